This is an optimization exercise on Yosys and OpenROAD, whose aim is small area, not a production implementation.
Function was checked by simulation only, so behaviour that the tests miss may differ from the original.
Runs are listed by start time; runs that overlapped did not see each other's results, and the first one shown may already differ from the original design.
Not every run is shown, and edits may drop behaviour that the tests do not exercise.
Power and IR drop assume default switching activity.

<file path="run.sh">
#!/bin/bash
# synth_recipe.tcl (not shown) runs the flow's synth.tcl, then flattens the netlist and writes it again
# the make line also repeats each setting of config.mk as NAME=value (left out here)
make -C /OpenROAD-flow-scripts/flow DESIGN_CONFIG=/design/flow/config.mk WORK_HOME=/design/flow/orfs CLKGATE_MAP_FILE= SYNTH_SCRIPT=/design/flow/synth_recipe.tcl finish
</file>
<file path="config.mk">
export PLATFORM = sky130hd
export DESIGN_NAME = MIPS_core
export DESIGN_NICKNAME = MIPS_core
export VERILOG_FILES = /design/flow/design.v
export SDC_FILE = /design/flow/constraint.sdc
export NUM_CORES = 4
export LEC_CHECK = 0
export CAP_MARGIN = 20
export CORE_MARGIN = 2
export CORE_UTILIZATION = 40
export SLEW_MARGIN = 20
</file>
<file path="constraint.sdc">
create_clock -name core_clock -period 9.5 [get_ports {clk}]
set_input_delay 1.9000 -clock core_clock [delete_from_list [all_inputs] [get_ports {clk}]]
set_output_delay 1.9000 -clock core_clock [all_outputs]
set_load 0.01 [all_outputs]
</file>
<file path="design.v">
package mips_pkg;
parameter ADDRESS_32_W = 32;
parameter DATA_32_W = ADDRESS_32_W;
parameter INSTR_32_W  = 32;
parameter REG_ADDR_W = 5;
parameter INSTR_OPCODE_W = 6;
parameter FUNCT3_W = 3;
parameter FUNCT7_W = 7;
parameter U_IMM_W = 25;
parameter PC_CNT_ADDR_WIDTH = 1024 ;
parameter PC_CNT_ADDR_SIZE = $clog2(PC_CNT_ADDR_WIDTH);
parameter GPIO_BYTE = 8;
parameter CLK_DIV_NAT = 4; 
parameter CLK_DIV = $clog2(CLK_DIV_NAT) ;  
parameter STACK_UPPER   = 32'h7fffeffc;
parameter TEXT_LOWER    = 32'h00400000;
parameter DATA_LOWER    = 32'h10010000;
parameter MMIO_LOWER    = 32'hffff0000;
typedef logic [REG_ADDR_W - 1:0] t_register_addr; 
typedef logic [ADDRESS_32_W - 1:0] t_pc_addr;
typedef struct packed {
    logic [6:0] funct7;
    logic [2:0] funct3;
    logic [6:0] opcode;
} t_current_operation;
parameter INST_OPCODE_MSB       = 6;
parameter INST_RD_LSB           = INST_OPCODE_MSB + 1;                   
parameter INST_RD_MSB           = INST_RD_LSB + REG_ADDR_W - 1;          
parameter INST_FUNCT3_LSB       = INST_RD_MSB + 1;                       
parameter INST_FUNCT3_MSB       = INST_FUNCT3_LSB + FUNCT3_W - 1;        
parameter INST_RS1_LSB          = INST_FUNCT3_MSB + 1;                   
parameter INST_RS1_MSB          = INST_RS1_LSB + REG_ADDR_W - 1;         
parameter INST_RS2_LSB          = INST_RS1_MSB + 1;                      
parameter INST_RS2_MSB          = INST_RS2_LSB + REG_ADDR_W - 1;         
parameter INST_FUNCT7_LSB       = INST_RS2_MSB + 1;                      
parameter INST_FUNCT7_MSB       = INST_FUNCT7_LSB + FUNCT7_W - 1;             
typedef enum logic [3:0] {
    ALU_ADD,     
    ALU_SUB,     
    ALU_SLL,     
    ALU_SLT,     
    ALU_ABS,     
    ALU_XOR,     
    ALU_SRL,     
    ALU_SRA,     
    ALU_OR,      
    ALU_AND      
} t_alu_opcode;
	parameter ZERO        = 6'b0;
	parameter ADD 		= 6'b100000;
	parameter AND 		= 6'b100100;
	parameter MULT        = 6'b011000;
	parameter MULTU       = 6'b011001;
	parameter OR          = 6'b100101;
	parameter SLT	        = 6'b101010;
	parameter SUB	        = 6'b100010;
	parameter XOR         = 6'b100110;
	parameter ADDI		= 6'b001000;
	parameter ADDIU		= 6'b001001;
	parameter BEQ 		= 6'b000100;
	parameter LW          = 6'b100011;
	parameter SW          = 6'b101011;
	parameter JUMP		= 6'b000010;
	parameter ABS         = 6'b100001;
typedef enum logic [INSTR_OPCODE_W-1:0] {
    NEM_ZERO        = 6'b0,
    NEM_ADD 		= 6'b100000,
    NEM_AND 		= 6'b100100,
    NEM_MULT        = 6'b011000,
    NEM_MULTU       = 6'b011001,
    NEM_OR          = 6'b100101,
    NEM_SLT	        = 6'b101010,
    NEM_SUB	        = 6'b100010,
    NEM_XOR         = 6'b100110,
    NEM_ADDI		= 6'b001000,
    NEM_ADDIU		= 6'b001001,
    NEM_BEQ 		= 6'b000100,
    NEM_LW          = 6'b100011,
    NEM_SW          = 6'b101011,
    NEM_JUMP		= 6'b000010,
    NEM_ABS         = 6'b100001
} t_instr_pnmen;
typedef enum {
    OP_ADD, 
    OP_SUB, 
    OP_XOR, 
    OP_OR, 
    OP_AND, 
    OP_SLL, 
    OP_SRL, 
    OP_SRA, 
    OP_SLT, 
    OP_SLTU,
    OP_ADDI, 
    OP_XORI, 
    OP_ORI, 
    OP_ANDI, 
    OP_SLLI, 
    OP_SRLI, 
    OP_SRAI, 
    OP_SLTI,
    OP_SLTIU, 
    OP_LB, 
    OP_LH, 
    OP_LW, 
    OP_LBU, 
    OP_LHU, 
    OP_JALR, 
    OP_ECALL, 
    OP_EBREAK,
    OP_SB, 
    OP_SH, 
    OP_SW,
    OP_BEQ, 
    OP_BNE, 
    OP_BLT, 
    OP_BGE, 
    OP_BLTU, 
    OP_BGEU,
    OP_JAL,
    OP_LUI, 
    OP_AUIPC,
    OP_NA
} t_instr_nmemonic;
typedef enum logic[REG_ADDR_W-1:0] { 
    ZZERO    = 5'd0,
    RA      = 5'd1,
    SP      = 5'd2,
    GP      = 5'd3,
    TP      = 5'd4,
    T0      = 5'd5,
    T1      = 5'd6,
    T2      = 5'd7,
    S0      = 5'd8,
    S1      = 5'd9,
    A0      = 5'd10,
    A1      = 5'd11,
    A2      = 5'd12,
    A3      = 5'd13,
    A4      = 5'd14,
    A5      = 5'd15,
    A6      = 5'd16,
    A7      = 5'd17,
    S2      = 5'd18,
    S3      = 5'd19,
    S4      = 5'd20,
    S5      = 5'd21,
    S6      = 5'd22,
    S7      = 5'd23,
    S8      = 5'd24,
    S9      = 5'd25,
    S10     = 5'd26,
    S11     = 5'd27,
    T3      = 5'd28,
    T4      = 5'd29,
    T5      = 5'd30,
    T6      = 5'd31
} t_instr_register;
parameter DATA_MAPPING_STACK_DIV = 32 / 2;
parameter MEM_MAP_STACK_UPPER_LIMIT = STACK_UPPER;                                      
parameter MEM_MAP_STACK_LOWER_LIMIT = MEM_MAP_STACK_UPPER_LIMIT - DATA_MAPPING_STACK_DIV;        
parameter MEM_MAP_DATA_LOWER_LIMIT = DATA_LOWER;
parameter MEM_MAP_DATA_UPPER_LIMIT = MEM_MAP_DATA_LOWER_LIMIT + DATA_MAPPING_STACK_DIV - 1;     
parameter MEM_MAP_TEXT_LOWER_LIMIT = TEXT_LOWER;
parameter MEM_MAP_TEXT_UPPER_LIMIT = MEM_MAP_TEXT_LOWER_LIMIT + 1024;
parameter MEM_MAP_MMIO_UPPER_LIMIT = MMIO_LOWER + 64;
parameter MEM_MAP_MMIO_LOWER_LIMIT = MMIO_LOWER;
endpackage
import mips_pkg::*;
module ALU (
    input logic [DATA_32_W - 1:0] alu_src_a,
    input logic [DATA_32_W - 1:0] alu_src_b,
    input mips_pkg::t_alu_opcode alu_ctrl,
    input logic alu_signed,
    output logic [DATA_32_W - 1:0] alu_result,
    output logic alu_zero,
    output logic alu_slt
);
always_comb begin
    case (alu_ctrl)
        ALU_ADD                     : begin
            alu_result = alu_src_a + alu_src_b;
        end
        ALU_SUB                     : begin
            alu_result = alu_src_a - alu_src_b;
        end
        ALU_SLL              : begin
            alu_result = alu_src_a << alu_src_b;
        end
        ALU_SLT           : begin          
            if (alu_signed) begin
                if ($signed(alu_src_a) < $signed(alu_src_b)) begin
                    alu_result  = 'h1;
                end
                else begin
                    alu_result  = 'h0;
                end
            end
            else begin 
                if (alu_src_a < alu_src_b) begin
                    alu_result  = 'h1;
                end
                else begin
                    alu_result  = 'h0;
                end                
            end
        end
        ALU_XOR                     : begin
            alu_result = alu_src_a ^ alu_src_b;
        end
        ALU_SRL                     : begin
            alu_result = alu_src_a  >> alu_src_b;
        end
        ALU_SRA                     : begin
            alu_result = alu_src_a  >>> alu_src_b;
        end
        ALU_OR                      : begin
            alu_result = alu_src_a | alu_src_b;
        end
        ALU_AND                     : begin
            alu_result = alu_src_a & alu_src_b;
        end 
		ALU_ABS						: begin  
			alu_result = (alu_src_a[31] == 1'b1) ?
							~alu_src_a +1 :
							alu_src_a;
		end
        default                     : begin
            alu_result = 'hDEADBEEF;
        end
    endcase
end
always_comb begin
    if (alu_signed) alu_slt = ($signed(alu_src_a) < $signed(alu_src_b)) ? 1'b1 : 1'b0;
    else            alu_slt = (alu_src_a < alu_src_b)? 1'b1 : 1'b0;
end
assign alu_zero = ~(|alu_result);
endmodule
import mips_pkg::*;
module control (
	input logic [5:0] instruction31_26,
	input logic [5:0] instruction5_0,
	output mips_pkg::t_alu_opcode alu_control,
	output logic RegDst,
	output logic Branch,
	output logic MemRead,
	output logic MemToReg,
	output logic MemWrite,
	output logic ALUSrc,
	output logic RegWrite,
	output logic Jump);
mips_pkg::t_instr_pnmen instr_pnem;
	always_comb begin
	Jump		= 0;
	RegDst		= 0;
	RegWrite	= 0;
	ALUSrc		= 0;
	alu_control	= ALU_ADD;
	MemWrite	= 0;
	MemRead		= 0;
	MemToReg	= 0;
	Branch		= 0;
	instr_pnem = NEM_ZERO;
		case(instruction31_26)
			ZERO: begin
				case(instruction5_0)
					ADD: begin
						RegDst		= 1;
						RegWrite	= 1;
						ALUSrc		= 0;
						alu_control	= ALU_ADD;
						MemWrite	= 0;
						MemRead		= 0;
						MemToReg	= 0;
						Branch		= 0;
						instr_pnem = NEM_ADD;
					end
					AND: begin
						RegDst		= 1;
						RegWrite		= 1;
						ALUSrc		= 0;
						alu_control	= ALU_AND;
						MemWrite		= 0;
						MemRead		= 0;
						MemToReg		= 0;
						Branch		= 0;
						instr_pnem = NEM_AND;
					end
					OR: begin
						RegDst		= 1;
						RegWrite		= 1;
						ALUSrc		= 0;
						alu_control	= ALU_OR;
						MemWrite		= 0;
						MemRead		= 0;
						MemToReg		= 0;
						Branch		= 0;
						instr_pnem = NEM_OR;
					end
					SLT: begin
						RegDst		= 1;
						RegWrite		= 1;
						ALUSrc		= 0;
						alu_control	= ALU_SLT;
						MemWrite		= 0;
						MemRead		= 0;
						MemToReg		= 0;
						Branch		= 0;
						instr_pnem = NEM_SLT;
					end
					SUB: begin
						RegDst		= 1;
						RegWrite		= 1;
						ALUSrc		= 0;
						alu_control	= ALU_SUB;
						MemWrite		= 0;
						MemRead		= 0;
						MemToReg		= 0;
						Branch		= 0;
						instr_pnem = NEM_SUB;
					end
					XOR: begin
						RegDst		= 1;
						RegWrite		= 1;
						ALUSrc		= 0;
						alu_control	= ALU_XOR;
						MemWrite		= 0;
						MemRead		= 0;
						MemToReg		= 0;
						Branch		= 0;
						instr_pnem = NEM_XOR;
					end
					ZERO: begin
						RegDst		= 0;
						RegWrite		= 0;
						ALUSrc		= 0;
						alu_control	= ALU_ADD;
						MemWrite		= 0;
						MemRead		= 0;
						MemToReg		= 0;
						Branch		= 0;
						instr_pnem = NEM_ZERO;
					end
				endcase
			end
			ADDI: begin
				RegDst		= 0;
				RegWrite		= 1;
				ALUSrc		= 1;
				alu_control	= ALU_ADD;
				MemWrite		= 0;
				MemRead		= 0;
				MemToReg		= 0;
				Branch		= 0;
				instr_pnem = NEM_ADDI;
			end
			ADDIU: begin
				RegDst		= 0;
				RegWrite		= 1;
				ALUSrc		= 1;
				alu_control	= ALU_ADD;
				MemWrite		= 0;
				MemRead		= 0;
				MemToReg		= 0;
				Branch		= 0;
				instr_pnem = NEM_ADDIU;
			end
			BEQ: begin
				RegDst		= 1'b0;
				RegWrite		= 0;
				ALUSrc		= 0;
				alu_control	= ALU_SUB;
				MemWrite		= 0;
				MemRead		= 0;
				MemToReg		= 1'b0;
				Branch		= 1;
				instr_pnem = NEM_BEQ;
			end
			LW: begin
				RegDst		= 0;
				RegWrite		= 1;
				ALUSrc		= 1;
				alu_control	= ALU_ADD;
				MemWrite		= 0;
				MemRead		= 1;
				MemToReg		= 1;
				Branch		= 0;
				instr_pnem = NEM_LW;
			end
			SW: begin
				RegDst		= 1'b0;
				RegWrite		= 0;
				ALUSrc		= 1;
				alu_control	= ALU_ADD;
				MemWrite		= 1;
				MemRead		= 0;
				MemToReg		= 1'b0;
				Branch		= 0;
				instr_pnem = NEM_SW;
			end
			JUMP: begin
				RegDst		= 0;
				RegWrite		= 0;
				ALUSrc		= 0;
				alu_control	= ALU_ADD;
				MemWrite		= 0;
				MemRead		= 0;
				MemToReg		= 0;
				Branch		= 0;
				Jump			= 1;
				instr_pnem = NEM_JUMP;
			end
			ABS: begin
				RegDst		= 0;
				RegWrite		= 1;
				ALUSrc		= 0;
				alu_control	= ALU_ABS;
				MemWrite		= 0;
				MemRead		= 0;
				MemToReg		= 0;
				Branch		= 0;
				instr_pnem = NEM_ABS;
			end
		endcase
	end
endmodule
module RegBank(
	input clk,
	input rst,
	input [4:0] ReadReg1,
	input [4:0] ReadReg2,
	input [4:0] WriteReg,
	input RegWrite,
	input [31:0] WriteData,
	input done,
	output logic [31:0] ReadData1,
	output logic [31:0] ReadData2);
	logic [31:0] regs [31:0];
		assign ReadData1 = regs[ReadReg1];
		assign ReadData2 = regs[ReadReg2];
	always_ff @ (posedge clk ) begin
		if (rst) begin
		 	for(int j = 0; j<32; j= j +1) begin
				regs[j] <= 0;
			end	
		end
		else if(RegWrite) begin
			regs[WriteReg] <= WriteData;
		end
	end
endmodule
import mips_pkg::*;
module DataMemory #(
    parameter DATA_MEM_DEPTH = 16
)(
    input logic clk,
    input logic rst,
    input [$clog2(DATA_MEM_DEPTH) + 1:0] Address,      
    input logic MemWrite,               
    input logic [DATA_32_W - 1:0] WriteData,
    output logic [DATA_32_W - 1:0] ReadData
);
parameter DATA_BYTES = DATA_32_W/8;
logic [DATA_MEM_DEPTH - 1:0][DATA_32_W - 1:0] data_mem;
logic [DATA_MEM_DEPTH - 1:0][DATA_32_W - 1:0] data_mem_ff;
logic [$clog2(DATA_MEM_DEPTH) - 1:0] Address_allign;
logic error_addr;
assign Address_allign = Address >> 2;
assign error_addr = |(Address_allign % 4);
genvar depth;
generate
    for (depth = 0; depth < DATA_MEM_DEPTH; depth++) begin : g_data_mem 
        assign data_mem[depth] = (MemWrite & (depth == Address_allign))? WriteData : data_mem_ff[depth];
	always_ff @(posedge clk)					
		begin																
          if (rst) data_mem_ff[depth] <= '0 ;										
			else data_mem_ff[depth] <= data_mem[depth] ;												
		end  
    end
endgenerate
assign ReadData = (Address_allign < DATA_MEM_DEPTH) ? data_mem_ff[Address_allign] : 'b0;
endmodule
module pc (
	input [9:0] pcIn,
	input rst,
	input clk,
	output logic [9:0] pcOut);
	always_ff @(posedge clk) begin
		if (rst)
			pcOut <= 0;
		else
			pcOut <= pcIn;
	end
endmodule
module incrementer (
	input [9:0] instruction,
	output logic [9:0] instructionB);
	assign instructionB = instruction + 10'h4;
endmodule
module adderInstruction (
	input [9:0] instructionB,
	input [9:0] SignExtend,
	output logic [9:0] instructionC);
	assign instructionC = instructionB + SignExtend;
endmodule
module signExtend (
	input [15:0] in16,
	output logic [31:0] out32);
	logic [15:0] tmp16;
	assign tmp16 = (in16[15]==1)? 16'hffff : 16'h0000;
	assign out32 = {tmp16,in16};
endmodule
import mips_pkg::*;
module MIPS_core (
	input clk,
	input rst,
	output logic [9:0] imem_addr,		 
	input  logic [31:0] imem_data,		 
	output logic wb_valid,				 
	output logic [4:0] wb_reg,
	output logic [31:0] wb_data,
	output logic st_valid,				 
	output logic [4:0] st_addr,
	output logic [31:0] st_data);
	logic [9:0] MuxBranch;
	logic [9:0] pcOut;
	logic [9:0] instructionB;
	logic [9:0] instructionC;
	mips_pkg::t_alu_opcode alu_control;																	 
	logic RegDst;
	logic Branch;
	logic MemRead;
	logic MemToReg;
	logic MemWrite;
	logic ALUSrc;
	logic RegWrite;
	logic zero;																				 
	logic [31:0] muxALUSrc;																	 
	logic [31:0] signExt;																	 
	logic [4:0] muxWriteReg; 																 
	logic [31:0] muxMemToReg;																
	logic [31:0] AddressData;																 
	logic [31:0] ReadDataMem;																 
	logic [31:0] ReadData1;																	 
	logic [31:0] ReadData2;
	logic [31:0] Instruction;
	logic beq_valid;
	logic Jump;
	logic [9:0] muxJump;	
	logic [9:0] instructionJump;
	logic [31:0] signExt_shift;
	assign beq_valid = (Branch & zero)? 1 : 0;					 
	assign MuxBranch = (beq_valid)? instructionC :  instructionB;  
	assign muxJump = (Jump)? instructionJump : MuxBranch;	 
	pc programCounter(
		.clk(clk), 
		.rst(rst), 
		.pcIn(muxJump), 
		.pcOut(pcOut));
	incrementer incrementer(			
		.instruction(pcOut), 
		.instructionB(instructionB));
	adderInstruction adder(
		.instructionB(instructionB),	 
		.SignExtend(signExt_shift),			 
		.instructionC(instructionC));	 
	assign imem_addr = pcOut;
	assign Instruction = imem_data;
	control control(
		.instruction31_26(Instruction[31:26]), 
		.instruction5_0(Instruction[5:0]), 
		.alu_control(alu_control), 
		.RegDst(RegDst), 
		.Branch(Branch), 
		.MemRead(MemRead), 
		.MemToReg(MemToReg), 
		.MemWrite(MemWrite), 
		.ALUSrc(ALUSrc), 
		.RegWrite(RegWrite), 
		.Jump(Jump));
	assign muxWriteReg = (RegDst)? Instruction[15:11] : Instruction[20:16];
	RegBank RegBank(
		.clk(clk), 
		.rst(rst), 
		.ReadReg1(Instruction[25:21]), 
		.ReadReg2(Instruction[20:16]), 
		.WriteReg(muxWriteReg), 
		.RegWrite(RegWrite), 
		.WriteData(muxMemToReg), 
		.ReadData1(ReadData1), 
		.ReadData2(ReadData2)
	);
	signExtend signExtend(
		.in16(Instruction[15:0]), 
		.out32(signExt)
	);
	assign signExt_shift = {signExt[29:0], 2'h0};
	assign muxALUSrc = (ALUSrc)? signExt : ReadData2;
	ALU ALU(
		.alu_src_a(ReadData1), 
		.alu_src_b(muxALUSrc), 
		.alu_ctrl(alu_control), 
		.alu_signed(1'b1), 
		.alu_result(AddressData), 
		.alu_zero(zero)
	);
	assign instructionJump = {4'h0, Instruction[26:0],2'h0};
	assign muxMemToReg = (MemToReg)? ReadDataMem : AddressData;
	DataMemory #(
    .DATA_MEM_DEPTH(32)
	) DataMemory(
		.clk(clk), 
		.rst(rst), 
		.MemWrite(MemWrite), 
		.Address(AddressData[$clog2(32) + 1:0]), 
		.WriteData(ReadData2), 
		.ReadData(ReadDataMem)
	);
	always_ff @(posedge clk) begin
		if (rst) begin
			wb_valid <= 1'b0;
			wb_reg   <= '0;
			wb_data  <= '0;
			st_valid <= 1'b0;
			st_addr  <= '0;
			st_data  <= '0;
		end
		else begin
			wb_valid <= RegWrite;
			wb_reg   <= muxWriteReg;
			wb_data  <= muxMemToReg;
			st_valid <= MemWrite;
			st_addr  <= AddressData[$clog2(32) + 1:2];
			st_data  <= ReadData2;
		end
	end
endmodule
</file>
==> flow_metrics.env, run 1 <==
export IMPL_hold_end="DataMemory.data_mem_ff[960]"
export IMPL_grt_antenna_before_repair=26
export IMPL_pwr_share_clk_pct=35.2
export IMPL_worstRegToRegCells=27
export IMPL_swShare_pct=34.1
export IMPL_overflow=0
export IMPL_reg2reg_from="RegBank.regs[12][1]"
export IMPL_worst_slew_pin_slew_ns=1.23
export IMPL_seqCellArea_um2=52900
export IMPL_hold_start="DataMemory.data_mem_ff[960]"
export IMPL_synth_area_leaders="edfxtp_1 28%, dfxtp_1 20%, mux4_2 10%, a211oi_1 9.1%, nor2_1 4.5%"
export IMPL_period_needed_ns=8.56
export IMPL_vdd_drop_max_mv=0.185
export IMPL_cp_slowest_stage_delay_ns=0.70
export IMPL_final_cell_mix="1312 x a211oi_1, 1268 x nor2_1, 1108 x dfxtp_1"
export IMPL_grt_max_degree=200
export IMPL_p_int_w=0.0178
export IMPL_ant_nets=0
export IMPL_layout_nets=10277
export IMPL_avgSynthCellArea_um2=10.5
export IMPL_clockRootBuffer="clkbuf_16"
export IMPL_viasPerCell=6.35
export IMPL_final_setup_tns_ns=0
export IMPL_area_delta_synth_final_pct=14.3
export IMPL_criticalPathCategory="primary input to flip-flop"
export IMPL_drt_iter0_drc=11893
export IMPL_crit_arrival_ns=9.44
export IMPL_power_net_switching_w=0.00917
export IMPL_vias=88311
export IMPL_reg2reg_setup_slack_ns=2.59
export IMPL_crit_slowest_cell="buf_8"
export IMPL_grt_usage_pct=30.3
export IMPL_synth_edff_count=1024
export IMPL_routedWlPerCell_um=31.0
export IMPL_async_flop_share_pct=0
export IMPL_ys_types=112
export IMPL_reg_top3="DataMemory.data_mem_ff (1024), RegBank.regs (1024)"
export IMPL_final_common_cell="a211oi_1"
export IMPL_firstDrtPassIters=8
export IMPL_dieArea_um2=276000
export IMPL_syn_inst=10350
export IMPL_fillers=24611
export IMPL_combPwrFrac_pct=27.7
export IMPL_post_cts_buffers=0
export IMPL_endpoint_kind="flip-flop"
export IMPL_yosys_warnings=7
export IMPL_start_util_pct=40.2
export IMPL_place_congestion=0.991
export IMPL_hold_depth=2
export IMPL_io_pins=120
export IMPL_synth_top_area_share_pct=28.3
export IMPL_cp_top_family="compound AO/OA/AOI/OAI gates"
export IMPL_setup_viol=0
export IMPL_clk_latency_ns=0.96
export IMPL_fp_dieW_um=526
export IMPL_netlist_area_um2=109000
export IMPL_cp_required_ns=10.38
export IMPL_clk_path_buf_depth=4
export IMPL_status="complete, no violations"
export IMPL_skew_ns=0.135
export IMPL_synth_top_cell_by_area="edfxtp_1"
export IMPL_cts_sinks=2132
export IMPL_cts_tree="done"
export IMPL_synth_seq_cells=2132
export IMPL_h_tree_depth=4
export IMPL_r2r_end="wb_data[20]"
export IMPL_die_h_um=526
export IMPL_cts_resized_gates=0
export IMPL_rows=191
export IMPL_io_buffers=117
export IMPL_drv_cap=0
export IMPL_grt_setup_unrepaired="false"
export IMPL_cts_buffers=234
export IMPL_stdcell_area_um2=124000
export IMPL_cp_max_fo=117
export IMPL_report_power_total_w=0.0269
export IMPL_clk_pin_slew_ns=0.06
export IMPL_finalCritPeriodShare_pct=90.1
export IMPL_ys_flop_type="dfxtp_1"
export IMPL_cts_hold_fix_buffers=0
export IMPL_path_buf_inv=7
export IMPL_hpwl_um=268000
export IMPL_leakage_nw=41.3
export IMPL_final_hold_viol_count=0
export IMPL_drive_above_1_share_pct=16.3
export IMPL_placed_area_um2=116000
export IMPL_slew_limit_headroom_pct=17.7
export IMPL_core_um2=271000
export IMPL_drt_wl_total_um=431000
export IMPL_power_density_nw_per_um2=217
export IMPL_hold_class="flip-flop to flip-flop"
export IMPL_max_freq_ghz=0.117
export IMPL_grt_pass1_wl_um=614000
export IMPL_startpoint_type="primary input"
export IMPL_grt_pass1_vias=85422
export IMPL_drc=0
export IMPL_crit_start="imem_data[16]"
export IMPL_power_frac_seq_pct=37.1
export IMPL_maxSlewViolCount=0
export IMPL_ys_seq_area_share_pct=48.7
export IMPL_multi_input_area_um2=51800
==> worst max-delay path by stage <==
| stage | endpoint | cells after the start | slack, ns |
|---|---|---|---|
| 2_1_floorplan | programCounter.pcOut[5] | 25 | 1.08 |
| 3_3_place_gp | RegBank.regs[23][26] | 26 | 0.01 |
| 3_5_place_dp | RegBank.regs[26][26] | 26 | 0.15 |
| 4_1_cts | RegBank.regs[17][26] | 26 | 1.13 |
| 5_1_grt | programCounter.pcOut[4] | 26 | 0.60 |
| 6_report | wb_data[20] | 28 | 0.94 |
==> layout make-up <==
class,instances,area share (%)
flip-flops and latches,2132,42.6
multi-input cells,6974,41.7
repair buffers,665,5.44
clock buffers,305,5.16
well taps,3570,3.59
clock inverters,115,1.15
inverters,129,0.390
diodes,14,0.0282
==> through the flow <==
step                worst slack (ns)  utilization [%]  cells  hold slack, ns
finish                         0.941             45.9  13904           0.493
global route                   0.598             45.9  13894           0.509
CTS                             1.13             45.9  13889           0.495
detailed placement             0.146             43.0  13469           0.487
global placement              0.0111             43.0  13469           0.481
floorplan                       1.08                -  10351           0.474
==> routing by layer <==
metal | routed length, um | up-vias | track usage [%]
li1 | - | 38014 | -
met1 | 158000 | 43487 | 37.2
met2 | 197000 | 5366 | 48.1
met3 | 45600 | 1438 | 7.27
met4 | 30600 | 6 | 18.3
met5 | 45 | - | 0
==> logic make-up (layout without fill, tap and decap cells) <==
family	after synthesis	in the layout	synth area share, %
AND/OR/NAND/NOR	3608	3608	15.9
AO/OA/AOI/OAI	2463	2463	16.3
flip-flops	2132	2132	48.7
buffers and inverters	1245	1214	4.84
multiplexers	754	754	12.7
adder cells (fa/ha/maj)	107	107	1.25
XOR/XNOR	40	40	0.322
other	1	16	0.00345
==> cell usage after synthesis (all sizes together) (20+ instances only) <==
cell    number
nor2      1318
a211oi    1313
dfxtp     1108
edfxtp    1024
clkbuf     800
and2       710
nand2      665
mux4       495
nor3       351
a21oi      334
buf        316
nor2b      274
mux2i      248
a31oi      144
a22oi      134
a311oi     132
inv        125
o21ai      117
ha         104
nand3       75
a21o        44
nor4        39
or2         37
xnor2       35
nand4       33
a221oi      32
nand2b      29
a22o        22
o21bai      20
==> power groups by stage <==
stage	Sequential [W]	Combinational, W	Clock [W]
detailed placement	0.0102	0.00726	0
finish	0.00998	0.00746	0.00949
global route	0.00999	0.00777	0.00988
global placement	0.0102	0.00723	0
CTS	0.00998	0.00729	0.00954
floorplan	0.0101	0.00408	0
==> worst register-to-register path, delay by kind of cell (launching register included) <==
family | cells | cell delay, ns
buf+inv | 5 | 1.11
simple gates | 5 | 1.06
compound gates | 13 | 2.64
flops | 1 | 0.42
fa+ha+maj | 1 | 0.35
mux | 3 | 1.25
==> run 2, diff against run 1 <==
==> design.v (replaced) <==
package mips_pkg;
parameter ADDRESS_32_W = 32;
parameter DATA_32_W = ADDRESS_32_W;
parameter INSTR_32_W  = 32;
parameter REG_ADDR_W = 5;
parameter INSTR_OPCODE_W = 6;
parameter FUNCT3_W = 3;
parameter FUNCT7_W = 7;
parameter U_IMM_W = 25;
parameter PC_CNT_ADDR_WIDTH = 1024 ;
parameter PC_CNT_ADDR_SIZE = $clog2(PC_CNT_ADDR_WIDTH);
parameter GPIO_BYTE = 8;
parameter CLK_DIV_NAT = 4; 
parameter CLK_DIV = $clog2(CLK_DIV_NAT) ;  
parameter STACK_UPPER   = 32'h7fffeffc;
parameter TEXT_LOWER    = 32'h00400000;
parameter DATA_LOWER    = 32'h10010000;
parameter MMIO_LOWER    = 32'hffff0000;
typedef logic [REG_ADDR_W - 1:0] t_register_addr; 
typedef logic [ADDRESS_32_W - 1:0] t_pc_addr;
typedef struct packed {
    logic [6:0] funct7;
    logic [2:0] funct3;
    logic [6:0] opcode;
} t_current_operation;
parameter INST_OPCODE_MSB       = 6;
parameter INST_RD_LSB           = INST_OPCODE_MSB + 1;                   
parameter INST_RD_MSB           = INST_RD_LSB + REG_ADDR_W - 1;          
parameter INST_FUNCT3_LSB       = INST_RD_MSB + 1;                       
parameter INST_FUNCT3_MSB       = INST_FUNCT3_LSB + FUNCT3_W - 1;        
parameter INST_RS1_LSB          = INST_FUNCT3_MSB + 1;                   
parameter INST_RS1_MSB          = INST_RS1_LSB + REG_ADDR_W - 1;         
parameter INST_RS2_LSB          = INST_RS1_MSB + 1;                      
parameter INST_RS2_MSB          = INST_RS2_LSB + REG_ADDR_W - 1;         
parameter INST_FUNCT7_LSB       = INST_RS2_MSB + 1;                      
parameter INST_FUNCT7_MSB       = INST_FUNCT7_LSB + FUNCT7_W - 1;             
typedef enum logic [3:0] {
    ALU_ADD,     
    ALU_SUB,     
    ALU_SLL,     
    ALU_SLT,     
    ALU_ABS,     
    ALU_XOR,     
    ALU_SRL,     
    ALU_SRA,     
    ALU_OR,      
    ALU_AND      
} t_alu_opcode;
	parameter ZERO        = 6'b0;
	parameter ADD 		= 6'b100000;
	parameter AND 		= 6'b100100;
	parameter MULT        = 6'b011000;
	parameter MULTU       = 6'b011001;
	parameter OR          = 6'b100101;
	parameter SLT	        = 6'b101010;
	parameter SUB	        = 6'b100010;
	parameter XOR         = 6'b100110;
	parameter ADDI		= 6'b001000;
	parameter ADDIU		= 6'b001001;
	parameter BEQ 		= 6'b000100;
	parameter LW          = 6'b100011;
	parameter SW          = 6'b101011;
	parameter JUMP		= 6'b000010;
	parameter ABS         = 6'b100001;
typedef enum logic [INSTR_OPCODE_W-1:0] {
    NEM_ZERO        = 6'b0,
    NEM_ADD 		= 6'b100000,
    NEM_AND 		= 6'b100100,
    NEM_MULT        = 6'b011000,
    NEM_MULTU       = 6'b011001,
    NEM_OR          = 6'b100101,
    NEM_SLT	        = 6'b101010,
    NEM_SUB	        = 6'b100010,
    NEM_XOR         = 6'b100110,
    NEM_ADDI		= 6'b001000,
    NEM_ADDIU		= 6'b001001,
    NEM_BEQ 		= 6'b000100,
    NEM_LW          = 6'b100011,
    NEM_SW          = 6'b101011,
    NEM_JUMP		= 6'b000010,
    NEM_ABS         = 6'b100001
} t_instr_pnmen;
typedef enum {
    OP_ADD, 
    OP_SUB, 
    OP_XOR, 
    OP_OR, 
    OP_AND, 
    OP_SLL, 
    OP_SRL, 
    OP_SRA, 
    OP_SLT, 
    OP_SLTU,
    OP_ADDI, 
    OP_XORI, 
    OP_ORI, 
    OP_ANDI, 
    OP_SLLI, 
    OP_SRLI, 
    OP_SRAI, 
    OP_SLTI,
    OP_SLTIU, 
    OP_LB, 
    OP_LH, 
    OP_LW, 
    OP_LBU, 
    OP_LHU, 
    OP_JALR, 
    OP_ECALL, 
    OP_EBREAK,
    OP_SB, 
    OP_SH, 
    OP_SW,
    OP_BEQ, 
    OP_BNE, 
    OP_BLT, 
    OP_BGE, 
    OP_BLTU, 
    OP_BGEU,
    OP_JAL,
    OP_LUI, 
    OP_AUIPC,
    OP_NA
} t_instr_nmemonic;
typedef enum logic[REG_ADDR_W-1:0] { 
    ZZERO    = 5'd0,
    RA      = 5'd1,
    SP      = 5'd2,
    GP      = 5'd3,
    TP      = 5'd4,
    T0      = 5'd5,
    T1      = 5'd6,
    T2      = 5'd7,
    S0      = 5'd8,
    S1      = 5'd9,
    A0      = 5'd10,
    A1      = 5'd11,
    A2      = 5'd12,
    A3      = 5'd13,
    A4      = 5'd14,
    A5      = 5'd15,
    A6      = 5'd16,
    A7      = 5'd17,
    S2      = 5'd18,
    S3      = 5'd19,
    S4      = 5'd20,
    S5      = 5'd21,
    S6      = 5'd22,
    S7      = 5'd23,
    S8      = 5'd24,
    S9      = 5'd25,
    S10     = 5'd26,
    S11     = 5'd27,
    T3      = 5'd28,
    T4      = 5'd29,
    T5      = 5'd30,
    T6      = 5'd31
} t_instr_register;
parameter DATA_MAPPING_STACK_DIV = 32 / 2;
parameter MEM_MAP_STACK_UPPER_LIMIT = STACK_UPPER;                                      
parameter MEM_MAP_STACK_LOWER_LIMIT = MEM_MAP_STACK_UPPER_LIMIT - DATA_MAPPING_STACK_DIV;        
parameter MEM_MAP_DATA_LOWER_LIMIT = DATA_LOWER;
parameter MEM_MAP_DATA_UPPER_LIMIT = MEM_MAP_DATA_LOWER_LIMIT + DATA_MAPPING_STACK_DIV - 1;     
parameter MEM_MAP_TEXT_LOWER_LIMIT = TEXT_LOWER;
parameter MEM_MAP_TEXT_UPPER_LIMIT = MEM_MAP_TEXT_LOWER_LIMIT + 1024;
parameter MEM_MAP_MMIO_UPPER_LIMIT = MMIO_LOWER + 64;
parameter MEM_MAP_MMIO_LOWER_LIMIT = MMIO_LOWER;
endpackage
module MIPS_core (
	input clk,
	input rst,
	output logic [9:0] imem_addr,
	input  logic [31:0] imem_data,
	output logic wb_valid,
	output logic [4:0] wb_reg,
	output logic [31:0] wb_data,
	output logic st_valid,
	output logic [4:0] st_addr,
	output logic [31:0] st_data);
	logic [7:0] pc;
	logic [31:0][31:0] regs;
	logic [31:0][31:0] mem;
	logic [4:0] tr_idx;
	logic [31:0] tr_data;
	wire [31:0] ins = imem_data;
	wire [5:0] op = ins[31:26];
	wire [5:0] fn = ins[5:0];
	wire [4:0] rs = ins[25:21];
	wire [4:0] rt = ins[20:16];
	wire [4:0] rd = ins[15:11];
	wire rtype  = (op == 6'h00);
	wire f_add  = rtype & (fn == 6'h20);
	wire f_sub  = rtype & (fn == 6'h22);
	wire f_and  = rtype & (fn == 6'h24);
	wire f_or   = rtype & (fn == 6'h25);
	wire f_xor  = rtype & (fn == 6'h26);
	wire f_slt  = rtype & (fn == 6'h2a);
	wire o_addi = (op[5:1] == 5'b00100);
	wire o_abs  = (op == 6'h21);
	wire o_lw   = (op == 6'h23);
	wire o_sw   = (op == 6'h2b);
	wire o_beq  = (op == 6'h04);
	wire o_j    = (op == 6'h02);
	wire r_wr   = f_add | f_sub | f_and | f_or | f_xor | f_slt;
	wire we     = r_wr | o_addi | o_abs | o_lw;
	wire [4:0] widx = rtype ? rd : rt;
	wire [31:0] dec_rs = 32'b1 << rs;
	wire [31:0] dec_rt = 32'b1 << rt;
	logic [31:0] a, b;
	always_comb begin
		a = '0;
		b = '0;
		for (int k = 0; k < 32; k++) begin
			a = a | ({32{dec_rs[k]}} & regs[k]);
			b = b | ({32{dec_rt[k]}} & regs[k]);
		end
	end
	wire [6:0] maddr_full = a[6:0] + ins[6:0];
	wire [4:0] maddr = maddr_full[6:2];
	wire [31:0] dec_m = 32'b1 << maddr;
	logic [31:0] mrd;
	always_comb begin
		mrd = '0;
		for (int k = 0; k < 32; k++)
			mrd = mrd | ({32{dec_m[k]}} & mem[k]);
	end
	wire sub = f_sub | f_slt;
	wire [31:0] se = {{16{ins[15]}}, ins[15:0]};
	wire [31:0] bop = (o_addi | o_lw | o_sw) ? se : (o_abs ? {32{a[31]}} : b);
	wire [32:0] sum_c = {a, 1'b1} + {bop ^ {32{sub}}, sub};
	wire [31:0] sum = sum_c[32:1];
	wire lt = (a[31] ^ b[31]) ? a[31] : sum[31];
	wire eq = (a == b);
	wire nr = ~rst;
	wire s_sum  = nr & (f_add | f_sub | o_addi | (o_abs & ~a[31]));
	wire s_nsum = nr & o_abs & a[31];
	wire s_y    = nr & (f_and | f_or);
	wire s_x    = nr & (f_xor | f_or);
	wire s_slt  = nr & f_slt;
	wire s_lw   = nr & o_lw;
	wire s_sw   = nr & o_sw;
	wire [31:0] wbus = ({32{s_sum}} & sum) | ({32{s_nsum}} & ~sum)
	                 | ({32{s_y}} & (a & b)) | ({32{s_x}} & (a ^ b))
	                 | {31'b0, s_slt & lt}
	                 | ({32{s_lw}} & mrd) | ({32{s_sw}} & b);
	wire [31:0] dec_w = 32'b1 << widx;
	genvar k;
	generate
		for (k = 0; k < 32; k++) begin : g_words
			always_ff @(posedge clk)
				if (rst | (we & dec_w[k])) regs[k] <= wbus;
			always_ff @(posedge clk)
				if (rst | (o_sw & dec_m[k])) mem[k] <= wbus;
		end
	endgenerate
	wire [7:0] pc1 = pc + 8'd1;
	wire [7:0] pcb = pc1 + ins[7:0];
	always_ff @(posedge clk)
		if (rst) pc <= '0;
		else if (o_j) pc <= ins[7:0];
		else if (o_beq & eq) pc <= pcb;
		else pc <= pc1;
	assign imem_addr = {pc, 2'b00};
	always_ff @(posedge clk) begin
		wb_valid <= nr & we;
		st_valid <= nr & o_sw;
		tr_idx   <= rst ? 5'd0 : (o_sw ? maddr : widx);
		tr_data  <= wbus;
	end
	assign wb_reg  = tr_idx;
	assign st_addr = tr_idx;
	assign wb_data = tr_data;
	assign st_data = tr_data;
endmodule
==> flow_metrics.env, run 2 <==
export IMPL_status="complete, no violations"
export IMPL_yosys_warnings=1
export IMPL_cp_slowest_stage_delay_ns=0.97
export IMPL_synth_top_cell_by_area="edfxtp_1"
export IMPL_period_needed_ns=9.27
export IMPL_finalCritPeriodShare_pct=97.6
export IMPL_grt_pass1_wl_um=562000
export IMPL_slew_limit_headroom_pct=17.0
export IMPL_final_hold_viol_count=0
export IMPL_h_tree_depth=4
export IMPL_cts_hold_fix_buffers=0
export IMPL_netlist_area_um2=87500
export IMPL_skew_ns=0.137
export IMPL_ant_nets=0
export IMPL_hpwl_um=267000
export IMPL_io_pins=120
export IMPL_setup_viol=0
export IMPL_overflow=0
export IMPL_cts_resized_gates=0
export IMPL_synth_area_leaders="edfxtp_1 70%, a22oi_1 8.9%, nand2_1 2.4%, a222oi_1 1.6%, nand4_1 1.2%"
export IMPL_final_common_cell="edfxtp_1"
export IMPL_die_h_um=472
export IMPL_place_congestion=1.03
export IMPL_synth_top_area_share_pct=70.3
export IMPL_avgSynthCellArea_um2=14.6
export IMPL_cp_max_fo=32
export IMPL_cts_buffers=214
export IMPL_post_synth_top_count_cell="edfxtp_1"
export IMPL_worstPathCellList="clkdlybuf4s50_1 > buf_4 > or3b_2 > nor2_4 > a221oi_1 > nand4_1 > or4_1 > ha_1 > nand2_1 > nor2_1 > a21boi_2 > o21a_1 > nor2_4 > buf_4 > buf_4 > mux2_2 > a222oi_1 > o21ai_0 > nor4_1 > o211ai_1 > buf_4"
export IMPL_syn_inst=5977
export IMPL_ys_flop_type="edfxtp_1"
export IMPL_drt_iter0_drc=15456
export IMPL_crit_arrival_ns=9.86
export IMPL_clk_path_buf_depth=3
export IMPL_firstDrtPassIters=7
export IMPL_cts_sinks=2095
export IMPL_cp_required_ns=10.09
export IMPL_synth_commonest_cells="2048 x edfxtp_1, 1039 x a22oi_1, 552 x nand2_1"
export IMPL_crit_path_frequent_cell="buf_4"
export IMPL_io_buffers=117
export IMPL_async_flop_share_pct=0
export IMPL_dieArea_um2=223000
export IMPL_clk_latency_ns=0.95
export IMPL_cts_tree="done"
export IMPL_synth_edff_count=2048
export IMPL_post_cts_buffers=0
export IMPL_worst_slew_pin_slew_ns=1.24
export IMPL_vias=68832
export IMPL_vdd_drop_max_mv=0.202
export IMPL_leakage_nw=36.8
export IMPL_crit_slowest_cell="nor4_1"
export IMPL_power_density_nw_per_um2=253
export IMPL_grt_max_degree=66
export IMPL_maxSlewViolCount=0
export IMPL_rows=171
export IMPL_routedWlPerCell_um=44.5
export IMPL_path_buf_inv=5
export IMPL_area_delta_synth_final_pct=18.9
export IMPL_core_um2=217000
export IMPL_fin_util_pct=47.9
export IMPL_grt_antenna_before_repair=18
export IMPL_reg_top3="mem (1024), regs (1024), tr_data (32)"
export IMPL_post_place_cells=9100
export IMPL_drive_above_1_share_pct=17.3
export IMPL_hold_class="flip-flop to flip-flop"
export IMPL_drv_cap=0
export IMPL_ys_types=105
export IMPL_setup_ws_ns=0.226
export IMPL_endpoint_kind="flip-flop"
export IMPL_start_util_pct=40.3
export IMPL_synth_seq_cells=2095
export IMPL_stdcell_count=9507
export IMPL_drt_wl_total_um=423000
export IMPL_drc=0
export IMPL_clockRootBuffer="clkbuf_16"
export IMPL_fp_dieW_um=472
export IMPL_viasPerCell=7.24
export IMPL_startpoint_type="primary input"
export IMPL_stdcell_area_um2=104000
export IMPL_criticalPathCategory="primary input to flip-flop"
export IMPL_ys_seq_area_share_pct=71.3
export IMPL_final_cell_mix="2048 x edfxtp_1, 1037 x a22oi_1, 505 x buf_4"
export IMPL_report_power_total_w=0.0263
export IMPL_placed_area_um2=96900
export IMPL_grt_pass1_vias=63843
export IMPL_layout_nets=6573
export IMPL_cp_top_family="simple AND/OR/NAND/NOR gates"
export IMPL_grt_usage_pct=37.0
export IMPL_grt_setup_unrepaired="false"
export IMPL_preCtsSetupSlack_ns=-0.336
export IMPL_clk_pin_slew_ns=0.06
export IMPL_max_freq_ghz=0.108
[run 2: stage by stage]
stage | hold WS, ns | TNS, ns
4_1_cts | 0.744 | 0
6_report | 0.752 | 0
3_5_place_dp | 0.734 | -29.45
2_1_floorplan | 0.712 | 0
3_3_place_gp | 0.717 | -19.14
5_1_grt | 0.814 | 0
[run 2: area by class of cell]
type	instances	area [um2]
well taps	2854	3570
diodes	6	15.0
multi-input cells	3409	24100
repair buffers	709	6700
clock buffers	264	5600
fillers	18578	113000
flip-flops and latches	2095	62400
inverters	33	125
clock inverters	137	1510
[run 2: cell families (layout without fill, tap and decap cells)]
family	count (synthesis)	in the layout	synth area share [%]
xor+xnor	79	79	0.799
simple gates	1338	1338	7.44
buf+inv	474	1143	2.40
compound gates	1851	1851	16.2
mux	62	62	0.726
flops	2095	2095	71.3
fa+ha+maj	77	77	1.11
other cells	1	8	0.00428
[run 2: worst paths after layout]
| kind | cells past startpoint | endpoint | slack, ns | start |
|---|---|---|---|---|
| worst max-delay path | 21 | regs[504] | 0.23 | imem_data[21] |
| worst min-delay path | 3 | pc[0] | 0.75 | pc[0] |
| worst max register to register | 18 | regs[504] | 2.46 | regs[641] |
| worst min register to register | 3 | pc[0] | 0.75 | pc[0] |
[run 2: worst min-delay path: stages, from the launching register on]
cell,delay (ns)
dfxtp_1,0.43
nor2_1,0.07
a21oi_1,0.12
a211oi_1,0.08
[run 2: power by group]
part	internal, W	switching [W]
clock	0.00477	0.00379
combinational	0.00154	0.00374
sequential	0.0119	0.000592
[run 2: per-layer routing]
| layer | wire length (um) | track usage [%] | share of wire [%] |
|---|---|---|---|
| met1 | 155000 | 50.8 | 37 |
| met2 | 173000 | 51.4 | 41 |
| met4 | 30300 | 21.2 | 7.2 |
| met3 | 65300 | 11.6 | 15 |
| met5 | 132 | 0 | 0.031 |
==> run 3, diff against run 2 <==
--- a/design.v
+++ b/design.v
@@ -204,26 +204,22 @@
 	wire r_wr   = f_add | f_sub | f_and | f_or | f_xor | f_slt;
 	wire we     = r_wr | o_addi | o_abs | o_lw;
 	wire [4:0] widx = rtype ? rd : rt;
+	wire [31:0] dec_tr = 32'b1 << tr_idx;
+	wire [31:0] pend_r = {32{wb_valid}} & dec_tr;
+	wire [31:0] pend_m = {32{st_valid}} & dec_tr;
 	wire [31:0] dec_rs = 32'b1 << rs;
 	wire [31:0] dec_rt = 32'b1 << rt;
+	wire byp_a = wb_valid & (tr_idx == rs);
+	wire byp_b = wb_valid & (tr_idx == rt);
 	logic [31:0] a, b;
-	always_comb begin
-		a = '0;
-		b = '0;
-		for (int k = 0; k < 32; k++) begin
-			a = a | ({32{dec_rs[k]}} & regs[k]);
-			b = b | ({32{dec_rt[k]}} & regs[k]);
-		end
-	end
+	rd_port rd_a (.sel({byp_a, dec_rs & ~pend_r}), .words({tr_data, regs}), .y(a));
+	rd_port rd_b (.sel({byp_b, dec_rt & ~pend_r}), .words({tr_data, regs}), .y(b));
 	wire [6:0] maddr_full = a[6:0] + ins[6:0];
 	wire [4:0] maddr = maddr_full[6:2];
 	wire [31:0] dec_m = 32'b1 << maddr;
+	wire byp_m = st_valid & (tr_idx == maddr);
 	logic [31:0] mrd;
-	always_comb begin
-		mrd = '0;
-		for (int k = 0; k < 32; k++)
-			mrd = mrd | ({32{dec_m[k]}} & mem[k]);
-	end
+	rd_port rd_m (.sel({byp_m, dec_m & ~pend_m}), .words({tr_data, mem}), .y(mrd));
 	wire sub = f_sub | f_slt;
 	wire [31:0] se = {{16{ins[15]}}, ins[15:0]};
 	wire [31:0] bop = (o_addi | o_lw | o_sw) ? se : (o_abs ? {32{a[31]}} : b);
@@ -239,18 +235,18 @@
 	wire s_slt  = nr & f_slt;
 	wire s_lw   = nr & o_lw;
 	wire s_sw   = nr & o_sw;
-	wire [31:0] wbus = ({32{s_sum}} & sum) | ({32{s_nsum}} & ~sum)
-	                 | ({32{s_y}} & (a & b)) | ({32{s_x}} & (a ^ b))
-	                 | {31'b0, s_slt & lt}
-	                 | ({32{s_lw}} & mrd) | ({32{s_sw}} & b);
-	wire [31:0] dec_w = 32'b1 << widx;
+	wire [31:0] res = ({32{s_sum}} & sum) | ({32{s_nsum}} & ~sum)
+	                | ({32{s_y}} & (a & b)) | ({32{s_x}} & (a ^ b))
+	                | {31'b0, s_slt & lt}
+	                | ({32{s_lw}} & mrd) | ({32{s_sw}} & b);
+	wire [31:0] wd = {32{nr}} & tr_data;
 	genvar k;
 	generate
 		for (k = 0; k < 32; k++) begin : g_words
 			always_ff @(posedge clk)
-				if (rst | (we & dec_w[k])) regs[k] <= wbus;
+				if (rst | pend_r[k]) regs[k] <= wd;
 			always_ff @(posedge clk)
-				if (rst | (o_sw & dec_m[k])) mem[k] <= wbus;
+				if (rst | pend_m[k]) mem[k] <= wd;
 		end
 	endgenerate
 	wire [7:0] pc1 = pc + 8'd1;
@@ -265,10 +261,44 @@
 		wb_valid <= nr & we;
 		st_valid <= nr & o_sw;
 		tr_idx   <= rst ? 5'd0 : (o_sw ? maddr : widx);
-		tr_data  <= wbus;
+		tr_data  <= res;
 	end
 	assign wb_reg  = tr_idx;
 	assign st_addr = tr_idx;
 	assign wb_data = tr_data;
 	assign st_data = tr_data;
 endmodule
+module rd_port (
+	input  logic [32:0] sel,
+	input  logic [32:0][31:0] words,
+	output logic [31:0] y);
+	genvar i, j;
+	generate
+		for (i = 0; i < 32; i++) begin : g_bit
+			logic [32:0] d;
+			for (j = 0; j < 33; j++) begin : g_d
+				assign d[j] = words[j][i];
+			end
+			rd_bit u (.s(sel), .d(d), .y(y[i]));
+		end
+	endgenerate
+endmodule
+module rd_bit (
+	input  logic [32:0] s,
+	input  logic [32:0] d,
+	output logic y);
+	logic [10:0] n;
+	genvar i;
+	generate
+		for (i = 0; i < 11; i++) begin : g_aoi
+			aoi222 u (.a0(d[3*i]), .b0(s[3*i]), .a1(d[3*i+1]), .b1(s[3*i+1]),
+			          .a2(d[3*i+2]), .b2(s[3*i+2]), .y(n[i]));
+		end
+	endgenerate
+	assign y = ~(&n[3:0]) | ~(&n[7:4]) | ~(&n[10:8]);
+endmodule
+module aoi222 (
+	input  logic a0, b0, a1, b1, a2, b2,
+	output logic y);
+	assign y = ~((a0 & b0) | (a1 & b1) | (a2 & b2));
+endmodule
--- a/config.mk
+++ b/config.mk
@@ -8,4 +8,9 @@
 export CAP_MARGIN = 20
 export CORE_MARGIN = 2
 export CORE_UTILIZATION = 40
+export CTS_BUF_LIST = sky130_fd_sc_hd__clkbuf_16
+export CTS_CLUSTER_DIAMETER = 80
+export CTS_CLUSTER_SIZE = 30
 export SLEW_MARGIN = 20
+export SYNTH_HIERARCHICAL = 1
+export SYNTH_MINIMUM_KEEP_SIZE = 0
==> flow_metrics.env, run 3 <==
export IMPL_leakage_nw=31.4
export IMPL_synth_area_leaders="edfxtp_1 74%, a222oi_1 13%, nand4_1 1.6%, ha_1 1.2%, dfxtp_1 1.1%"
export IMPL_firstDrtPassIters=13
export IMPL_finalCritPeriodShare_pct=90.8
export IMPL_status="complete, no violations"
export IMPL_final_cell_mix="2048 x edfxtp_1, 1080 x a222oi_1, 229 x buf_4"
export IMPL_layout_nets=5235
export IMPL_combPwrFrac_pct=13.9
export IMPL_endpoint_kind="flip-flop"
export IMPL_cp_max_fo=12
export IMPL_startpoint_type="flip-flop"
export IMPL_start_util_pct=40.2
export IMPL_power_net_switching_w=0.00552
export IMPL_ys_flop_type="edfxtp_1"
export IMPL_cts_hold_fix_buffers=0
export IMPL_synth_commonest_cells="2048 x edfxtp_1, 1080 x a222oi_1, 207 x nand4_1"
export IMPL_fin_util_pct=45.3
export IMPL_synth_seq_cells=2095
export IMPL_ant_nets=0
export IMPL_cts_tree="done"
export IMPL_syn_inst=4779
export IMPL_die_h_um=460
export IMPL_hold_class="flip-flop to flip-flop"
export IMPL_path_buf_inv=1
export IMPL_grt_use_met1_pct=36.9
export IMPL_criticalPathCategory="flip-flop to flip-flop"
export IMPL_final_hold_viol_count=0
export IMPL_grt_setup_unrepaired="false"
export IMPL_power_frac_seq_pct=57.3
export IMPL_ys_types=75
export IMPL_period_needed_ns=8.62
export IMPL_clockRootBuffer="clkbuf_16"
export IMPL_drt_iter0_drc=13462
export IMPL_yosys_warnings=7
export IMPL_synth_top_cell_by_area="edfxtp_1"
export IMPL_pwr_share_clk_pct=28.8
export IMPL_area_delta_synth_final_pct=12.7
export IMPL_core_um2=207000
export IMPL_place_congestion=1.03
export IMPL_fillers=17569
export IMPL_cp_required_ns=10.18
export IMPL_swShare_pct=28.5
export IMPL_h_tree_depth=3
export IMPL_io_buffers=117
export IMPL_viasPerCell=7.14
export IMPL_drv_cap=0
export IMPL_fp_dieW_um=460
export IMPL_hpwl_um=194000
export IMPL_dieArea_um2=211000
export IMPL_max_freq_ghz=0.116
export IMPL_ys_seq_area_share_pct=75.2
export IMPL_netlist_area_um2=83000
export IMPL_crit_arrival_ns=9.31
export IMPL_skew_ns=0.0505
export IMPL_cp_slowest_stage_delay_ns=1.05
export IMPL_power_density_nw_per_um2=207
export IMPL_synth_edff_count=2048
export IMPL_crit_slowest_cell="dfxtp_1"
export IMPL_clk_pin_slew_ns=0.10
export IMPL_drc=0
export IMPL_avgSynthCellArea_um2=17.4
export IMPL_vias=56877
export IMPL_grt_usage_pct=27.8
export IMPL_grt_pass1_wl_um=418000
export IMPL_global_route_usage_met2_pct=43.0
export IMPL_p_int_w=0.0139
export IMPL_maxSlewViolCount=0
export IMPL_grt_antenna_before_repair=42
export IMPL_synth_top_area_share_pct=74.1
export IMPL_routedWlPerCell_um=38.2
export IMPL_overflow=0
export IMPL_cp_top_family="simple AND/OR/NAND/NOR gates"
export IMPL_clk_path_buf_depth=3
export IMPL_cts_sinks=2095
export IMPL_post_synth_top_count_cell="edfxtp_1"
export IMPL_cts_resized_gates=0
export IMPL_met3_usage_pct=5.53
export IMPL_async_flop_share_pct=0
export IMPL_drt_wl_total_um=304000
export IMPL_top_usage_layer="met2"
export IMPL_post_cts_buffers=0
export IMPL_io_pins=120
export IMPL_reg_top3="mem (1024), regs (1024), tr_data (32)"
export IMPL_grt_max_degree=93
export IMPL_clk_latency_ns=0.81
export IMPL_final_setup_tns_ns=0
export IMPL_setup_viol=0
export IMPL_worst_slew_pin_slew_ns=1.20
export IMPL_slew_limit_headroom_pct=19.7
export IMPL_drive_above_1_share_pct=12.2
export IMPL_cts_buffers=106
export IMPL_grt_pass1_vias=53064
export IMPL_rows=167
export IMPL_final_common_cell="edfxtp_1"
export IMPL_vdd_drop_max_mv=0.151
-- run 3: cell types whose count changed after synthesis, moves of 65 or more --
cell / change
a22oi_1: -1035
a222oi_1: +940
nand2_1: -412
clkbuf_1: -195
a221oi_1: -100
or3_1: +80
nor2_1: -76
or2_2: +65
-- run 3: kinds of logic after synthesis --
| kind of cell | share of synthesized area, % |
|---|---|
| xor gates and xnor gates | 0.897 |
| adders and majority gates | 1.20 |
| buffers and inverters | 0.821 |
| muxes | 0.196 |
| other | 0.00452 |
| and+or+nand+nor | 6.71 |
| AOI/OAI and AO/OA | 15.0 |
| DFF | 75.2 |
-- run 3: routing by layer --
layer / vias up / share of wire, %
met3: 528 / 12
met2: 4290 / 46
met1: 29236 / 36
li1: 22809 / -
met4: 14 / 6.3
met5: - / 0.028
-- run 3: through the flow --
stage	power, W	area (um2)	setup slack [ns]	hold WS (ns)	std cells
floorplan	0.0125	83000	0.000668	0.652	4780
global placement	0.0139	89600	0.478	0.740	7716
detailed placement	0.0139	89600	0.513	0.763	7717
CTS	0.0193	93400	1.33	0.780	7903
global route	0.0198	93500	0.717	0.840	7950
finish	0.0194	93600	0.875	0.778	7961
-- run 3: power by group through the flow --
stage / combinational (W) / clock (W) / sequential [W]
finish: 0.00270 / 0.00558 / 0.0111
CTS: 0.00263 / 0.00561 / 0.0111
floorplan: 0.00130 / 0 / 0.0112
global placement: 0.00260 / 0 / 0.0113
detailed placement: 0.00262 / 0 / 0.0113
global route: 0.00278 / 0.00591 / 0.0111
-- run 3: path summary, 6_finish.rpt --
check | slack [ns] | to | start | cells past startpoint
worst max-delay path | 0.88 | tr_data[30] | tr_idx[3] | 25
worst min-delay path | 0.78 | pc[6] | pc[6] | 3
worst max register to register | 0.88 | tr_data[30] | tr_idx[3] | 25
worst min register to register | 0.78 | pc[6] | pc[6] | 3
-- run 3: tightest hold or removal path, delay by kind of cell, from the launching register on --
kind	cells	cell delay (ns)
flops	1	0.35
compound gates	2	0.22
xor+xnor	1	0.16
-- run 3: per-module statistics from Yosys (local to each module, per instance), a selection --
module / area, um2 / flops+latches / cells inside / times used
aoi222: 10.0 / 0 / 1 / 1056
MIPS_core: 70200 / 2095 / 3339 / 1
rd_bit: 23.8 / 0 / 4 / 96
-- run 3: final cells by class --
cell class	count	area, um2	share of cell area [%]
Clock buffer	107	2680	2.86
Tap cell	2704	3380	3.62
Multi-Input combinational cell	2543	20700	22.1
Sequential cell	2095	62400	66.7
Antenna cell	57	143	0.152
Inverter	20	75.1	0.0802
Clock inverter	79	1050	1.12
Timing Repair Buffer	356	3090	3.30
==> run 4, diff against run 3 <==
==> flow/run.sh (new file) <==
#!/bin/bash
# Layout flow: the standard ORFS flow (standard.sh, with the standard
# synthesis) with two changes:
#  - every input and output port is buffered with buf_1 instead of the
#    default delay buffer;
#  - clock tree synthesis without dummy loads (30-sink clusters of at most
#    80 um, clkbuf_16 only, as in config.mk).
# make's full output goes to flow.log; ORFS writes each step's log under
# orfs/logs/.
set -euo pipefail
bash standard.sh \
  "BUFFER_PORTS_ARGS=-buffer_cell sky130_fd_sc_hd__buf_1" \
  "CTS_ARGS=-sink_clustering_enable -repair_clock_nets -sink_clustering_size 30 -sink_clustering_max_diameter 80 -buf_list sky130_fd_sc_hd__clkbuf_16 -dont_use_dummy_load" \
  finish > flow.log 2>&1
==> standard.sh (new file) <==
#!/bin/bash
# synth_recipe.tcl (not shown) runs the flow's synth.tcl, then flattens the netlist and writes it again
# the make line also repeats each setting of config.mk as NAME=value (left out here)
make -C /OpenROAD-flow-scripts/flow DESIGN_CONFIG=/design/flow/config.mk WORK_HOME=/design/flow/orfs CLKGATE_MAP_FILE= SYNTH_SCRIPT=/design/flow/synth_recipe.tcl "${@:-finish}"
removed: run.sh
==> flow_metrics.env, run 4 <==
export IMPL_grt_pass1_wl_um=416000
export IMPL_grt_antenna_before_repair=49
export IMPL_crit_arrival_ns=9.20
export IMPL_synth_simple_area_share_pct=6.71
export IMPL_drt_wl_total_um=304000
export IMPL_finalCritPeriodShare_pct=89.9
export IMPL_cts_resized_gates=0
export IMPL_ys_seq_area_share_pct=75.2
export IMPL_hpwl_um=192000
export IMPL_cts_sinks=2095
export IMPL_core_um2=207000
export IMPL_viasPerCell=7.21
export IMPL_synth_xor_area_share_pct=0.897
export IMPL_cts_hold_fix_buffers=0
export IMPL_reg_top3="mem (1024), regs (1024), tr_data (32)"
export IMPL_dieArea_um2=211000
export IMPL_final_cell_mix="2048 x edfxtp_1, 1080 x a222oi_1, 207 x nand4_1"
export IMPL_synth_top_area_share_pct=74.1
export IMPL_yosys_warnings=7
export IMPL_ys_flop_type="edfxtp_1"
export IMPL_power_density_nw_per_um2=202
export IMPL_synth_edff_count=2048
export IMPL_rows=167
export IMPL_vias=56464
export IMPL_place_congestion=0.989
export IMPL_avgSynthCellArea_um2=17.4
export IMPL_cts_buffers=102
export IMPL_criticalPathCategory="flip-flop to flip-flop"
export IMPL_clk_path_buf_depth=3
export IMPL_path_buf_inv=2
export IMPL_cp_required_ns=10.16
export IMPL_cp_top_family="simple AND/OR/NAND/NOR gates"
export IMPL_grt_setup_unrepaired="false"
export IMPL_maxSlewViolCount=0
export IMPL_final_setup_tns_ns=0
export IMPL_cp_max_fo=32
export IMPL_clk_latency_ns=0.82
export IMPL_synth_top_cell_by_area="edfxtp_1"
export IMPL_h_tree_depth=3
export IMPL_synthMuxAreaShare_pct=0.196
export IMPL_ant_nets=0
export IMPL_layout_nets=5202
export IMPL_synth_commonest_cells="2048 x edfxtp_1, 1080 x a222oi_1, 207 x nand4_1"
export IMPL_slew_limit_headroom_pct=21.7
export IMPL_start_util_pct=40.2
export IMPL_synth_top_family_by_area="compound AO/OA/AOI/OAI gates"
export IMPL_drc=0
export IMPL_routedWlPerCell_um=38.8
export IMPL_grt_pass1_vias=52338
export IMPL_cts_tree="done"
export IMPL_period_needed_ns=8.54
export IMPL_syn_inst=4779
export IMPL_crit_slowest_cell="dfxtp_1"
export IMPL_skew_ns=0.149
export IMPL_cp_slowest_stage_delay_ns=1.07
export IMPL_startpoint_type="flip-flop"
export IMPL_worst_slew_pin_slew_ns=1.17
export IMPL_drv_cap=0
export IMPL_synth_adder_area_share_pct=1.20
export IMPL_preCtsSetupSlack_ns=0.837
export IMPL_post_synth_top_count_cell="edfxtp_1"
export IMPL_worstPathCellList="nor2b_1 > nand3_1 > nor2_1 > nor3_2 > buf_4 > a222oi_1 > nand4_1 > or3_1 > ha_1 > o21a_1 > o21a_1 > nor2_1 > xor2_1 > nand2_1 > nor3_2 > buf_4 > a222oi_1 > nand4_1 > or3_1 > a22o_1 > a221oi_1 > nor3b_1 > mux2_1 > nor2_1"
export IMPL_synth_compound_area_share_pct=15.0
export IMPL_grt_max_degree=65
export IMPL_clk_pin_slew_ns=0.08
export IMPL_report_power_total_w=0.0184
export IMPL_synth_seq_cells=2095
export IMPL_status="complete, no violations"
export IMPL_setup_ws_ns=0.957
export IMPL_drt_iter0_drc=14206
export IMPL_grt_usage_pct=27.8
export IMPL_leakage_nw=30.4
export IMPL_max_freq_ghz=0.117
export IMPL_final_hold_viol_count=0
export IMPL_netlist_area_um2=83000
export IMPL_area_delta_synth_final_pct=9.96
export IMPL_setup_viol=0
export IMPL_vdd_drop_max_mv=0.152
export IMPL_endpoint_kind="flip-flop"
export IMPL_ys_types=75
export IMPL_firstDrtPassIters=16
export IMPL_clockRootBuffer="clkbuf_16"
export IMPL_drive_above_1_share_pct=10.4
export IMPL_overflow=0
export IMPL_async_flop_share_pct=0
export IMPL_hold_ws_ns=0.780
export IMPL_crit_path_frequent_cell="nor2_1"
export IMPL_hold_class="flip-flop to flip-flop"
export IMPL_io_buffers=117
export IMPL_synth_area_leaders="edfxtp_1 74%, a222oi_1 13%, nand4_1 1.6%, ha_1 1.2%, dfxtp_1 1.1%"
export IMPL_die_h_um=460
export IMPL_final_common_cell="edfxtp_1"
export IMPL_io_pins=120
export IMPL_post_cts_buffers=0
export IMPL_fp_dieW_um=460
run 4: cell counts after synthesis:
No cell type changed its count.
run 4: logic make-up after synthesis:
kind of cell	count (synthesis)
xor gates and xnor gates	85
DFF	2095
AOI/OAI and AO/OA	1328
buffers and inverters	142
adders and majority gates	79
other	1
and+or+nand+nor	1033
muxes	16
run 4: final cells by class:
type,count,area (um2)
tap,2704,3380
antenna,36,90.1
fill,17863,115000
sequential,2095,62400
timing repair buffer,327,2070
multi-input combinational,2543,20700
inverter,20,75.1
clock buffer,102,2550
run 4: path summary, 6_finish.rpt:
check / from / endpoint / slack (ns) / depth (start not counted)
max reg2reg: tr_idx[3] / tr_data[31] / 0.96 / 24
min reg2reg: mem[999] / tr_data[7] / 0.78 / 5
min: mem[999] / tr_data[7] / 0.78 / 5
max: tr_idx[3] / tr_data[31] / 0.96 / 24
run 4: worst reg2reg max path, cell delays in order (launching register included):
cell and delay [ns]:
dfxtp_1 1.07, nor2b_1 0.37, nand3_1 0.40, nor2_1 0.50, nor3_2 0.26, buf_4 0.28
a222oi_1 0.42, nand4_1 0.41, or3_1 0.67, ha_1 0.39, o21a_1 0.13, o21a_1 0.20
nor2_1 0.21, xor2_1 0.21, nand2_1 0.33, nor3_2 0.08, buf_4 0.28, a222oi_1 0.51
nand4_1 0.23, or3_1 0.42, a22o_1 0.20, a221oi_1 0.41, nor3b_1 0.24, mux2_1 0.15
nor2_1 0.04
run 4: power by group:
group / total (W) / leakage, nW / switching [W] / internal [W]
clock: 0.00467 / 1.26 / 0.00276 / 0.00191
combinational: 0.00268 / 7.66 / 0.00200 / 0.000681
sequential: 0.0111 / 21.5 / 0.000273 / 0.0108
run 4: through the flow:
stage	instances	utilization (%)	instance area [um2]
after floorplan	4780	-	83000
after global placement	7689	42.9	88600
after detailed placement	7689	42.9	88600
after CTS	7791	44.1	91200
after global routing	7818	44.2	91300
final	7827	44.2	91300
run 4: layer usage:
layer	share of wire, %	track usage [%]	up-vias
li1	-	-	22627
met1	36	37.1	28822
met2	45	41.9	4442
met3	13	6.29	559
met4	6.4	15.6	14
met5	0.034	0	-
run 4: modules after synthesis, one instance, submodules excluded, a selection:
module / copies in the design / flops+latches / area, um2 / cells inside
aoi222: 1056 / 0 / 10.0 / 1
rd_bit: 96 / 0 / 23.8 / 4
MIPS_core: 1 / 2095 / 70200 / 3339
==> run 5, diff against run 4 <==
--- a/design.v
+++ b/design.v
@@ -223,8 +223,8 @@
 	wire sub = f_sub | f_slt;
 	wire [31:0] se = {{16{ins[15]}}, ins[15:0]};
 	wire [31:0] bop = (o_addi | o_lw | o_sw) ? se : (o_abs ? {32{a[31]}} : b);
-	wire [32:0] sum_c = {a, 1'b1} + {bop ^ {32{sub}}, sub};
-	wire [31:0] sum = sum_c[32:1];
+	wire [31:0] sum;
+	add32 u_add (.a(a), .b(bop ^ {32{sub}}), .ci(sub), .s(sum));
 	wire lt = (a[31] ^ b[31]) ? a[31] : sum[31];
 	wire eq = (a == b);
 	wire nr = ~rst;
@@ -302,3 +302,29 @@
 	output logic y);
 	assign y = ~((a0 & b0) | (a1 & b1) | (a2 & b2));
 endmodule
+module add32 (
+	input  logic [31:0] a,
+	input  logic [31:0] b,
+	input  logic ci,
+	output logic [31:0] s);
+	wire [31:0] p = a ^ b;
+	wire [31:0] g = a & b;
+	wire [8:0] bc;
+	wire [31:0] c;
+	assign bc[0] = ci;
+	genvar k;
+	generate
+		for (k = 0; k < 8; k++) begin : g_blk
+			wire [3:0] pp = p[4*k+3:4*k];
+			wire [3:0] gg = g[4*k+3:4*k];
+			wire bg = gg[3] | (pp[3] & (gg[2] | (pp[2] & (gg[1] | (pp[1] & gg[0])))));
+			wire bp = &pp;
+			assign bc[k+1] = bg | (bp & bc[k]);
+			assign c[4*k]   = bc[k];
+			assign c[4*k+1] = gg[0] | (pp[0] & bc[k]);
+			assign c[4*k+2] = gg[1] | (pp[1] & c[4*k+1]);
+			assign c[4*k+3] = gg[2] | (pp[2] & c[4*k+2]);
+		end
+	endgenerate
+	assign s = p ^ c;
+endmodule
--- a/config.mk
+++ b/config.mk
@@ -7,7 +7,7 @@
 export LEC_CHECK = 0
 export CAP_MARGIN = 20
 export CORE_MARGIN = 2
-export CORE_UTILIZATION = 40
+export CORE_UTILIZATION = 55
 export CTS_BUF_LIST = sky130_fd_sc_hd__clkbuf_16
 export CTS_CLUSTER_DIAMETER = 80
 export CTS_CLUSTER_SIZE = 30
==> flow_metrics.env, run 5 <==
export IMPL_status="complete, no violations"
export IMPL_post_cts_buffers=0
export IMPL_worstRegToRegCells=26
export IMPL_synth_commonest_cells="2048 x edfxtp_1, 1088 x a222oi_1, 203 x nand4_1"
export IMPL_io_pins=120
export IMPL_hold_depth=4
export IMPL_final_cell_mix="2048 x edfxtp_1, 1088 x a222oi_1, 221 x buf_4"
export IMPL_clockRootBuffer="clkbuf_16"
export IMPL_hold_end="pc[6]"
export IMPL_max_freq_ghz=0.115
export IMPL_synth_seq_cells=2095
export IMPL_cts_resized_gates=0
export IMPL_crit_arrival_ns=9.33
export IMPL_setup_viol=0
export IMPL_synth_edff_count=2048
export IMPL_ant_nets=0
export IMPL_synth_top_area_share_pct=74.3
export IMPL_layout_nets=5084
export IMPL_period_needed_ns=8.67
export IMPL_grt_antenna_before_repair=50
export IMPL_area_delta_synth_final_pct=9.31
export IMPL_netlist_area_um2=82800
export IMPL_clk_path_buf_depth=3
export IMPL_startpoint_type="flip-flop"
export IMPL_reg_top3="mem (1024), regs (1024), tr_data (32)"
export IMPL_viasPerCell=8.00
export IMPL_syn_inst=4618
export IMPL_grt_setup_unrepaired="false"
export IMPL_reg2reg_from="tr_idx[2]"
export IMPL_worst_slew_pin_slew_ns=1.19
export IMPL_final_hold_viol_count=0
export IMPL_drt_iter0_drc=14310
export IMPL_drv_cap=0
export IMPL_io_buffers=117
export IMPL_vias=56298
export IMPL_fp_dieW_um=392
export IMPL_firstDrtPassIters=15
export IMPL_grt_pass1_wl_um=420000
export IMPL_maxSlewViolCount=0
export IMPL_cts_sinks=2095
export IMPL_finalCritPeriodShare_pct=91.3
export IMPL_async_flop_share_pct=0
export IMPL_leakage_nw=30.7
export IMPL_cp_required_ns=10.15
export IMPL_ys_seq_area_share_pct=75.4
export IMPL_r2r_end="tr_data[0]"
export IMPL_slew_limit_headroom_pct=20.4
export IMPL_rows=142
export IMPL_hold_start="pc[5]"
export IMPL_drive_above_1_share_pct=11.6
export IMPL_reg2reg_setup_slack_ns=0.83
export IMPL_post_synth_top_count_cell="edfxtp_1"
export IMPL_post_place_cells=6862
export IMPL_avgSynthCellArea_um2=17.9
export IMPL_cts_buffers=101
export IMPL_grt_max_degree=73
export IMPL_clk_latency_ns=0.79
export IMPL_die_h_um=392
export IMPL_drt_wl_total_um=309000
export IMPL_grt_usage_pct=39.6
export IMPL_ys_flop_type="edfxtp_1"
export IMPL_cts_hold_fix_buffers=0
export IMPL_yosys_warnings=7
export IMPL_grt_pass1_vias=52769
export IMPL_vdd_drop_max_mv=0.154
export IMPL_drc=0
export IMPL_ys_types=71
export IMPL_final_common_cell="edfxtp_1"
export IMPL_stdcell_count=7036
export IMPL_hpwl_um=185000
export IMPL_cts_tree="done"
export IMPL_hold_class="flip-flop to flip-flop"
export IMPL_hold_ws_ns=0.795
export IMPL_synth_top_cell_by_area="edfxtp_1"
export IMPL_routedWlPerCell_um=43.9
export IMPL_dieArea_um2=154000
export IMPL_final_setup_tns_ns=0
export IMPL_cp_max_fo=32
export IMPL_skew_ns=0.105
export IMPL_place_congestion=0.995
export IMPL_overflow=0
export IMPL_power_density_nw_per_um2=196
export IMPL_endpoint_kind="flip-flop"
export IMPL_clk_pin_slew_ns=0.08
export IMPL_core_um2=150000
export IMPL_start_util_pct=55.3
export IMPL_criticalPathCategory="flip-flop to flip-flop"
export IMPL_h_tree_depth=3
export IMPL_synth_area_leaders="edfxtp_1 74%, a222oi_1 13%, nand4_1 1.5%, dfxtp_1 1.1%, ha_1 1.1%"
run 5: changes by cell type in the layout (fill, tap and decap cells not counted), sizes merged, moves of 28 or more:
cell   before  now
a211o       1   33
nand3     149  121
diode      36   70
a21oi      84   34
inv        20   49
nand2     140   44
run 5: cell type report:
type | instances | area [um2]
flip-flops and latches | 2095 | 62400
fillers | 11250 | 59100
multi-input cells | 2355 | 20300
clock buffers | 101 | 2530
well taps | 2016 | 2520
repair buffers | 350 | 2350
inverters | 49 | 184
diodes | 70 | 175
run 5: modules after synthesis (local to each module, per instance), a selection:
module / times used / cells inside
MIPS_core: 1 / 3064
add32: 1 / 114
rd_bit: 96 / 4
aoi222: 1056 / 1
run 5: per-stage QoR:
| stage | total power [W] | cell area (um2) | setup WS, ns | util, % |
|---|---|---|---|---|
| 6_report | 0.0178 | 90500 | 0.826 | 60.5 |
| 5_1_grt | 0.0181 | 90500 | 0.600 | 60.5 |
| 4_1_cts | 0.0177 | 90300 | 1.16 | 60.3 |
| 3_5_place_dp | 0.0132 | 87700 | 0.517 | 58.6 |
| 3_3_place_gp | 0.0132 | 87700 | 0.526 | 58.6 |
| 2_1_floorplan | 0.0120 | 82800 | 0.0865 | - |
run 5: cell families after synthesis:
| group | synth area share, % |
|---|---|
| xor gates and xnor gates | 0.922 |
| other | 0.00453 |
| and+or+nand+nor | 5.95 |
| adders and majority gates | 1.71 |
| AOI/OAI and AO/OA | 14.8 |
| DFF | 75.4 |
| muxes | 0.150 |
| buffers and inverters | 1.01 |
run 5: worst max path at each step:
| stage | startpoint | to | slack [ns] | depth (start not counted) |
|---|---|---|---|---|
| after CTS | tr_idx[2] | tr_data[11] | 1.16 | 21 |
| after detailed placement | imem_data[19] | tr_data[0] | 0.52 | 24 |
| after global routing | tr_idx[2] | tr_data[0] | 0.60 | 26 |
| final | tr_idx[2] | tr_data[0] | 0.83 | 26 |
| after global placement | imem_data[20] | tr_data[0] | 0.53 | 25 |
| after floorplan | imem_data[24] | tr_data[0] | 0.09 | 18 |
run 5: worst max-delay path, stage by stage (launching register included):
cell and delay, ns:
dfxtp_1 0.89, nor2b_1 0.57, nand3_1 0.26, nor2_1 0.50
nor3_2 0.12, buf_4 0.31, a222oi_1 0.46, nand4_1 0.29
or3_1 0.59, a21oi_1 0.20, o21ai_0 0.12, xnor2_1 0.29
ha_1 0.32, a211o_1 0.32, a21oi_1 0.21, a211oi_2 0.17
nor4_4 0.41, o21ai_1 0.14, fa_1 0.39, fa_1 0.39
fa_1 0.42, xnor2_1 0.29, mux2_2 0.21, a31oi_1 0.07
or2_2 0.29, a21oi_1 0.17, a221o_1 0.13
run 5: layer usage:
| layer | vias to the layer above | routed length, um | track usage [%] |
|---|---|---|---|
| met5 | - | 273 | 0 |
| met4 | 22 | 19900 | 22.0 |
| met3 | 637 | 45200 | 11.8 |
| met2 | 4813 | 134000 | 57.6 |
| met1 | 28670 | 110000 | 53.6 |
| li1 | 22156 | - | - |
run 5: power breakdown:
group,total (W),switching (W),internal [W]
combinational,0.00240,0.00180,0.000597
sequential,0.0107,0.000192,0.0105
clock,0.00465,0.00275,0.00189
total,0.0178,0.00474,0.0130
==> run 6, diff against run 5 <==
--- a/design.v
+++ b/design.v
@@ -223,10 +223,10 @@
 	wire sub = f_sub | f_slt;
 	wire [31:0] se = {{16{ins[15]}}, ins[15:0]};
 	wire [31:0] bop = (o_addi | o_lw | o_sw) ? se : (o_abs ? {32{a[31]}} : b);
-	wire [31:0] sum;
-	add32 u_add (.a(a), .b(bop ^ {32{sub}}), .ci(sub), .s(sum));
+	wire [31:0] sum, ap, ag;
+	add32 u_add (.a(a), .b(bop ^ {32{sub}}), .ci(sub), .s(sum), .p(ap), .g(ag));
 	wire lt = (a[31] ^ b[31]) ? a[31] : sum[31];
-	wire eq = (a == b);
+	wire eq = ~|ap;
 	wire nr = ~rst;
 	wire s_sum  = nr & (f_add | f_sub | o_addi | (o_abs & ~a[31]));
 	wire s_nsum = nr & o_abs & a[31];
@@ -236,7 +236,7 @@
 	wire s_lw   = nr & o_lw;
 	wire s_sw   = nr & o_sw;
 	wire [31:0] res = ({32{s_sum}} & sum) | ({32{s_nsum}} & ~sum)
-	                | ({32{s_y}} & (a & b)) | ({32{s_x}} & (a ^ b))
+	                | ({32{s_y}} & ag) | ({32{s_x}} & ap)
 	                | {31'b0, s_slt & lt}
 	                | ({32{s_lw}} & mrd) | ({32{s_sw}} & b);
 	wire [31:0] wd = {32{nr}} & tr_data;
@@ -306,9 +306,11 @@
 	input  logic [31:0] a,
 	input  logic [31:0] b,
 	input  logic ci,
-	output logic [31:0] s);
-	wire [31:0] p = a ^ b;
-	wire [31:0] g = a & b;
+	output logic [31:0] s,
+	output logic [31:0] p,
+	output logic [31:0] g);
+	assign p = a ^ b;
+	assign g = a & b;
 	wire [8:0] bc;
 	wire [31:0] c;
 	assign bc[0] = ci;
==> flow/run.sh (replaced) <==
#!/bin/bash
# Layout flow: the standard ORFS flow (standard.sh, with the standard
# synthesis) with two changes:
#  - every input and output port is buffered with buf_1 instead of the
#    default delay buffer;
#  - clock tree synthesis without dummy loads, clkbuf_8 at the root and
#    inner tree levels (30-sink clusters of at most
#    80 um, clkbuf_16 only, as in config.mk).
# make's full output goes to flow.log; ORFS writes each step's log under
# orfs/logs/.
set -euo pipefail
bash standard.sh \
  "BUFFER_PORTS_ARGS=-buffer_cell sky130_fd_sc_hd__buf_1" \
  "CTS_ARGS=-sink_clustering_enable -repair_clock_nets -sink_clustering_size 30 -sink_clustering_max_diameter 80 -buf_list sky130_fd_sc_hd__clkbuf_16 -root_buf sky130_fd_sc_hd__clkbuf_8 -tree_buf sky130_fd_sc_hd__clkbuf_8 -dont_use_dummy_load" \
  finish > flow.log 2>&1
==> flow_metrics.env, run 6 <==
export IMPL_netlist_area_um2=82700
export IMPL_final_common_cell="edfxtp_1"
export IMPL_async_flop_share_pct=0
export IMPL_grt_antenna_before_repair=45
export IMPL_drive_above_1_share_pct=12.4
export IMPL_grt_usage_pct=39.9
export IMPL_die_h_um=392
export IMPL_crit_arrival_ns=9.96
export IMPL_criticalPathCategory="flip-flop to flip-flop"
export IMPL_vdd_drop_max_mv=0.222
export IMPL_period_needed_ns=9.11
export IMPL_synth_commonest_cells="2048 x edfxtp_1, 1057 x a222oi_1, 202 x nand4_1"
export IMPL_clk_latency_ns=0.99
export IMPL_drt_wl_total_um=310000
export IMPL_area_delta_synth_final_pct=9.39
export IMPL_synth_top_area_share_pct=74.3
export IMPL_preCtsSetupSlack_ns=0.586
export IMPL_slew_limit_headroom_pct=18.1
export IMPL_avgSynthCellArea_um2=17.9
export IMPL_hpwl_um=190000
export IMPL_power_net_switching_w=0.00473
export IMPL_firstDrtPassIters=17
export IMPL_crit_slowest_cell="nor4_2"
export IMPL_reg2reg_setup_slack_ns=0.39
export IMPL_synth_top_cell_by_area="edfxtp_1"
export IMPL_stdcell_area_um2=90500
export IMPL_final_hold_viol_count=0
export IMPL_grt_pass1_vias=52866
export IMPL_cts_resized_gates=0
export IMPL_ys_seq_area_share_pct=75.5
export IMPL_reg_top3="mem (1024), regs (1024), tr_data (32)"
export IMPL_power_density_nw_per_um2=196
export IMPL_drc=0
export IMPL_viasPerCell=8.01
export IMPL_cts_sinks=2095
export IMPL_cts_tree="done"
export IMPL_dieArea_um2=154000
export IMPL_vias=56145
export IMPL_power_frac_seq_pct=60.5
export IMPL_syn_inst=4612
export IMPL_combPwrFrac_pct=13.6
export IMPL_io_pins=120
export IMPL_cp_slowest_stage_delay_ns=1.08
export IMPL_post_cts_buffers=0
export IMPL_status="complete, no violations"
export IMPL_ys_types=76
export IMPL_clk_path_buf_depth=3
export IMPL_leakage_nw=30.4
export IMPL_start_util_pct=55.3
export IMPL_synth_area_leaders="edfxtp_1 74%, a222oi_1 13%, nand4_1 1.5%, dfxtp_1 1.1%, or3_1 0.80%"
export IMPL_cp_max_fo=23
export IMPL_final_setup_tns_ns=0
export IMPL_ant_nets=0
export IMPL_grt_pass1_wl_um=422000
export IMPL_pwr_share_clk_pct=25.9
export IMPL_p_int_w=0.0130
export IMPL_cts_hold_fix_buffers=0
export IMPL_maxSlewViolCount=0
export IMPL_hold_ws_ns=0.746
export IMPL_setup_viol=0
export IMPL_grt_max_degree=82
export IMPL_swShare_pct=26.7
export IMPL_post_synth_top_count_cell="edfxtp_1"
export IMPL_worstPathCellList="nor2b_1 > nand3_1 > nor2_1 > nor3_2 > buf_4 > a222oi_1 > nand4_1 > or3_1 > ha_1 > nor2_1 > a211oi_2 > xor2_1 > nand2b_1 > nor4_2 > buf_4 > a222oi_1 > nand3_1 > or3_1 > a22oi_1 > o22a_1 > o2111ai_2"
export IMPL_path_buf_inv=2
export IMPL_drt_iter0_drc=13797
export IMPL_rows=142
export IMPL_clockRootBuffer="clkbuf_8"
export IMPL_yosys_warnings=7
export IMPL_setup_ws_ns=0.388
export IMPL_finalCritPeriodShare_pct=95.9
export IMPL_core_um2=150000
export IMPL_synth_edff_count=2048
export IMPL_cts_buffers=105
export IMPL_layout_nets=5077
export IMPL_worst_slew_pin_slew_ns=1.23
export IMPL_drv_cap=0
export IMPL_hold_class="flip-flop to flip-flop"
export IMPL_final_cell_mix="2048 x edfxtp_1, 1057 x a222oi_1, 241 x buf_4"
export IMPL_endpoint_kind="flip-flop"
export IMPL_skew_ns=0.111
export IMPL_overflow=0
export IMPL_startpoint_type="flip-flop"
export IMPL_grt_setup_unrepaired="false"
export IMPL_routedWlPerCell_um=44.2
export IMPL_fp_dieW_um=392
export IMPL_placed_area_um2=87800
export IMPL_ys_flop_type="edfxtp_1"
export IMPL_io_buffers=117
export IMPL_synth_seq_cells=2095
export IMPL_cp_top_family="simple AND/OR/NAND/NOR gates"
export IMPL_fillers=11210
export IMPL_h_tree_depth=3
export IMPL_max_freq_ghz=0.110
export IMPL_clk_pin_slew_ns=0.09
export IMPL_place_congestion=1.05
export IMPL_cp_required_ns=10.35
## run 6: changes by cell type after synthesis, moves of 11 or more
cell | previous run | this run
a211o_1 | 20 | 3
a21oi_1 | 33 | 14
a222oi_1 | 1088 | 1057
a21o_1 | 9 | 20
o22a_1 | 0 | 31
nand2_1 | 44 | 95
o2111ai_2 | 0 | 30
nor2_1 | 137 | 108
mux2i_1 | 9 | 20
a211o_2 | 13 | 0
a22oi_1 | 2 | 33
o21ai_0 | 38 | 17
a22o_1 | 32 | 0
ha_1 | 73 | 45
## run 6: final cells by class
class                           instances  area [um2]  share of cell area (%)
Sequential cell                      2095       62400                    69.0
Multi-Input combinational cell       2348       20200                    22.3
Timing Repair Buffer                  372        2540                    2.81
Clock buffer                          105        2530                    2.79
Tap cell                             2016        2520                    2.79
Inverter                               51         196                   0.217
Antenna cell                           25        62.6                  0.0691
## run 6: through the flow
| stage | cells | util (%) | total power, W |
|---|---|---|---|
| floorplan | 4613 | - | 0.0120 |
| global placement | 6878 | 58.7 | 0.0132 |
| detailed placement | 6879 | 58.7 | 0.0132 |
| CTS | 6984 | 60.4 | 0.0176 |
| global route | 7002 | 60.5 | 0.0181 |
| finish | 7012 | 60.5 | 0.0177 |
## run 6: modules after synthesis, one instance, submodules excluded, excerpt
module	cell area, um2	cells inside	flip-flops and latches
MIPS_core	68600	3052	2095
add32	1260	120	0
aoi222	10.0	1	0
rd_bit	23.8	4	0
## run 6: layer usage
metal,vias up,part of all wire (%),wire (um),GRT usage [%]
met4,26,6.8,21200,22.8
met5,-,0.059,184,0
met1,28658,35,107000,52.5
met3,744,15,45600,12.7
li1,22089,-,-,-
met2,4628,44,136000,58.8
## run 6: final timing paths
check                           startpoint           to  depth (start not counted)
worst max-delay path             tr_idx[4]  tr_data[13]                         21
worst min-delay path                 pc[6]        pc[6]                          3
worst max register to register   tr_idx[4]  tr_data[13]                         21
worst min register to register       pc[6]        pc[6]                          3
## run 6: power groups by stage
stage / sequential, W / combinational (W) / clock [W]
after global placement: 0.0109 / 0.00230 / 0
final: 0.0107 / 0.00241 / 0.00459
after detailed placement: 0.0109 / 0.00231 / 0
after CTS: 0.0107 / 0.00232 / 0.00461
after global routing: 0.0108 / 0.00245 / 0.00489
after floorplan: 0.0109 / 0.00112 / 0
## run 6: cell families (layout without fill, tap and decap cells)
| family | count (synthesis) | after routing | synth area share [%] |
|---|---|---|---|
| AOI/OAI and AO/OA | 1257 | 1257 | 14.8 |
| xor gates and xnor gates | 77 | 77 | 0.883 |
| adders and majority gates | 71 | 71 | 1.30 |
| buffers and inverters | 170 | 528 | 1.05 |
| DFF | 2095 | 2095 | 75.5 |
| muxes | 22 | 22 | 0.269 |
| other | 1 | 27 | 0.00453 |
| and+or+nand+nor | 919 | 919 | 6.18 |
## run 6: worst min-delay path: stages, from the launching register on
cell,delay [ns]
dfxtp_1,0.39
xnor2_1,0.18
a31oi_1,0.09
o41ai_1,0.06

what the ideal ports hide:
Ports are ideal in the flow. The routed layouts listed here were re-timed in OpenROAD.
Step 1 (the two cells are an assumption about what drives the block):
set clk [get_ports {clk}]
set_driving_cell -lib_cell sky130_fd_sc_hd__clkbuf_16 $clk
set_driving_cell -lib_cell sky130_fd_sc_hd__buf_2 [delete_from_list [all_inputs] $clk]
Step 2 moves the port delays by t, midway between the first and last clock arrival at a register: inputs arrive t later, outputs are due t later. That takes back most of the time a late clock gives input paths.
Three values: no drivers, after step 1, after step 2; two values: the first two.
run	t, ns	slack for setup (ns)	hold WS [ns]	cell pins on the clock port's net
run 1	0.996	0.941 / 1.002 / 0.006	0.493 / 0.493 / 0.493	1
run 2	0.977	0.226 / 0.301 / -0.676	0.752 / 0.752 / 0.752	1
run 3	0.873	0.875 / 0.875 / 0.144	0.778 / 0.778 / 0.778	1
run 4	0.842	0.957 / 0.957 / 0.488	0.780 / 0.780 / 0.780	1
run 5	0.829	0.826 / 0.826 / 0.159	0.795 / 0.795 / 0.795	1
run 6	1.014	0.388 / 0.388 / 0.200	0.746 / 0.746 / 0.746	1
With both steps, setup timing fails in run 2, where it was met with ideal ports. For run 1, which loses most, drivers alone change the setup slack by +0.061 ns; drivers and shift together by -0.935 ns.
